This is an optimization exercise on Yosys and OpenROAD, whose aim is small area, a short achievable clock period and few clock cycles, not a production implementation. Where RTL was checked, it was by simulation tests only, not by an equivalence proof against the original. Order is by start time. A run may have started before the one above it ended, and the first run may already hold edits. Some runs may be left out. An edit can pass the tests and still lose a function that they never use. Only the layout flow was run in runs 2 to 10; the RTL was not checked for function there.

**flow/design.v**
```verilog
`timescale 1 ps / 1 ps
module day2pt2(
  input  logic clk,
  input  logic rst,
  input logic tvalid_rx,
  output logic tready_rx,
  input logic [7:0] tdata_rx,
  input logic tlast_rx,
  output logic tvalid_tx,
  input logic tready_tx,
  output logic [31:0] tdata_tx,
  output logic tlast_tx
);
logic [31:0] acc;
logic [31:0] pow;
logic [7:0] read_val;
logic [3:0] num_shift;
logic [7:0] red_max;
logic [7:0] blue_max;
logic [7:0] green_max;
logic is_number, is_space;
assign is_number = (tdata_rx <= 8'h39 && tdata_rx >= 8'h30);
assign is_space = (tdata_rx == 8'h20);
assign num_shift = (tdata_rx - 8'h30);
logic take;
assign take = tvalid_rx & tready_rx;
typedef enum {PARSE_FRONT, READ_NUMBER_1, READ_NUMBER_2, READ_COLOUR, OUTPUT_RESULT} state_t;
state_t state;
always @(posedge clk) begin
  if(rst) begin
    state <= PARSE_FRONT;
    acc <= '0;
    pow <= '0;
    red_max <= '0;
    blue_max <= '0;
    green_max <= '0;
    read_val <= '0;
    tready_rx <= 1'b0;
    tlast_tx <= 1'b0;
    tdata_tx <= '0;
    tvalid_tx <= 1'b0;
  end else begin
    case (state)
      PARSE_FRONT: begin
        tready_rx <= 1'b1;
        red_max <= '0;
        blue_max <= '0;
        green_max <= '0;
        if(take && tdata_rx == 8'h3A) begin
          acc <= acc + pow;
          state <= READ_NUMBER_1;
        end
        if(tready_tx) begin
          acc <= acc + pow;
          state <= OUTPUT_RESULT;
        end
      end
      READ_NUMBER_1: begin
        tready_rx <= 1'b1;
        if(take && is_number) begin
          read_val <= num_shift;
          state <= READ_NUMBER_2;
        end
        if(take && tlast_rx) begin
          state <= PARSE_FRONT;
          pow <= red_max * blue_max * green_max;
        end
      end
      READ_NUMBER_2: begin
        tready_rx <= 1'b1;
        if(take) begin
          if(is_number) begin
            read_val <= (read_val * 10) + num_shift;
          end
          state <= READ_COLOUR;
        end
      end
      READ_COLOUR: begin
        tready_rx <= 1'b1;
        if(take && ~is_space) begin
          if(8'h72 == tdata_rx && read_val > red_max) begin
            red_max <= read_val;
          end
          if(8'h62 == tdata_rx && read_val > blue_max) begin
            blue_max <= read_val;
          end
          if(8'h67 == tdata_rx && read_val > green_max) begin
            green_max <= read_val;
          end
          state <= READ_NUMBER_1;
        end
      end
      OUTPUT_RESULT: begin
        tready_rx <= 1'b0;
        tvalid_tx <= 1'b1;
        tdata_tx <= acc;
        tlast_tx <= 1'b1;
      end
      default: state <= PARSE_FRONT;
    endcase
  end
end
endmodule
```
**flow/run.sh**
```bash
#!/bin/bash
# synth_recipe.tcl (not shown) runs the flow's synth.tcl, then flattens the netlist and writes it again
# the make line also repeats each setting of config.mk as NAME=value (left out here)
make -C /OpenROAD-flow-scripts/flow DESIGN_CONFIG=/design/flow/config.mk WORK_HOME=/design/flow/orfs CLKGATE_MAP_FILE= SYNTH_SCRIPT=/design/flow/synth_recipe.tcl finish
```
**flow/config.mk**
```make
export PLATFORM = sky130hd
export DESIGN_NAME = day2pt2
export DESIGN_NICKNAME = day2pt2
export VERILOG_FILES = /design/flow/design.v
export SDC_FILE = /design/flow/constraint.sdc
export NUM_CORES = 4
export LEC_CHECK = 0
export CAP_MARGIN = 20
export CORE_MARGIN = 2
export CORE_UTILIZATION = 40
export SLEW_MARGIN = 20
```
**flow/constraint.sdc**
```tcl
create_clock -name core_clock -period 10.0 [get_ports {clk}]
set_input_delay 2.0000 -clock core_clock [delete_from_list [all_inputs] [get_ports {clk}]]
set_output_delay 2.0000 -clock core_clock [all_outputs]
set_load 0.01 [all_outputs]
```
==> results of run 1 <==
## flip-flops by register name, summed over array words and instances (netlist names)
signal     flops
blue_max       8
green_max      8
state          3
tlast_tx       1
acc           32
tready_rx      1
read_val       8
tdata_tx      32
pow           24
red_max        8
## path summary, 6_finish.rpt
check | from | endpoint | slack (ns)
max | red_max[0] | pow[23] | 1.26
max reg2reg | red_max[0] | pow[23] | 1.26
min | tdata_tx[2] | tdata_tx[2] | 0.45
min reg2reg | tdata_tx[2] | tdata_tx[2] | 0.45
## layer usage
layer	part of all wire [%]	up-vias
li1	-	5339
met1	47	5173
met2	47	191
met3	3.0	51
met4	2.2	0
met5	0	-
## logic make-up after synthesis
family | count (synthesis)
adders and majority gates | 261
and+or+nand+nor | 581
buffers and inverters | 246
xor gates and xnor gates | 46
muxes | 30
DFF | 125
AOI/OAI and AO/OA | 296
## cell type report
cell class,instances,area [µm²]
repair buffers,53,513
well taps,442,553
multi-input cells,1214,9610
clock buffers,22,464
clock inverters,10,90.1
flip-flops and latches,125,2500
inverters,187,702
fillers,3288,17900
## stage by stage
stage	util, %	setup WS (ns)	instances	hold WS [ns]
3_3_place_gp	42.9	1.43	2021	0.443
4_1_cts	44.6	1.25	2053	0.454
3_5_place_dp	42.9	1.26	2021	0.446
5_1_grt	44.6	0.633	2053	0.466
2_1_floorplan	-	1.98	1585	0.436
6_report	44.6	1.26	2053	0.450
## worst max-delay path: cells and delay by family (launching register included)
| family | cells | cell delay [ns] |
|---|---|---|
| AOI/OAI and AO/OA | 6 | 1.31 |
| xor gates and xnor gates | 1 | 0.53 |
| adders and majority gates | 10 | 4.90 |
| buffers and inverters | 7 | 0.35 |
| DFF | 1 | 0.71 |
| and+or+nand+nor | 5 | 0.83 |
## cell usage in the layout (no fill, tap or decap), types with 24 or more instances in the layout
cell type        count
xnor2_1             29
a21o_1              30
fa_1               123
a21oi_1            125
dfxtp_1            125
mux2i_1             26
nand2_1            210
ha_1               138
nand3_1             24
inv_1              186
o21ai_0             32
and2_1              88
clkdlybuf4s50_1     46
nor2_1             132
==> summary.md, run 1 <==
| Metric | Value |
|---|---|
| DRC | 0 |
| GRT Total Usage | 19.7% |
| Area fraction in compound gates after synthesis | 14.6% |
| Final Hold Viols | 0 |
| Via count of the first global-routing pass | 10849 |
| TritonCTS buffer count | 17 |
| Mapped Cells | 1585 |
| Seq/Total Area, Yosys | 19.2% |
| Setup Fix Bufs, Post-CTS | 0 |
| Initial Util | 40.3% |
| Die height | 185 µm |
| Fraction of final layout cells with drive strength greater than 1 | 3.60% |
| Die area | 34100 µm² |
| Clock latency at the later pin of the worst-skew pair | 0.43 ns |
| First-pass GRT wire length | 53.8 mm |
| Fin nets | 1872 |
| Xor/xnor cell area share of the yosys netlist | 3.09% |
| Met3 GRT Util | 2.67% |
| Cell taking the most area after synthesis | dfxtp_1 |
| Min cycle time layout | 8.74 ns |
| Met1 GRT Util | 25.9% |
| Synth area leaders | dfxtp_1 (19%), fa_1 (19%), ha_1 (13%) |
| Largest net degree at the start of global routing | 67 |
| Sum Neg Setup Slack | 0 ns |
| Netlist cell types | 77 |
| Slew Viols, Final | 0 |
| Final setup skew | 0.0136 ns |
| # diodes | 0 |
| Routed WL per cell | 15.4 µm |
| CTS tree | yes |
| RSZ-0062 raised after global routing | false |
| Slew HR | 24.9% |
| Final Cell Area | 14400 µm² |
| GR Overflow Total | 0 |
| Slowest stage cell, crit path | dfxtp_1 |
| CORE AREA | 32400 µm² |
| Port-buffer cells | 47 |
| Synth Register Bits | 125 |
| Most used DFF post-synth | dfxtp_1 |
| Most instantiated cells after synthesis | nand2_1 (211), inv_1 (186), ha_1 (138), nor2_1 (132) |
| EDFF count, synth | 0 |
| CP Data Required Time | 10.33 ns |
| CP Class | reg2reg |
| Initial antenna violation count | 0 |
| Synth Area in Simple Gates | 21.5% |
| Initial DRC count | 496 |
| Post-synthesis mux area share | 2.34% |
| Gr busiest metal | met2 |
| Worst Reg2Reg Path Length in Cells | 29 |
| Cell Area, Synth | 13100 µm² |
| Avg Vias per Cell | 5.24 |
| Final setup violation count | 0 |
| Die width | 185 µm |
| Adder-cell area share of the yosys netlist | 32.1% |
| Post-Syn Nets | 1859 |
| Met2 usage | 33.2% |
| Worst Path Arrival | 9.07 ns |
| CP startpoint kind | flop |
| Max Root-Sink Buffers | 2 |
| Most common cell in the netlist | nand2_1 |
| Worst Tran Pin Value | 1.12 ns |
| Post-cts sizing count | 0 |
| Final HPWL DP | 25.1 mm |
| Routability Congestion | 0.921 |
| Detailed-route via count | 10754 |
| CP max stage delay | 0.71 ns |
| Top-level port count | 48 |
| H-tree depth | 4 |
| Status | complete, no violations |
| ANT nets after route | 0 |
| Clock Root Buffer | clkbuf_16 |
| Async set-reset flop share out of synthesis | 0% |
| CTS clk-pin slew, worst paths | 0.06 ns |
| Top-area cell type share of the netlist area | 19.2% |
| Largest family of logic cells by synthesized area | adder cells |
| Area Growth Syn to Fin | 10.6% |
| Hold Crit Depth | 2 |
| Crit Path Max Fanout | 17 |
| Worst Hold Class | reg2reg |
| First-pass detailed-route iteration total | 5 |
| CTS sink cnt | 125 |
| Final WL | 31.6 mm |
| Synthesized area per cell | 8.24 µm² |
| Worst Setup End Kind | flop |
| FMAX | 0.114 GHz |
| Maxcap violations | 0 |
| Core Rows | 66 |
| Area after DPL | 13900 µm² |
| Synth warnings | 1 |
| Critical Path Most Common Cell | fa_1 |
| Tcrit/Tclk final | 87.4% |
| CTS Hold Buffers Added | 0 |
Testbench counts, summed over its fixed seeds: cycles 53,556.
Power of run 1 is not shown: the default activity estimate is doubtful for this run.
==> run 2, diff against run 1 <==
==> flow/design.v (replaced) <==
`timescale 1 ps / 1 ps
module day2pt2(
  input  logic clk,
  input  logic rst,
  input logic tvalid_rx,
  output logic tready_rx,
  input logic [7:0] tdata_rx,
  input logic tlast_rx,
  output logic tvalid_tx,
  input logic tready_tx,
  output logic [31:0] tdata_tx,
  output logic tlast_tx
);
logic take;
assign take = tvalid_rx & tready_rx;
logic is_digit;
assign is_digit = ~tdata_rx[6] & tdata_rx[4] & ~(tdata_rx[3] & tdata_rx[1]);
logic       prevd;       
logic       sp;          
logic [7:0] v;           
logic       pR, pG, pB;  
logic       urgent;      
logic       end_flag;    
logic [6:0] mR, mG, mB;
logic [6:0] A;
logic [3:0] ph;
logic [31:0] acc;
logic        c1, c2;
logic pending, blocked, go, s1, s2, s1_last, s2_last;
assign pending = pR | pG | pB;
assign blocked = (ph != 4'd0);
assign go      = end_flag & ~blocked & ~pending;
assign s1      = go | (ph != 4'd0 && ph <= 4'd6);
assign s1_last = (ph == 4'd6);
assign s2      = (ph >= 4'd7);
assign s2_last = (ph == 4'd13);
logic commit;
assign commit = pending & ~blocked;
logic [6:0] msel;
assign msel = pR ? mR : (pG ? mG : mB);
logic gt;
assign gt = v[6:0] > msel;
logic [6:0] vbin;
assign vbin = v[7:4] * 4'd10 + v[3:0];
logic [7:0] sum1;
assign sum1 = {1'b0, A} + (mG[0] ? mR : 7'd0);
logic [19:0] T;
assign T = {mR[5:0], A, mG};
logic [19:0] addend;
assign addend = (s2 & mB[0]) ? T : 20'd0;
logic [10:0] a0;
logic [10:0] a1;
logic [11:0] a2;
assign a0 = {1'b0, acc[9:0]} + {1'b0, addend[9:0]};
assign a1 = {1'b0, acc[19:10]} + {1'b0, addend[19:10]} + {10'd0, c1};
assign a2 = acc[31:20] + {11'd0, c2};
logic [3:0] ph_n;
always_comb begin
  if (go) ph_n = 4'd1;
  else if (s2_last) ph_n = 4'd0;
  else if (ph != 4'd0) ph_n = ph + 4'd1;
  else ph_n = 4'd0;
end
logic pR_n, pG_n, pB_n, pend_n, urgent_n, end_n;
logic newc;
assign newc = take & sp;
assign pR_n = newc ? ( tdata_rx[4])                : (pR & ~commit);
assign pG_n = newc ? (~tdata_rx[4] &  tdata_rx[0]) : (pG & ~commit);
assign pB_n = newc ? (~tdata_rx[4] & ~tdata_rx[0]) : (pB & ~commit);
assign pend_n   = pR_n | pG_n | pB_n;
assign urgent_n = pend_n & pending & (urgent | (take & ~tdata_rx[6]));
assign end_n    = (end_flag & ~go) | (take & tlast_rx);
logic stall_n;
assign stall_n = (pend_n & urgent_n & (ph_n != 4'd0)) |
                 (end_n & ((ph_n != 4'd0) | pend_n));
logic done;
assign done = tready_tx & ~end_flag & ~blocked & ~c1 & ~c2;
always @(posedge clk) begin
  if (rst) begin
    prevd <= 1'b0;
    sp <= 1'b0;
    pR <= 1'b0;
    pG <= 1'b0;
    pB <= 1'b0;
    urgent <= 1'b0;
    end_flag <= 1'b0;
    ph <= 4'd0;
    tready_rx <= 1'b0;
    tvalid_tx <= 1'b0;
  end else begin
    if (take) begin
      prevd <= is_digit;
      sp <= prevd & ~tdata_rx[4];
    end
    pR <= pR_n;
    pG <= pG_n;
    pB <= pB_n;
    urgent <= urgent_n;
    end_flag <= end_n;
    ph <= ph_n;
    tready_rx <= ~stall_n;
    tvalid_tx <= tvalid_tx | done;
  end
end
always @(posedge clk) begin
  if (take & is_digit)
    v <= prevd ? {v[3:0], tdata_rx[3:0]} : {4'd0, tdata_rx[3:0]};
  else if (take & prevd & ~tdata_rx[4])
    v <= {1'b0, vbin};
end
always @(posedge clk) begin
  if (rst) begin
    mR <= '0;
    mG <= '0;
    mB <= '0;
    A  <= '0;
  end else begin
    if (s1) begin
      A  <= sum1[7:1];
      mG <= {sum1[0], mG[6:1]};
      if (s1_last) mR <= '0;
    end else if (s2) begin
      mB <= {1'b0, mB[6:1]};
      if (s2_last) begin
        mR <= '0;
        A  <= '0;
        mG <= '0;
      end else begin
        {mR[5:0], A, mG} <= {T[18:0], 1'b0};
      end
    end else if (commit & gt) begin
      if (pR) mR <= v[6:0];
      if (pG) mG <= v[6:0];
      if (pB) mB <= v[6:0];
    end
  end
end
always @(posedge clk) begin
  if (rst) begin
    acc <= '0;
    c1 <= 1'b0;
    c2 <= 1'b0;
  end else begin
    acc <= {a2, a1[9:0], a0[9:0]};
    c1 <= a0[10];
    c2 <= a1[10];
  end
end
assign tdata_tx = acc;
assign tlast_tx = tvalid_tx;
endmodule
==> run 2 against run 1 <==
Sequential share of layout area grew 11 points. First-iteration DRC count shrank 44%. Non-clock buffer count fell by 3. Worst setup slack better by 4.8 ns. Fmax up 120%.
==> summary.md, run 2 <==
| Metric | Value |
|---|---|
| Status | complete, no violations |
| CP Class | in2reg |
| Routed WL per cell | 14.9 µm (-3.3%) |
| CORE AREA | 12700 µm² (-61%) |
| Die width | 119 µm (-36%) |
| Sum Neg Setup Slack | 0 ns (unchanged) |
| Async set-reset flop share out of synthesis | 0% (unchanged) |
| Most frequent cells in the layout | dfxtp_1 (75), nor2_1 (72), a21oi_1 (49) |
| Most common cell in the netlist | dfxtp_1 |
| Min cycle time layout | 3.90 ns (-4.84 ns) |
| Cell taking the most area after synthesis | dfxtp_1 |
| RSZ-0062 raised after global routing | false |
| Clock latency at the later pin of the worst-skew pair | 0.34 ns (-0.09 ns) |
| Post-Syn Nets | 674 (-64%) |
| Maxcap violations | 0 (unchanged) |
| Area Growth Syn to Fin | 16.5% |
| Port-buffer cells | 45 (-4.3%) |
| Final WL | 12.1 mm (-62%) |
| EDFF count, synth | 8 (+8) |
| Synth warnings | 1 (unchanged) |
| Die area | 14100 µm² (-59%) |
| Final HPWL DP | 8.49 mm (-66%) |
| Largest net degree at the start of global routing | 85 (+27%) |
| DRC | 0 (unchanged) |
| Worst Setup SP | tvalid_rx |
| Via count of the first global-routing pass | 4276 (-61%) |
| Most used DFF post-synth | dfxtp_1 |
| First-pass GRT wire length | 20.5 mm (-62%) |
| Detailed-route via count | 4409 (-59%) |
| Fraction of final layout cells with drive strength greater than 1 | 6.51% (+2.9 points) |
| Setup Fix Bufs, Post-CTS | 0 (unchanged) |
| Initial antenna violation count | 0 (unchanged) |
| Crit Path Max Fanout | 13 (-4) |
| First-pass detailed-route iteration total | 5 (unchanged) |
| Worst Path Arrival | 3.91 ns (-5.16 ns) |
| Final setup violation count | 0 (unchanged) |
| ANT nets after route | 0 (unchanged) |
| Avg Vias per Cell | 5.40 (+3.0%) |
| Largest register FFs | 32 |
| GR Overflow Total | 0 (unchanged) |
| Slew Viols, Final | 0 (unchanged) |
| Slew HR | 37.7% (+13 points) |
| Synth Register Bits | 83 (-34%) |
| Core Rows | 41 (-38%) |
| FMAX | 0.257 GHz (+120%) |
| Final Hold Viols | 0 (unchanged) |
| H-tree depth | 3 (-1) |
| GRT Total Usage | 17.9% (-1.8 points) |
| CP Data Required Time | 10.01 ns (-0.32 ns) |
| Mapped Cells | 610 (-62%) |
| Die height | 119 µm (-36%) |
| Worst Setup End Kind | flop |
| Final core occ | 48.2% (+3.6 points) |
| CTS Hold Buffers Added | 0 (unchanged) |
| Post-cts sizing count | 0 (unchanged) |
| CTS tree | yes |
| Synthesized area per cell | 8.62 µm² (+4.6%) |
| Clock Root Buffer | clkbuf_16 |
| CTS clk-pin slew, worst paths | 0.06 ns (about the same) |
| Initial Util | 41.3% (+1.0 points) |
| Synth area leaders | dfxtp_1 (29%), ha_1 (11%), nor2_1 (5.1%) |
| CP startpoint kind | input pin |
| Top reg by flops | acc |
| Fin nets | 704 (-62%) |
| Routability Congestion | 0.841 (-8.7%) |
| Most common cell after layout, fill and taps aside | dfxtp_1 |
| Largest regs | acc: 32 flops, v: 8 flops |
| # diodes | 0 (unchanged) |
| Cell Area, Synth | 5260 µm² (-60%) |
| CTS sink cnt | 83 (-34%) |
| Final setup skew | 0.00467 ns (-0.00894 ns) |
| Seq/Total Area, Yosys | 33.1% (+14 points) |
| Hold_ws | 0.463 ns (+0.0128 ns) |
| Most instantiated cells after synthesis | dfxtp_1 (75), nor2_1 (72), a21oi_1 (50), ha_1 (45), nand2_1 (36) |
| TritonCTS buffer count | 9 (-8) |
| Top-level port count | 48 (unchanged) |
| Top-area cell type share of the netlist area | 28.6% (+9.4 points) |
| Worst Hold Class | reg2reg |
| Worst Tran Pin Value | 0.934 ns (-0.184 ns) |
| Tcrit/Tclk final | 39.0% (-48 points) |
| Max Root-Sink Buffers | 2 (unchanged) |
| FF-to-FF Start | ph[1] |
| Initial DRC count | 280 (-44%) |
| Hold_sp | sp |
| Netlist cell types | 59 (-23%) |
-- run 2: cell count changes after synthesis, moves of 12 or more --
| cell | previous run | this run |
|---|---|---|
| a21o_1 | 30 | 8 |
| a21oi_1 | 125 | 50 |
| a31oi_1 | 17 | 3 |
| and2_1 | 88 | 9 |
| clkbuf_1 | 52 | 17 |
| dfxtp_1 | 125 | 75 |
| fa_1 | 123 | 6 |
| ha_1 | 138 | 45 |
| inv_1 | 186 | 26 |
| mux2i_1 | 26 | 13 |
| nand2_1 | 211 | 36 |
| nand4_1 | 16 | 4 |
| nor2_1 | 132 | 72 |
| xnor2_1 | 29 | 13 |
-- run 2: final cells by class --
type                    instances  area, µm²
flip-flops and latches         83       1740
inverters                      26       97.6
clock buffers                  11        233
clock inverters                 5        101
well taps                     172        215
repair buffers                 50        483
multi-input cells             470       3260
fillers                      1282       6600
-- run 2: kinds of logic (layout without fill, tap and decap cells) --
kind of cell             Yosys count  count (layout)  share of synthesized area (%)
flip-flops                        83              83                           33.1
XOR/XNOR                          27              27                           4.50
AO/OA/AOI/OAI                    147             147                           19.3
AND/OR/NAND/NOR                  230             230                           22.1
buffers and inverters             57              92                           5.04
multiplexers                      15              15                           2.90
adder cells (fa/ha/maj)           51              51                           13.0
-- run 2: worst paths after layout --
check,end,depth (start not counted),slack (ns)
min reg2reg,sp,2,0.46
max,v[1],6,6.10
min,sp,2,0.46
max reg2reg,acc[18],13,6.46
-- run 2: per-layer routing --
| layer | GRT usage [%] | routed length, µm | vias to the layer above |
|---|---|---|---|
| met5 | 0 | 0 | - |
| met4 | 6.18 | 172 | 0 |
| met3 | 3.04 | 389 | 12 |
| met2 | 30.1 | 5750 | 80 |
| met1 | 23.2 | 5830 | 2072 |
| li1 | - | - | 2245 |
-- run 2: metrics by stage --
stage	worst slack (ns)	cells	area, µm²
6_report	6.10	817	6130
2_1_floorplan	6.86	610	5260
3_5_place_dp	5.75	801	5790
3_3_place_gp	5.78	801	5790
5_1_grt	5.91	817	6130
4_1_cts	6.12	817	6130
-- run 2: worst max-delay path, stage by stage --
cell             delay [ns]
clkdlybuf4s50_1        0.53
nand2_1                0.12
nor2_1                 0.15
nand2_1                0.11
a21oi_1                0.59
nand2b_1               0.41
Power of run 2 is not shown: the default activity estimate is doubtful for this run.
==> run 3, diff against run 2 <==
--- a/flow/design.v
+++ b/flow/design.v
@@ -11,6 +11,7 @@
   output logic [31:0] tdata_tx,
   output logic tlast_tx
 );
+localparam logic [31:0] CUT = 32'h0410_8420;  
 logic take;
 assign take = tvalid_rx & tready_rx;
 logic is_digit;
@@ -25,8 +26,8 @@
 logic [6:0] A;
 logic [3:0] ph;
 logic [31:0] acc;
-logic        c1, c2;
-logic pending, blocked, go, s1, s2, s1_last, s2_last;
+logic [31:0] cr;         
+logic pending, blocked, go, s1, s1_last, s2, s2_last;
 assign pending = pR | pG | pB;
 assign blocked = (ph != 4'd0);
 assign go      = end_flag & ~blocked & ~pending;
@@ -37,23 +38,71 @@
 logic commit;
 assign commit = pending & ~blocked;
 logic [6:0] msel;
-assign msel = pR ? mR : (pG ? mG : mB);
+assign msel = ({7{pR}} & mR) | ({7{pG}} & mG) | ({7{pB}} & mB);
 logic gt;
-assign gt = v[6:0] > msel;
+always_comb begin
+  logic g, e;
+  g = 1'b0; e = 1'b1;
+  for (int i = 6; i >= 0; i--) begin
+    g = g | (e & v[i] & ~msel[i]);
+    e = e & ~(v[i] ^ msel[i]);
+  end
+  gt = g;
+end
 logic [6:0] vbin;
-assign vbin = v[7:4] * 4'd10 + v[3:0];
+always_comb begin
+  logic [6:0] x, y, z, s;
+  logic c;
+  x = {v[7:4], 3'b0};
+  y = {2'b0, v[7:4], 1'b0};
+  z = {3'b0, v[3:0]};
+  c = 1'b0;
+  for (int i = 0; i < 7; i++) begin
+    s[i] = x[i] ^ y[i] ^ z[i];
+  end
+  vbin = '0;
+  begin
+    logic [6:0] cs;
+    cs[0] = 1'b0;
+    for (int i = 0; i < 6; i++) cs[i+1] = (x[i] & y[i]) | (x[i] & z[i]) | (y[i] & z[i]);
+    for (int i = 0; i < 7; i++) begin
+      vbin[i] = s[i] ^ cs[i] ^ c;
+      c = (s[i] & cs[i]) | (s[i] & c) | (cs[i] & c);
+    end
+  end
+end
 logic [7:0] sum1;
-assign sum1 = {1'b0, A} + (mG[0] ? mR : 7'd0);
+always_comb begin
+  logic c, b;
+  c = 1'b0;
+  for (int i = 0; i < 7; i++) begin
+    b = mG[0] & mR[i];
+    sum1[i] = A[i] ^ b ^ c;
+    c = (A[i] & b) | (A[i] & c) | (b & c);
+  end
+  sum1[7] = c;
+end
 logic [19:0] T;
 assign T = {mR[5:0], A, mG};
-logic [19:0] addend;
-assign addend = (s2 & mB[0]) ? T : 20'd0;
-logic [10:0] a0;
-logic [10:0] a1;
-logic [11:0] a2;
-assign a0 = {1'b0, acc[9:0]} + {1'b0, addend[9:0]};
-assign a1 = {1'b0, acc[19:10]} + {1'b0, addend[19:10]} + {10'd0, c1};
-assign a2 = acc[31:20] + {11'd0, c2};
+logic [31:0] addend;
+assign addend = {12'd0, T & {20{s2 & mB[0]}}};
+logic [31:0] accn;
+logic [31:0] crn;
+always_comb begin
+  logic c;
+  c = 1'b0;
+  crn = '0;
+  for (int i = 0; i < 32; i++) begin
+    if (CUT[i]) begin
+      crn[i] = c;
+      c = cr[i];
+    end
+    accn[i] = acc[i] ^ addend[i] ^ c;
+    c = (acc[i] & addend[i]) | (acc[i] & c) | (addend[i] & c);
+  end
+end
+logic carries;
+assign carries = |(cr & CUT);
 logic [3:0] ph_n;
 always_comb begin
   if (go) ph_n = 4'd1;
@@ -74,7 +123,7 @@
 assign stall_n = (pend_n & urgent_n & (ph_n != 4'd0)) |
                  (end_n & ((ph_n != 4'd0) | pend_n));
 logic done;
-assign done = tready_tx & ~end_flag & ~blocked & ~c1 & ~c2;
+assign done = tready_tx & ~end_flag & ~blocked & ~carries;
 always @(posedge clk) begin
   if (rst) begin
     prevd <= 1'b0;
@@ -138,12 +187,10 @@
 always @(posedge clk) begin
   if (rst) begin
     acc <= '0;
-    c1 <= 1'b0;
-    c2 <= 1'b0;
+    cr <= '0;
   end else begin
-    acc <= {a2, a1[9:0], a0[9:0]};
-    c1 <= a0[10];
-    c2 <= a1[10];
+    acc <= accn;
+    cr <= crn & CUT;
   end
 end
 assign tdata_tx = acc;
==> run 3 against run 2 <==
Worst setup slack got worse by 0.056 ns. Synthesized area fell by 11%. Critical path depth is the same. Count of clock-buffer cells in the layout unchanged. Clock skew up 0.0021 ns. First-iteration DRC count fell by 8.9%. Die area shrank 11%. Routed wire length down 14%. Critical path type unchanged. Critical endpoint is now v[7]. Highest routed layer unchanged.
==> summary.md, run 3 <==
| Metric | Value |
|---|---|
| Largest register FFs | 32 (unchanged) |
| Area Growth Syn to Fin | 17.8% |
| RSZ-0062 raised after global routing | false |
| Routability Congestion | 0.846 (+0.59%) |
| Final WL | 10.4 mm (-14%) |
| Final setup violation count | 0 (unchanged) |
| CTS tree | yes |
| FF/Latch Area | 1800 µm² (+3.4%) |
| Core Rows | 39 (-4.9%) |
| Setup Fix Bufs, Post-CTS | 0 (unchanged) |
| Synthesized area per cell | 9.61 µm² (+12%) |
| CP Class | in2reg |
| Post-Syn Nets | 549 (-19%) |
| CORE AREA | 11400 µm² (-10%) |
| Worst Tran Pin Value | 1.02 ns (+0.0834 ns) |
| Worst Setup End Kind | flop |
| Initial DRC count | 255 (-8.9%) |
| Crit-path cells | clkdlybuf4s50_1, nand2_1, nor2_1, nand2_1, a21oi_1, nand2b_1 |
| CP Data Required Time | 10.01 ns (about the same) |
| Initial antenna violation count | 0 (unchanged) |
| First-pass GRT wire length | 17.3 mm (-16%) |
| WP buf/inv | 1 (unchanged) |
| DRC | 0 (unchanged) |
| FMAX | 0.253 GHz (-1.4%) |
| Slew Viols, Final | 0 (unchanged) |
| Final non-filler cell total | 664 (-19%) |
| Initial Util | 40.8% (-0.50 points) |
| Placed cell count | 648 (-19%) |
| Avg Vias per Cell | 5.34 (-0.96%) |
| Final HPWL DP | 7.29 mm (-14%) |
| FF-to-FF Start | mG[0] |
| Die width | 112 µm (-5.6%) |
| CP max stage delay | 0.63 ns (+0.04 ns) |
| FILL cells | 1105 (-14%) |
| Most common cell in the netlist | dfxtp_1 |
| Via count of the first global-routing pass | 3431 (-20%) |
| Most instantiated cells after synthesis | dfxtp_1 (78), nand2_1 (59), nor2_1 (41), inv_1 (33), fa_1 (29) |
| Fin nets | 580 (-18%) |
| EDFF count, synth | 8 (unchanged) |
| Synth Register Bits | 86 (+3.6%) |
| Synth warnings | 1 (unchanged) |
| CTS sink cnt | 86 (+3.6%) |
| Footprint of the multi-input gates | 2600 µm² (-20%) |
| Final setup skew | 0.00680 ns (+0.00213 ns) |
| Die area | 12500 µm² (-11%) |
| ANT nets after route | 0 (unchanged) |
| Cell taking the most area after synthesis | dfxtp_1 |
| Max Root-Sink Buffers | 2 (unchanged) |
| Crit Path Max Fanout | 12 (-1) |
| Maxcap violations | 0 (unchanged) |
| Netlist cell types | 57 (-3.4%) |
| Routed WL per cell | 15.7 µm (+5.5%) |
| Detailed-route via count | 3549 (-20%) |
| Synth area leaders | dfxtp_1 (33%), fa_1 (12%), ha_1 (5.9%) |
| Top-area cell type share of the netlist area | 33.5% (+4.9 points) |
| Tcrit/Tclk final | 39.5% (+0.56 points) |
| Fraction of final layout cells with drive strength greater than 1 | 5.95% (-0.56 points) |
| Min cycle time layout | 3.95 ns (+0.0558 ns) |
| Critical Path Most Common Cell | nand2_1 |
| Async set-reset flop share out of synthesis | 0% (unchanged) |
| Cell Area, Synth | 4660 µm² (-11%) |
| Top-level port count | 48 (unchanged) |
| Slew HR | 31.9% (-5.8 points) |
| Top reg by flops | acc |
| Flop2flop setup slack | 6.44 ns (-0.02 ns) |
| Clock Root Buffer | clkbuf_16 |
| Largest net degree at the start of global routing | 77 (-9.4%) |
| Worst Hold Class | reg2reg |
| CP startpoint kind | input pin |
| GRT Total Usage | 17.4% (-0.52 points) |
| Status | complete, no violations |
| Sum Neg Setup Slack | 0 ns (unchanged) |
| Post-cts sizing count | 0 (unchanged) |
| H-tree depth | 3 (unchanged) |
| Seq/Total Area, Yosys | 38.6% (+5.5 points) |
| Most common cell after layout, fill and taps aside | dfxtp_1 |
| TritonCTS buffer count | 9 (unchanged) |
| Die height | 112 µm (-5.6%) |
| Worst Path Arrival | 3.96 ns (+0.05 ns) |
| CTS clk-pin slew, worst paths | 0.06 ns (about the same) |
| Worst Setup SP | tvalid_rx |
| Hold_sp | sp |
| First-pass detailed-route iteration total | 5 (unchanged) |
| Final Hold Viols | 0 (unchanged) |
| # diodes | 0 (unchanged) |
| Largest regs | acc: 32 flops, v: 8 flops |
| Clock latency at the later pin of the worst-skew pair | 0.35 ns (about the same) |
| Largest delay share family, worst path | simple AND/OR/NAND/NOR gates |
| Mapped Cells | 485 (-20%) |
| GR Overflow Total | 0 (unchanged) |
| Most frequent cells in the layout | dfxtp_1 (78), nand2_1 (59), clkdlybuf4s50_1 (44) |
| Port-buffer cells | 45 (unchanged) |
| Slowest stage cell, crit path | a21oi_1 |
| CTS Hold Buffers Added | 0 (unchanged) |
| Most used DFF post-synth | dfxtp_1 |
## run 3: changes by cell type in the layout (fill, tap and decap cells not counted), moves of 10 or more
cell,previous run,this run
a21oi_1,49,11
nor2_1,72,41
fa_1,6,29
ha_1,45,22
nand2_1,36,59
o21ai_0,23,6
or3_1,14,1
nor2b_1,15,27
xor2_1,14,3
xnor2_1,13,3
## run 3: final timing paths
kind | cells past startpoint | endpoint
max | 6 | v[7]
min | 2 | sp
max reg2reg | 12 | A[5]
min reg2reg | 2 | sp
## run 3: cell families (layout without fill, tap and decap cells)
kind of cell / after synthesis / count (layout) / share of synthesized area (%)
AOI/OAI and AO/OA: 82 / 82 / 14.2
xor gates and xnor gates: 6 / 6 / 1.13
adders and majority gates: 51 / 51 / 18.4
buffers and inverters: 63 / 99 / 5.58
DFF: 86 / 86 / 38.6
muxes: 15 / 15 / 3.27
and+or+nand+nor: 182 / 182 / 18.8
## run 3: cell type report
cell class,instances,area share [%]
clock buffers,11,4.62
clock inverters,5,1.00
inverters,34,2.32
multi-input cells,336,47.3
flip-flops and latches,86,32.8
well taps,143,3.26
repair buffers,49,8.65
## run 3: through the flow
| step | util, % | worst slack (ns) | hold WS [ns] | cell area, µm² |
|---|---|---|---|---|
| after global routing | 48.1 | 5.86 | 0.496 | 5490 |
| after global placement | 45.4 | 5.70 | 0.455 | 5180 |
| after detailed placement | 45.4 | 5.66 | 0.467 | 5180 |
| after floorplan | - | 6.60 | 0.445 | 4660 |
| after CTS | 48.1 | 6.02 | 0.475 | 5490 |
| final | 48.1 | 6.05 | 0.471 | 5490 |
## run 3: worst register-to-register path: cells and delay by family, from the launching register on
family,cells,cell delay (ns)
AO/OA/AOI/OAI,1,0.24
adder cells (fa/ha/maj),7,2.39
buffers and inverters,3,0.21
flip-flops,1,0.41
AND/OR/NAND/NOR,1,0.21
## run 3: metal layers
layer	wire [µm]	vias to the layer above	global-route usage (%)
li1	-	1734	-
met3	474	18	4.14
met2	4900	96	28.2
met1	4780	1701	22.6
met5	0	-	0
met4	265	0	6.91
Power of run 3 is not shown: the default activity estimate is doubtful for this run.
==> run 4, diff against run 3 <==
==> flow/design.v (replaced) <==
`timescale 1 ps / 1 ps
module day2pt2(
  input  logic clk,
  input  logic rst,
  input logic tvalid_rx,
  output logic tready_rx,
  input logic [7:0] tdata_rx,
  input logic tlast_rx,
  output logic tvalid_tx,
  input logic tready_tx,
  output logic [31:0] tdata_tx,
  output logic tlast_tx
);
localparam logic [31:0] CUT = 32'h0410_8420;  
logic       rv;          
logic       rl;          
logic [6:0] rd;          
always @(posedge clk) begin
  rv <= ~rst & tvalid_rx & tready_rx;
  rl <= tlast_rx;
  rd <= tdata_rx[6:0];
end
logic is_digit;
assign is_digit = ~rd[6] & rd[4] & ~(rd[3] & rd[1]);
logic       prevd;       
logic       sp;          
logic [7:0] v;           
logic       pR, pG, pB;  
logic       urgent;      
logic       end_flag;    
logic [6:0] mR, mG, mB;
logic [6:0] A;
logic [3:0] ph;
logic       en2;         
logic [31:0] acc;
logic [31:0] cr;         
logic pending, blocked, go, s1, s1_last, s2, s2_last;
assign pending = pR | pG | pB;
assign blocked = (ph != 4'd0);
assign go      = end_flag & ~blocked & ~pending;
assign s1      = go | (ph != 4'd0 && ph <= 4'd6);
assign s1_last = (ph == 4'd6);
assign s2      = (ph >= 4'd7);
assign s2_last = (ph == 4'd13);
logic commit;
assign commit = pending & ~blocked;
logic [6:0] msel;
assign msel = ({7{pR}} & mR) | ({7{pG}} & mG) | ({7{pB}} & mB);
logic gt;
always_comb begin
  logic g, e;
  g = 1'b0; e = 1'b1;
  for (int i = 6; i >= 0; i--) begin
    g = g | (e & v[i] & ~msel[i]);
    e = e & ~(v[i] ^ msel[i]);
  end
  gt = g;
end
logic [6:0] vbin;
always_comb begin
  logic [6:0] x, y, z, s, cs;
  logic c;
  x = {v[7:4], 3'b0};
  y = {2'b0, v[7:4], 1'b0};
  z = {3'b0, v[3:0]};
  cs[0] = 1'b0;
  for (int i = 0; i < 7; i++) s[i] = x[i] ^ y[i] ^ z[i];
  for (int i = 0; i < 6; i++) cs[i+1] = (x[i] & y[i]) | (x[i] & z[i]) | (y[i] & z[i]);
  c = 1'b0;
  for (int i = 0; i < 7; i++) begin
    vbin[i] = s[i] ^ cs[i] ^ c;
    c = (s[i] & cs[i]) | (s[i] & c) | (cs[i] & c);
  end
end
logic [7:0] sum1;
always_comb begin
  logic c, c0, c1, b;
  logic [2:0] h0, h1;
  c = 1'b0;
  for (int i = 0; i < 4; i++) begin
    b = s1 & mG[0] & mR[i];
    sum1[i] = A[i] ^ b ^ c;
    c = (A[i] & b) | (A[i] & c) | (b & c);
  end
  c0 = 1'b0; c1 = 1'b1;
  for (int i = 4; i < 7; i++) begin
    b = s1 & mG[0] & mR[i];
    h0[i-4] = A[i] ^ b ^ c0;
    h1[i-4] = A[i] ^ b ^ c1;
    c0 = (A[i] & b) | (A[i] & c0) | (b & c0);
    c1 = (A[i] & b) | (A[i] & c1) | (b & c1);
  end
  sum1[6:4] = c ? h1 : h0;
  sum1[7]   = c ? c1 : c0;
end
logic [19:0] T;
assign T = {A, mG, mR[5:0]};
logic [31:0] addend;
assign addend = {12'd0, T & {20{en2}}};
logic [31:0] accn;
logic [31:0] crn;
always_comb begin
  logic c;
  c = 1'b0;
  crn = '0;
  for (int i = 0; i < 32; i++) begin
    if (CUT[i]) begin
      crn[i] = c;
      c = cr[i];
    end
    accn[i] = acc[i] ^ addend[i] ^ c;
    c = (acc[i] & addend[i]) | (acc[i] & c) | (addend[i] & c);
  end
end
logic carries;
assign carries = |(cr & CUT);
logic [3:0] ph_n;
always_comb begin
  if (go) ph_n = 4'd1;
  else if (s2_last) ph_n = 4'd0;
  else if (ph != 4'd0) ph_n = ph + 4'd1;
  else ph_n = 4'd0;
end
logic pR_n, pG_n, pB_n, pend_n, urgent_n, end_n;
logic newc;
assign newc = rv & sp;
assign pR_n = newc ? ( rd[4])          : (pR & ~commit);
assign pG_n = newc ? (~rd[4] &  rd[0]) : (pG & ~commit);
assign pB_n = newc ? (~rd[4] & ~rd[0]) : (pB & ~commit);
assign pend_n   = pR_n | pG_n | pB_n;
assign urgent_n = pend_n & pending & (urgent | (rv & ~rd[6]));
assign end_n    = (end_flag & ~go) | (rv & rl);
logic stall_n;
assign stall_n = (pend_n & urgent_n & (ph_n != 4'd0)) |
                 (end_n & ((ph_n != 4'd0) | pend_n));
logic done;
assign done = tready_tx & ~end_flag & ~blocked & ~rv & ~carries;
always @(posedge clk) begin
  if (rst) begin
    prevd <= 1'b0;
    sp <= 1'b0;
    pR <= 1'b0;
    pG <= 1'b0;
    pB <= 1'b0;
    urgent <= 1'b0;
    end_flag <= 1'b0;
    ph <= 4'd0;
    en2 <= 1'b0;
    tready_rx <= 1'b0;
    tvalid_tx <= 1'b0;
  end else begin
    if (rv) begin
      prevd <= is_digit;
      sp <= prevd & ~rd[4];
    end
    pR <= pR_n;
    pG <= pG_n;
    pB <= pB_n;
    urgent <= urgent_n;
    end_flag <= end_n;
    ph <= ph_n;
    en2 <= (ph_n >= 4'd7) & (s2 ? mB[5] : mB[6]);
    tready_rx <= ~stall_n;
    tvalid_tx <= tvalid_tx | done;
  end
end
always @(posedge clk) begin
  if (rv & is_digit)
    v <= prevd ? {v[3:0], rd[3:0]} : {4'd0, rd[3:0]};
  else if (rv & prevd & ~rd[4])
    v <= {1'b0, vbin};
end
always @(posedge clk) begin
  if (rst) A <= '0;
  else A <= sum1[7:1];
end
always @(posedge clk) begin
  if (rst) begin
    mR <= '0;
    mG <= '0;
    mB <= '0;
  end else begin
    if (s1 | s2) begin
      if (s2_last) mG <= '0;
      else mG <= {sum1[0], mG[6:1]};
    end else if (commit & gt & pG) mG <= v[6:0];
    if (s1_last | s2_last) mR <= '0;
    else if (s2) mR <= {1'b0, mG[0], mR[5:1]};
    else if (commit & gt & pR) mR <= v[6:0];
    if (s2) mB <= {mB[5:0], 1'b0};
    else if (commit & gt & pB) mB <= v[6:0];
  end
end
always @(posedge clk) begin
  if (rst) begin
    acc <= '0;
    cr <= '0;
  end else begin
    acc <= accn;
    cr <= crn & CUT;
  end
end
assign tdata_tx = acc;
assign tlast_tx = tvalid_tx;
endmodule
==> run 4 against run 3 <==
Non-clock buffer count did not move. Worst setup slack gained 0.18 ns. Count of clock-buffer cells in the layout fell by 2. Synthesized cell count is 9.1% higher. Flip-flop and latch count rose by 9. Synthesized area is 7.6% higher. First-iteration DRC count fell by 17%. Final cell count increased by 10%. Via count increased by 11%. Register-to-register slack worse by 0.21 ns. Critical endpoint is now A[5].
==> summary.md, run 4 <==
| Metric | Value |
|---|---|
| Worst Hold Class | reg2reg |
| Maxcap violations | 0 (unchanged) |
| Die width | 116 µm (+3.6%) |
| Top-area cell type share of the netlist area | 34.7% (+1.2 points) |
| Final WL | 10.8 mm (+3.3%) |
| Top reg by flops | acc |
| CP startpoint kind | flop |
| CTS Hold Buffers Added | 0 (unchanged) |
| Routed WL per cell | 14.7 µm (-6.1%) |
| EDFF count, synth | 8 (unchanged) |
| Netlist cell types | 59 (+3.5%) |
| Synthesized area per cell | 9.48 µm² (-1.4%) |
| First-pass detailed-route iteration total | 5 (unchanged) |
| Final non-filler cell total | 731 (+10%) |
| Initial antenna violation count | 0 (unchanged) |
| Status | complete, no violations |
| Post-cts sizing count | 0 (unchanged) |
| Initial DRC count | 212 (-17%) |
| Die area | 13500 µm² (+7.3%) |
| Detailed-route via count | 3950 (+11%) |
| CP Class | reg2reg |
| Clock Root Buffer | clkbuf_16 |
| Hold endpoint | rv |
| Port-buffer cells | 45 (unchanged) |
| Placed cell count | 715 (+10%) |
| Synth area leaders | dfxtp_1 (35%), fa_1 (10%), ha_1 (6.5%) |
| Most frequent cells in the layout | dfxtp_1 (87), clkdlybuf4s50_1 (44), inv_1 (35), nand2_1 (35) |
| ANT nets after route | 0 (unchanged) |
| CTS sink cnt | 95 (+10%) |
| Async set-reset flop share out of synthesis | 0% (unchanged) |
| Synth warnings | 1 (unchanged) |
| GR Overflow Total | 0 (unchanged) |
| Largest net degree at the start of global routing | 73 (-5.2%) |
| Setup Fix Bufs, Post-CTS | 0 (unchanged) |
| Worst Setup End Kind | flop |
| Top-level port count | 48 (unchanged) |
| Mapped Cells | 529 (+9.1%) |
| Slew HR | 45.7% (+14 points) |
| Final setup violation count | 0 (unchanged) |
| Hold_sp | tready_rx |
| DRC | 0 (unchanged) |
| Area Growth Syn to Fin | 16.6% |
| FMAX | 0.265 GHz (+4.9%) |
| # diodes | 0 (unchanged) |
| Sum Neg Setup Slack | 0 ns (unchanged) |
| Max Root-Sink Buffers | 2 (unchanged) |
| RSZ-0062 raised after global routing | false |
| Final HPWL DP | 7.88 mm (+8.2%) |
| Via count of the first global-routing pass | 3834 (+12%) |
| CP Data Required Time | 10.26 ns (+0.25 ns) |
| First-pass GRT wire length | 18.1 mm (+4.8%) |
| Avg Vias per Cell | 5.40 (+1.1%) |
| Die height | 116 µm (+3.6%) |
| FF-to-FF Start | ph[0] |
| Fin nets | 623 (+7.4%) |
| Most used DFF post-synth | dfxtp_1 |
| Core Rows | 40 (+2.6%) |
| Most common cell in the netlist | dfxtp_1 |
| Largest regs | acc: 32 flops, v: 8 flops |
| CTS clk-pin slew, worst paths | 0.06 ns (about the same) |
| Routability Congestion | 0.890 (+5.2%) |
| Hold_ws | 0.438 ns (-0.0334 ns) |
| Most instantiated cells after synthesis | dfxtp_1 (87), inv_1 (35), nand2_1 (35), nor2_1 (32), nor2b_1 (32) |
| Final setup skew | 0.00741 ns (+0.000602 ns) |
| Tcrit/Tclk final | 37.7% (-1.8 points) |
| Hold Crit Depth | 2 (unchanged) |
| CORE AREA | 12100 µm² (+6.1%) |
| Flop2flop setup slack | 6.23 ns (-0.21 ns) |
| Post-Syn Nets | 594 (+8.2%) |
| Clock latency at the later pin of the worst-skew pair | 0.34 ns (about the same) |
| Crit Path Max Fanout | 7 (-5) |
| RR Endpoint | A[5] |
| Worst Path Arrival | 4.03 ns (+0.07 ns) |
| H-tree depth | 3 (unchanged) |
| Seq/Total Area, Yosys | 39.5% (+0.87 points) |
| Min cycle time layout | 3.77 ns (-0.183 ns) |
| Cell Area, Synth | 5020 µm² (+7.6%) |
| CTS tree | yes |
| GRT Total Usage | 17.0% (-0.44 points) |
| Most common cell after layout, fill and taps aside | dfxtp_1 |
| Initial Util | 41.4% (+0.58 points) |
| Largest register FFs | 32 (unchanged) |
| Fraction of final layout cells with drive strength greater than 1 | 4.80% (-1.2 points) |
| Final Hold Viols | 0 (unchanged) |
| Worst Reg2Reg Path Length in Cells | 17 (+5) |
| Cell taking the most area after synthesis | dfxtp_1 |
| Slew Viols, Final | 0 (unchanged) |
| Worst Tran Pin Value | 0.814 ns (-0.204 ns) |
| TritonCTS buffer count | 9 (unchanged) |
| Synth Register Bits | 95 (+10%) |
## run 4: cell count changes in the layout (fill, tap and decap cells not counted), sizes merged, moves of 10 or more
cell / previous run / this run
nand4: 0 / 14
and3: 16 / 4
a21oi: 15 / 25
nand2: 59 / 35
and2: 8 / 23
o21ai: 8 / 28
mux2i: 13 / 1
a31oi: 1 / 11
o311ai: 0 / 13
## run 4: per-stage QoR
step	util, %	instance area, µm²	setup slack (ns)
2_1_floorplan	-	5020	6.53
3_3_place_gp	45.9	5560	6.34
3_5_place_dp	45.9	5560	6.26
4_1_cts	48.3	5850	6.23
5_1_grt	48.3	5850	5.87
6_report	48.3	5850	6.23
## run 4: how the worst max path moves through the flow
stage                     start  endpoint  depth (start not counted)
after floorplan           ph[0]      A[5]                         16
after detailed placement  ph[0]      A[5]                         17
after global routing      ph[0]      A[6]                         17
after global placement    ph[0]      A[6]                         17
final                     ph[0]      A[5]                         17
after CTS                 ph[0]      A[5]                         17
## run 4: cell families (layout without fill, tap and decap cells)
family	Yosys count	in the layout	share of synthesized area, %
DFF	95	95	39.5
xor gates and xnor gates	8	8	1.40
AOI/OAI and AO/OA	123	123	16.7
muxes	2	2	0.424
adders and majority gates	52	52	16.9
and+or+nand+nor	183	183	19.7
buffers and inverters	66	100	5.46
## run 4: final cells by class
cell class              instances  area, µm²
clock buffers                   9        225
clock inverters                 7       63.8
fillers                      1201       6260
inverters                      35        131
multi-input cells             368       2760
flip-flops and latches         95       1980
well taps                     168        210
repair buffers                 49        475
## run 4: metal layers
| metal | GRT usage, % | share of wire (%) | routed length (µm) | vias to the layer above |
|---|---|---|---|---|
| li1 | - | - | - | 1943 |
| met1 | 21.8 | 46 | 5000 | 1900 |
| met2 | 28.5 | 48 | 5180 | 95 |
| met3 | 4.13 | 4.1 | 439 | 12 |
| met4 | 4.92 | 1.3 | 142 | 0 |
| met5 | 0 | 0 | 0 | - |
## run 4: worst max-delay path, stage by stage, from the launching register on
cell and delay (ns):
dfxtp_1 0.36, inv_1 0.16, ha_1 0.22, nor3b_1 0.20
buf_4 0.19, nand3_1 0.27, a21oi_1 0.43, and2_1 0.19
ha_1 0.16, fa_1 0.16, inv_1 0.05, fa_1 0.34
inv_1 0.07, fa_1 0.22, mux2i_1 0.29, a21oi_1 0.10
o21a_1 0.18, nor3_1 0.12
Power of run 4 is not shown: the default activity estimate is doubtful for this run.
==> run 5, diff against run 4 <==
==> flow/flow/run.sh (new file) <==
#!/bin/bash
# The standard layout, with plain buffers on the ports instead of the delay
# buffers buffer_ports picks by default.  Everything else is standard.sh.
set -euo pipefail
export BUFFER_PORTS_ARGS="-buffer_cell sky130_fd_sc_hd__buf_1"
bash standard.sh > make_finish.log 2>&1
==> flow/standard.sh (new file) <==
#!/bin/bash
# synth_recipe.tcl (not shown) runs the flow's synth.tcl, then flattens the netlist and writes it again
# the make line also repeats each setting of config.mk as NAME=value (left out here)
make -C /OpenROAD-flow-scripts/flow DESIGN_CONFIG=/design/flow/config.mk WORK_HOME=/design/flow/orfs CLKGATE_MAP_FILE= SYNTH_SCRIPT=/design/flow/synth_recipe.tcl "${@:-finish}"
removed: flow/run.sh
==> run 5 against run 4 <==
Utilization fell by 2.5 points. Worst setup slack improved by 0.019 ns. Final area fell by 5.1%. Clock skew fell by 0.0024 ns. First-iteration DRC count rose by 54%. Synthesized cell count did not move. Worst hold slack improved by 0.0025 ns. Synthesized area did not move. Critical path depth fell by 1. Fmax rose by 0.51%. Routed wire length rose by 2.6%.
==> summary.md, run 5 <==
| Metric | Value |
|---|---|
| CTS clk-pin slew, worst paths | 0.06 ns (about the same) |
| Final HPWL DP | 7.75 mm (-1.7%) |
| Largest net degree at the start of global routing | 73 (unchanged) |
| Initial Util | 41.4% (unchanged) |
| CP Data Required Time | 10.27 ns (about the same) |
| Synth area leaders | dfxtp_1 (35%), fa_1 (10%), ha_1 (6.5%) |
| Worst Path Arrival | 4.02 ns (about the same) |
| Via count of the first global-routing pass | 3865 (+0.81%) |
| Cell taking the most area after synthesis | dfxtp_1 |
| Slew Viols, Final | 0 (unchanged) |
| Core Rows | 40 (unchanged) |
| Final WL | 11.0 mm (+2.6%) |
| Min cycle time layout | 3.75 ns (-0.0191 ns) |
| Status | complete, no violations |
| First-pass GRT wire length | 18.9 mm (+4.4%) |
| Final Hold Viols | 0 (unchanged) |
| Setup Fix Bufs, Post-CTS | 0 (unchanged) |
| Die height | 116 µm (unchanged) |
| Final setup violation count | 0 (unchanged) |
| CP max stage delay | 0.44 ns (about the same) |
| Die area | 13500 µm² (unchanged) |
| Most frequent cells in the layout | dfxtp_1 (87), buf_1 (44), inv_1 (35), nand2_1 (35) |
| CP Class | reg2reg |
| FF/Latch Area | 1980 µm² (unchanged) |
| Port-buffer cells | 45 (unchanged) |
| Seq/Total Area, Yosys | 39.5% (unchanged) |
| Async set-reset flop share out of synthesis | 0% (unchanged) |
| Synthesized area per cell | 9.48 µm² (unchanged) |
| Detailed-route via count | 3968 (+0.46%) |
| Post-cts sizing count | 0 (unchanged) |
| Largest register FFs | 32 (unchanged) |
| Synth Register Bits | 95 (unchanged) |
| CTS tree | yes |
| Maxcap violations | 0 (unchanged) |
| EDFF count, synth | 8 (unchanged) |
| Most instantiated cells after synthesis | dfxtp_1 (87), inv_1 (35), nand2_1 (35), nor2_1 (32), nor2b_1 (32) |
| Die width | 116 µm (unchanged) |
| Initial antenna violation count | 0 (unchanged) |
| Post-Syn Nets | 594 (unchanged) |
| FMAX | 0.267 GHz (+0.51%) |
| Top-level port count | 48 (unchanged) |
| Cell Area, Synth | 5020 µm² (unchanged) |
| Final setup margin | 6.25 ns (+0.0191 ns) |
| Final core occ | 45.8% (-2.5 points) |
| GR Overflow Total | 0 (unchanged) |
| Netlist cell types | 59 (unchanged) |
| Most common cell in the netlist | dfxtp_1 |
| H-tree depth | 3 (unchanged) |
| First-pass detailed-route iteration total | 8 (+3) |
| RSZ-0062 raised after global routing | false |
| Clock latency at the later pin of the worst-skew pair | 0.34 ns (about the same) |
| Top reg by flops | acc |
| Worst Setup End Kind | flop |
| Largest regs | acc: 32 flops, v: 8 flops |
| Slew HR | 42.4% (-3.3 points) |
| Area Growth Syn to Fin | 10.7% |
| Max Root-Sink Buffers | 2 (unchanged) |
| Routability Congestion | 0.866 (-2.7%) |
| Final setup skew | 0.00501 ns (-0.00240 ns) |
| Most common cell after layout, fill and taps aside | dfxtp_1 |
| Most used DFF post-synth | dfxtp_1 |
| Worst Hold Class | reg2reg |
| Initial DRC count | 326 (+54%) |
| Fin nets | 623 (unchanged) |
| Routed WL per cell | 15.1 µm (+2.6%) |
| Worst Tran Pin Value | 0.863 ns (+0.0496 ns) |
| # diodes | 0 (unchanged) |
| ANT nets after route | 0 (unchanged) |
| Crit-path cells | inv_1, ha_1, nor3b_1, nand3_1, a21oi_1, and2_1, ha_1, fa_1, inv_1, fa_1, inv_1, fa_1, mux2i_1, a21oi_1, o21a_1, nor3_1 |
| FILL cells | 1185 (-1.3%) |
| Slowest stage cell, crit path | a21oi_1 |
| CP startpoint kind | flop |
| WP buf/inv | 3 (-1) |
| DP Worst Slack | 6.34 ns (+0.0831 ns) |
| DRC | 0 (unchanged) |
| CORE AREA | 12100 µm² (unchanged) |
| Mapped Cells | 529 (unchanged) |
| Top-area cell type share of the netlist area | 34.7% (unchanged) |
| Avg Vias per Cell | 5.43 (+0.46%) |
| Fraction of final layout cells with drive strength greater than 1 | 4.80% (unchanged) |
| GRT Total Usage | 17.8% (+0.87 points) |
| Tcrit/Tclk final | 37.5% (-0.19 points) |
| Sum Neg Setup Slack | 0 ns (unchanged) |
| CTS sink cnt | 95 (unchanged) |
| Largest delay share family, worst path | adder cells |
| Synth warnings | 1 (unchanged) |
| TritonCTS buffer count | 9 (unchanged) |
| Clock Root Buffer | clkbuf_16 |
| Crit Path Max Fanout | 7 (unchanged) |
| Footprint of the multi-input gates | 2760 µm² (unchanged) |
| CTS Hold Buffers Added | 0 (unchanged) |
-- run 5: cell counts after synthesis --
Identical to the previous run, type by type.
-- run 5: cell families (layout without fill, tap and decap cells) --
kind of cell | Yosys count | count (layout) | synth area share (%)
AO/OA/AOI/OAI | 123 | 123 | 16.7
XOR/XNOR | 8 | 8 | 1.40
adder cells (fa/ha/maj) | 52 | 52 | 16.9
buffers and inverters | 66 | 100 | 5.46
flip-flops | 95 | 95 | 39.5
multiplexers | 2 | 2 | 0.424
AND/OR/NAND/NOR | 183 | 183 | 19.7
-- run 5: cell type report --
cell class	instances	share of cell area (%)
timing repair buffer	49	3.61
tap	168	3.79
clock inverter	6	0.676
multi-input combinational	368	49.7
clock buffer	10	4.13
inverter	35	2.37
sequential	95	35.7
-- run 5: path summary, 6_finish.rpt --
kind | endpoint | start | slack [ns] | depth (start not counted)
hold reg to reg | rv | tready_rx | 0.44 | 2
hold / removal | rv | tready_rx | 0.44 | 2
setup / recovery | A[5] | ph[0] | 6.25 | 16
setup reg to reg | A[5] | ph[0] | 6.25 | 16
-- run 5: layer usage --
metal	track usage [%]	routed length, µm
met5	0	0
met4	7.38	265
met3	3.61	521
met2	27.9	5110
met1	24.2	5150
-- run 5: worst register-to-register path, stage by stage, from the launching register on --
cell	delay, ns
dfxtp_1	0.37
inv_1	0.17
ha_1	0.24
nor3b_1	0.26
nand3_1	0.30
a21oi_1	0.44
and2_1	0.19
ha_1	0.17
fa_1	0.16
inv_1	0.05
fa_1	0.35
inv_1	0.07
fa_1	0.22
mux2i_1	0.28
a21oi_1	0.11
o21a_1	0.18
nor3_1	0.12
-- run 5: through the flow --
step | cells | instance area [µm²] | hold WS [ns]
after floorplan | 529 | 5020 | 0.455
after global routing | 731 | 5550 | 0.480
after detailed placement | 715 | 5280 | 0.430
final | 731 | 5550 | 0.440
after CTS | 731 | 5550 | 0.444
after global placement | 715 | 5280 | 0.422
Power of run 5 is not shown: the default activity estimate is doubtful for this run.
==> run 6, diff against run 5 <==
==> flow/design.v (replaced) <==
`timescale 1 ps / 1 ps
module day2pt2(
  input  logic clk,
  input  logic rst,
  input logic tvalid_rx,
  output logic tready_rx,
  input logic [7:0] tdata_rx,
  input logic tlast_rx,
  output logic tvalid_tx,
  input logic tready_tx,
  output logic [31:0] tdata_tx,
  output logic tlast_tx
);
localparam logic [31:0] CUT = 32'h0410_8420;  
logic       clr;         
logic       rv;          
logic       rl;          
logic [6:0] rd;          
always @(posedge clk) begin
  clr <= rst;
  rv <= ~rst & tvalid_rx & tready_rx;
  rl <= tlast_rx;
  rd <= tdata_rx[6:0];
end
logic is_digit;
assign is_digit = ~rd[6] & rd[4] & ~(rd[3] & rd[1]);
logic       prevd;       
logic       sp;          
logic [6:0] v;           
logic       pR, pG, pB;  
logic       wR, wG, wB;  
logic       urgent;      
logic       end_flag;    
logic [6:0] mR, mG, mB;
logic [6:0] A;
logic       st1, st2;    
logic [2:0] cnt;         
logic       m1;          
logic       en2;         
logic [31:0] acc;
logic [31:0] cr;         
logic busy, last, pend, go;
assign busy = st1 | st2;
assign last = (cnt == 3'd6);
assign pend = pR | pG | pB;
logic [6:0] msel;
assign msel = ({7{pR}} & mR) | ({7{pG}} & mG) | ({7{pB}} & mB);
logic gt;
always_comb begin
  logic g, e;
  g = 1'b0; e = 1'b1;
  for (int i = 6; i >= 0; i--) begin
    g = g | (e & v[i] & ~msel[i]);
    e = e & ~(v[i] ^ msel[i]);
  end
  gt = g;
end
logic [6:0] vn;
always_comb begin
  logic [6:0] x, y, z, s, cs;
  logic c;
  x = prevd ? {v[3:0], 3'b0} : 7'd0;
  y = prevd ? {v[5:0], 1'b0} : 7'd0;
  z = {3'b0, rd[3:0]};
  cs[0] = 1'b0;
  for (int i = 0; i < 7; i++) s[i] = x[i] ^ y[i] ^ z[i];
  for (int i = 0; i < 6; i++) cs[i+1] = (x[i] & y[i]) | (x[i] & z[i]) | (y[i] & z[i]);
  c = 1'b0;
  for (int i = 0; i < 7; i++) begin
    vn[i] = s[i] ^ cs[i] ^ c;
    c = (s[i] & cs[i]) | (s[i] & c) | (cs[i] & c);
  end
end
logic [7:0] sum1;
always_comb begin
  logic c, c0, c1, b;
  logic [2:0] h0, h1;
  c = 1'b0;
  for (int i = 0; i < 4; i++) begin
    b = m1 & mR[i];
    sum1[i] = A[i] ^ b ^ c;
    c = (A[i] & b) | (A[i] & c) | (b & c);
  end
  c0 = 1'b0; c1 = 1'b1;
  for (int i = 4; i < 7; i++) begin
    b = m1 & mR[i];
    h0[i-4] = A[i] ^ b ^ c0;
    h1[i-4] = A[i] ^ b ^ c1;
    c0 = (A[i] & b) | (A[i] & c0) | (b & c0);
    c1 = (A[i] & b) | (A[i] & c1) | (b & c1);
  end
  sum1[6:4] = c ? h1 : h0;
  sum1[7]   = c ? c1 : c0;
end
logic [19:0] T;
assign T = {A, mG, mR[5:0]};
logic [31:0] addend;
assign addend = {12'd0, T & {20{en2}}};
logic [31:0] accn;
logic [31:0] crn;
always_comb begin
  logic c;
  c = 1'b0;
  crn = '0;
  for (int i = 0; i < 32; i++) begin
    if (CUT[i]) begin
      crn[i] = c;
      c = cr[i];
    end
    accn[i] = acc[i] ^ addend[i] ^ c;
    c = (acc[i] & addend[i]) | (acc[i] & c) | (addend[i] & c);
  end
end
logic carries;
assign carries = |(cr & CUT);
logic end_c;             
assign end_c = end_flag | (rv & rl);
assign go = end_c & ~busy & ~pend;
logic cmp;               
assign cmp = pend & ~busy;
logic st1_n, st2_n;
assign st1_n = go | (st1 & ~last);
assign st2_n = (st1 & last) | (st2 & ~last);
logic pR_n, pG_n, pB_n, pend_n, urgent_n, end_n;
logic newc;
assign newc = rv & sp;
assign pR_n = newc ? ( rd[4])          : (pR & ~cmp);
assign pG_n = newc ? (~rd[4] &  rd[0]) : (pG & ~cmp);
assign pB_n = newc ? (~rd[4] & ~rd[0]) : (pB & ~cmp);
assign pend_n   = pR_n | pG_n | pB_n;
assign urgent_n = pend_n & pend & (urgent | (rv & ~rd[6]));
assign end_n    = end_c & ~go;
logic busy_n;
assign busy_n = st1_n | st2_n;
logic stall_n;
assign stall_n = (pend_n & urgent_n & busy_n) |
                 (end_n & (busy_n | pend_n));
logic done;
assign done = tready_tx & ~end_flag & ~busy & ~rv & ~pend & ~carries;
always @(posedge clk) begin
  tready_rx <= ~rst & ~stall_n;
  tvalid_tx <= ~rst & ~clr & (tvalid_tx | done);
end
always @(posedge clk) begin
  if (clr) begin
    prevd <= 1'b0;
    sp <= 1'b0;
    pR <= 1'b0;
    pG <= 1'b0;
    pB <= 1'b0;
    wR <= 1'b0;
    wG <= 1'b0;
    wB <= 1'b0;
    urgent <= 1'b0;
    end_flag <= 1'b0;
    st1 <= 1'b0;
    st2 <= 1'b0;
    cnt <= 3'd0;
    m1 <= 1'b0;
    en2 <= 1'b0;
  end else begin
    if (rv) begin
      prevd <= is_digit;
      sp <= prevd & ~rd[4];
    end
    pR <= pR_n;
    pG <= pG_n;
    pB <= pB_n;
    wR <= cmp & gt & pR;
    wG <= cmp & gt & pG;
    wB <= cmp & gt & pB;
    urgent <= urgent_n;
    end_flag <= end_n;
    st1 <= st1_n;
    st2 <= st2_n;
    cnt <= (busy & ~last) ? cnt + 3'd1 : 3'd0;
    m1 <= st1_n & (st1 ? mG[1] : (wG ? v[0] : mG[0]));
    en2 <= st2_n & (st2 ? mB[5] : mB[6]);
  end
end
always @(posedge clk) begin
  if (rv & is_digit) v <= vn;
end
always @(posedge clk) begin
  if (clr) A <= '0;
  else A <= sum1[7:1];
end
always @(posedge clk) begin
  if (clr) begin
    mR <= '0;
    mG <= '0;
    mB <= '0;
  end else begin
    if (busy) begin
      if (st2 & last) mG <= '0;
      else mG <= {sum1[0], mG[6:1]};
    end else if (wG) mG <= v;
    if (last) mR <= '0;
    else if (st2) mR <= {1'b0, mG[0], mR[5:1]};
    else if (wR & ~busy) mR <= v;
    if (st2) mB <= {mB[5:0], 1'b0};
    else if (wB & ~busy) mB <= v;
  end
end
always @(posedge clk) begin
  if (clr) begin
    acc <= '0;
    cr <= '0;
  end else begin
    acc <= accn;
    cr <= crn & CUT;
  end
end
assign tdata_tx = acc;
assign tlast_tx = tvalid_tx;
endmodule
==> flow/run.sh (new file) <==
#!/bin/bash
# synth_recipe.tcl (not shown) runs the flow's synth.tcl, then flattens the netlist and writes it again
# the make line also repeats each setting of config.mk as NAME=value (left out here)
make -C /OpenROAD-flow-scripts/flow DESIGN_CONFIG=/design/flow/config.mk WORK_HOME=/design/flow/orfs CLKGATE_MAP_FILE= SYNTH_SCRIPT=/design/flow/synth_recipe.tcl finish
removed: flow/flow/run.sh
removed: flow/standard.sh
==> run 6 against run 5 <==
Still clean. Synthesized area fell by 7.9%. Flip-flop and latch count grew 5. Worst hold slack gained 0.0013 ns. Utilization grew 2.2 points. Non-clock buffer count is 3 lower.
==> summary.md, run 6 <==
| Metric | Value |
|---|---|
| Status | complete, no violations |
| Initial antenna violation count | 0 (unchanged) |
| Synth warnings | 1 (unchanged) |
| Mapped Cells | 456 (-14%) |
| Async set-reset flop share out of synthesis | 0% (unchanged) |
| Detailed-route via count | 3247 (-18%) |
| Cell Area, Synth | 4620 µm² (-7.9%) |
| CTS clk-pin slew, worst paths | 0.07 ns (about the same) |
| Slowest stage cell, crit path | clkdlybuf4s50_1 |
| Post-Syn Nets | 520 (-12%) |
| Max Root-Sink Buffers | 2 (unchanged) |
| Final setup violation count | 0 (unchanged) |
| Hold_sp | tready_rx |
| Final setup skew | 0.00356 ns (-0.00144 ns) |
| Crit-path cells | clkdlybuf4s50_1 |
| Initial Util | 40.6% (-0.77 points) |
| GRT Total Usage | 15.6% (-2.2 points) |
| First-pass detailed-route iteration total | 6 (-2) |
| Worst Tran Pin Value | 0.987 ns (+0.124 ns) |
| DP Worst Slack | 6.89 ns (+0.553 ns) |
| First-pass GRT wire length | 15.5 mm (-18%) |
| Final non-filler cell total | 638 (-13%) |
| CP Class | reg2out |
| Met2 usage | 23.8% (-4.1 points) |
| Final setup margin | 6.75 ns (+0.494 ns) |
| Gr busiest metal | met2 |
| Setup Fix Bufs, Post-CTS | 0 (unchanged) |
| GR Overflow Total | 0 (unchanged) |
| CORE AREA | 11400 µm² (-6.1%) |
| Clock Root Buffer | clkbuf_16 |
| Slew Viols, Final | 0 (unchanged) |
| CTS sink cnt | 100 (+5.3%) |
| Cell taking the most area after synthesis | dfxtp_1 |
| Clock latency at the later pin of the worst-skew pair | 0.34 ns (about the same) |
| Tcrit/Tclk final | 32.5% (-4.9 points) |
| Min cycle time layout | 3.25 ns (-0.494 ns) |
| Netlist cell types | 48 (-19%) |
| Worst Hold Class | reg2reg |
| FILL cells | 1074 (-9.4%) |
| Most used DFF post-synth | dfxtp_1 |
| Sum Neg Setup Slack | 0 ns (unchanged) |
| Die width | 111 µm (-3.9%) |
| Placed cell count | 622 (-13%) |
| Top reg by flops | acc |
| Worst Path Arrival | 1.25 ns (-2.77 ns) |
| EDFF count, synth | 7 (-1) |
| Core Rows | 39 (-2.5%) |
| Routed WL per cell | 14.3 µm (-5.1%) |
| Maxcap violations | 0 (unchanged) |
| Area Growth Syn to Fin | 18.2% |
| Most common cell after layout, fill and taps aside | dfxtp_1 |
| Synth area leaders | dfxtp_1 (40%), fa_1 (11%), ha_1 (6.8%) |
| RR Endpoint | acc[9] |
| RSZ-0062 raised after global routing | false |
| Final WL | 9.15 mm (-17%) |
| FF-to-FF Start | en2 |
| CTS tree | yes |
| CP startpoint kind | flop |
| ANT nets after route | 0 (unchanged) |
| Synthesized area per cell | 10.1 µm² (+6.9%) |
| FMAX | 0.307 GHz (+15%) |
| # diodes | 0 (unchanged) |
| Slew HR | 34.1% (-8.4 points) |
| Most instantiated cells after synthesis | dfxtp_1 (93), inv_1 (34), nor2_1 (34), a21oi_1 (32), nand2_1 (31) |
| Largest register FFs | 32 (unchanged) |
| Via count of the first global-routing pass | 3163 (-18%) |
| Initial DRC count | 188 (-42%) |
| Port-buffer cells | 45 (unchanged) |
| Largest delay share family, worst path | buffers and inverters |
| CP Data Required Time | 8.00 ns (-2.27 ns) |
| Worst Reg2Reg Path Length in Cells | 8 (-8) |
| Final Hold Viols | 0 (unchanged) |
| WP buf/inv | 1 (-2) |
| Post-cts sizing count | 0 (unchanged) |
| Largest net degree at the start of global routing | 48 (-34%) |
| Flop2flop setup slack | 7.05 ns (+0.80 ns) |
| Top-area cell type share of the netlist area | 40.3% (+5.6 points) |
| Hold endpoint | rv |
| Synth Register Bits | 100 (+5.3%) |
| Fin nets | 554 (-11%) |
| CP max stage delay | 0.55 ns (+0.11 ns) |
| Routability Congestion | 0.879 (+1.5%) |
| H-tree depth | 3 (unchanged) |
| TritonCTS buffer count | 9 (unchanged) |
| Cell depth of the worst setup path | 1 (-15) |
| Fraction of final layout cells with drive strength greater than 1 | 4.85% (+0.053 points) |
| CTS Hold Buffers Added | 0 (unchanged) |
| Worst Setup End Kind | output port |
| DRC | 0 (unchanged) |
| Die height | 111 µm (-3.9%) |
| Avg Vias per Cell | 5.09 (-6.2%) |
| Most frequent cells in the layout | dfxtp_1 (92), clkdlybuf4s50_1 (45), nor2_1 (34), inv_1 (34), a21oi_1 (32) |
| Hold Crit Depth | 2 (unchanged) |
| Seq/Total Area, Yosys | 44.8% (+5.3 points) |
| Met1 GRT Util | 21.8% (-2.4 points) |
| Top-level port count | 48 (unchanged) |
| Die area | 12400 µm² (-7.6%) |
| Most common cell in the netlist | dfxtp_1 |
| Crit Path Max Fanout | 2 (-5) |
| Final HPWL DP | 6.53 mm (-16%) |
| Final core occ | 48.0% (+2.2 points) |
| Met3 GRT Util | 4.41% (+0.80 points) |
run 6: changes by cell type in the layout (fill, tap and decap cells not counted), moves of 5 or more:
cell / before / now
nand4_1: 14 / 0
dfxtp_1: 87 / 92
o311ai_1: 12 / 0
nand3_1: 14 / 0
nor4_1: 9 / 1
clkdlybuf4s50_1: 0 / 45
a22oi_1: 3 / 13
nor3_1: 5 / 20
buf_1: 44 / 0
a31oi_1: 11 / 1
a211oi_1: 8 / 0
a21oi_1: 25 / 32
o21ai_0: 28 / 2
run 6: area by class of cell:
class	count	area (µm²)	area share [%]
Clock buffer	13	292	5.34
Timing Repair Buffer	46	458	8.38
Tap cell	143	179	3.28
Multi-Input combinational cell	299	2310	42.2
Clock inverter	3	25.0	0.458
Sequential cell	100	2070	38.0
Inverter	34	128	2.34
run 6: logic make-up (layout without fill, tap and decap cells):
| kind of cell | count (synthesis) | after routing | share of synthesized area (%) |
|---|---|---|---|
| buf+inv | 57 | 96 | 5.33 |
| fa+ha+maj | 51 | 51 | 18.0 |
| mux | 6 | 6 | 1.33 |
| flops | 100 | 100 | 44.8 |
| xor+xnor | 9 | 9 | 1.71 |
| compound gates | 77 | 77 | 11.2 |
| simple gates | 156 | 156 | 17.5 |
run 6: how the worst max path moves through the flow:
stage	from	to	slack, ns
2_1_floorplan	en2	acc[9]	7.30
3_3_place_gp	tready_tx	tvalid_tx	6.91
3_5_place_dp	tready_tx	tvalid_tx	6.89
4_1_cts	acc[11]	tdata_tx[11]	6.72
5_1_grt	acc[11]	tdata_tx[11]	6.67
6_report	acc[13]	tdata_tx[13]	6.75
run 6: routing by layer:
| metal | vias up | share of wire, % |
|---|---|---|
| li1 | 1606 | - |
| met1 | 1562 | 49 |
| met4 | 0 | 1.2 |
| met3 | 8 | 4.4 |
| met2 | 71 | 46 |
| met5 | - | 0 |
run 6: through the flow:
step                      cell area, µm²  hold slack, ns
after floorplan                     4620           0.417
after global placement              5140           0.426
after detailed placement            5140           0.431
after CTS                           5460           0.446
after global routing                5460           0.470
final                               5460           0.441
Power of run 6 is not shown: the default activity estimate is doubtful for this run.
==> run 7, diff against run 6 <==
==> flow/flow/run.sh (new file) <==
#!/bin/bash
# The standard layout, with plain buffers on the ports instead of the delay
# buffers buffer_ports picks by default.  Everything else is standard.sh.
set -euo pipefail
export BUFFER_PORTS_ARGS="-buffer_cell sky130_fd_sc_hd__buf_1"
bash standard.sh > make_finish.log 2>&1
==> flow/standard.sh (new file) <==
#!/bin/bash
# synth_recipe.tcl (not shown) runs the flow's synth.tcl, then flattens the netlist and writes it again
# the make line also repeats each setting of config.mk as NAME=value (left out here)
make -C /OpenROAD-flow-scripts/flow DESIGN_CONFIG=/design/flow/config.mk WORK_HOME=/design/flow/orfs CLKGATE_MAP_FILE= SYNTH_SCRIPT=/design/flow/synth_recipe.tcl "${@:-finish}"
removed: flow/run.sh
==> run 7 against run 6 <==
Sequential share of layout area grew 2.2 points. Flip-flop and latch count is the same. Worst setup slack gained 0.34 ns. Non-clock buffer count grew 1. Fmax grew 12%. Highest routed layer unchanged. Critical path depth grew 7. Final area shrank 5.4%. Clock skew grew 0.0055 ns. Routed wire length shrank 0.26%. Critical path type is now reg2reg. Largest cell class unchanged. Worst hold slack lost 0.0029 ns. Still clean. Global-route usage is essentially flat. Die area is the same.
==> summary.md, run 7 <==
| Metric | Value |
|---|---|
| Status | complete, no violations |
| Die area | 12400 µm² (unchanged) |
| Core Rows | 39 (unchanged) |
| Mapped Cells | 456 (unchanged) |
| CORE AREA | 11400 µm² (unchanged) |
| Crit Path Max Fanout | 20 (+18) |
| Worst Tran Pin Value | 0.967 ns (-0.0199 ns) |
| EDFF count, synth | 7 (unchanged) |
| Synth Register Bits | 100 (unchanged) |
| Most common cell after layout, fill and taps aside | dfxtp_1 |
| Top-area cell type share of the netlist area | 40.3% (unchanged) |
| Final HPWL DP | 6.52 mm (-0.19%) |
| Most frequent cells in the layout | dfxtp_1 (92), buf_1 (45), nor2_1 (34), inv_1 (34), a21oi_1 (32) |
| Final Hold Viols | 0 (unchanged) |
| GR Overflow Total | 0 (unchanged) |
| DRC | 0 (unchanged) |
| Avg Vias per Cell | 5.10 (+0.30%) |
| Footprint of the multi-input gates | 2300 µm² (-0.22%) |
| Die width | 111 µm (unchanged) |
| Cell Area, Synth | 4620 µm² (unchanged) |
| FILL cells | 1119 (+4.2%) |
| Final setup violation count | 0 (unchanged) |
| Die height | 111 µm (unchanged) |
| Initial Util | 40.6% (unchanged) |
| Area Growth Syn to Fin | 11.8% |
| CP Class | reg2reg |
| CP Data Required Time | 10.28 ns (+2.28 ns) |
| CP startpoint kind | flop |
| First-pass GRT wire length | 15.5 mm (+0.14%) |
| CTS tree | yes |
| Via count of the first global-routing pass | 3162 (-0.032%) |
| CTS clk-pin slew, worst paths | 0.07 ns (about the same) |
| ANT nets after route | 0 (unchanged) |
| Clock latency at the later pin of the worst-skew pair | 0.35 ns (about the same) |
| Final WL | 9.13 mm (-0.26%) |
| Largest register FFs | 32 (unchanged) |
| Cell taking the most area after synthesis | dfxtp_1 |
| Final setup skew | 0.00905 ns (+0.00549 ns) |
| Crit-path cells | and2_1, fa_1, fa_1, fa_1, fa_1, inv_1, fa_1, nor2_1 |
| Worst Reg2Reg Path Length in Cells | 8 (unchanged) |
| Initial antenna violation count | 0 (unchanged) |
| Routed WL per cell | 14.3 µm (-0.42%) |
| Most used DFF post-synth | dfxtp_1 |
| Largest net degree at the start of global routing | 52 (+8.3%) |
| Most instantiated cells after synthesis | dfxtp_1 (93), inv_1 (34), nor2_1 (34), a21oi_1 (32), nand2_1 (31) |
| Port-buffer cells | 45 (unchanged) |
| Most common cell in the netlist | dfxtp_1 |
| Worst Hold Class | reg2reg |
| Routability Congestion | 0.871 (-0.97%) |
| Clock Root Buffer | clkbuf_16 |
| Synthesized area per cell | 10.1 µm² (unchanged) |
| Hold_sp | tready_rx |
| Hold_ws | 0.439 ns (-0.00290 ns) |
| Detailed-route via count | 3262 (+0.46%) |
| Fin nets | 555 (+0.18%) |
| CTS Hold Buffers Added | 0 (unchanged) |
| Top-level port count | 48 (unchanged) |
| Setup Fix Bufs, Post-CTS | 0 (unchanged) |
| Tcrit/Tclk final | 29.2% (-3.4 points) |
| GRT Total Usage | 15.6% (-0.027 points) |
| First-pass detailed-route iteration total | 5 (-1) |
| Fraction of final layout cells with drive strength greater than 1 | 4.84% (-0.0098 points) |
| Top reg by flops | acc |
| Max Root-Sink Buffers | 2 (unchanged) |
| RSZ-0062 raised after global routing | false |
| Min cycle time layout | 2.92 ns (-0.339 ns) |
| Critical Path Most Common Cell | fa_1 |
| Synth area leaders | dfxtp_1 (40%), fa_1 (11%), ha_1 (6.8%) |
| Final setup margin | 7.08 ns (+0.339 ns) |
| Post-Syn Nets | 520 (unchanged) |
| Maxcap violations | 0 (unchanged) |
| Slowest stage cell, crit path | dfxtp_1 |
| Worst Path Arrival | 3.20 ns (+1.95 ns) |
| FMAX | 0.343 GHz (+12%) |
| CTS sink cnt | 100 (unchanged) |
| Initial DRC count | 160 (-15%) |
| Sum Neg Setup Slack | 0 ns (unchanged) |
| # diodes | 0 (unchanged) |
| Synth warnings | 1 (unchanged) |
| H-tree depth | 3 (unchanged) |
| Netlist cell types | 48 (unchanged) |
| Slew HR | 35.4% (+1.3 points) |
| FF/Latch Area | 2070 µm² (unchanged) |
| Async set-reset flop share out of synthesis | 0% (unchanged) |
| Hold endpoint | rv |
| FF-to-FF Start | en2 |
| Seq/Total Area, Yosys | 44.8% (unchanged) |
| Hold Crit Depth | 2 (unchanged) |
| TritonCTS buffer count | 9 (unchanged) |
| RR Endpoint | acc[9] |
| Flop2flop setup slack | 7.08 ns (+0.03 ns) |
| DP Worst Slack | 7.06 ns (+0.163 ns) |
| Worst Setup End Kind | flop |
| Slew Viols, Final | 0 (unchanged) |
| CP max stage delay | 0.48 ns (-0.07 ns) |
| Post-cts sizing count | 0 (unchanged) |
-- run 7: cell counts after synthesis --
No cell type changed its count.
-- run 7: cell families (layout without fill, tap and decap cells) --
logic type / count (synthesis) / after routing / share of synthesized area [%]
adders and majority gates: 51 / 51 / 18.0
xor gates and xnor gates: 9 / 9 / 1.71
buffers and inverters: 57 / 97 / 5.33
AOI/OAI and AO/OA: 77 / 77 / 11.2
muxes: 6 / 6 / 1.33
and+or+nand+nor: 156 / 156 / 17.5
DFF: 100 / 100 / 44.8
-- run 7: stage by stage --
step | cell area [µm²] | util, % | std cells
3_3_place_gp | 4860 | 42.7 | 622
2_1_floorplan | 4620 | - | 456
4_1_cts | 5160 | 45.4 | 639
6_report | 5160 | 45.4 | 639
3_5_place_dp | 4860 | 42.8 | 623
5_1_grt | 5160 | 45.4 | 639
-- run 7: metal layers --
metal	global-route usage, %	wire, µm	vias to the layer above
met2	23.4	3990	77
met3	3.70	468	16
met5	0	0	-
met4	6.09	192	0
li1	-	-	1612
met1	21.8	4480	1557
-- run 7: layout make-up --
class,instances,share of cell area (%)
inverter,34,2.47
clock buffer,10,4.63
tap,143,3.46
multi-input combinational,299,44.6
timing repair buffer,47,3.51
sequential,100,40.1
clock inverter,6,1.21
-- run 7: worst max-delay path: cells and delay by family, from the launching register on --
kind          cells  cell delay [ns]
fa+ha+maj         5             1.92
simple gates      2             0.36
flops             1             0.48
buf+inv           1             0.08
-- run 7: worst max-delay path by stage --
stage	start	endpoint	slack, ns	cells past startpoint
after floorplan	en2	acc[9]	7.30	9
after global routing	en2	acc[9]	6.87	8
after detailed placement	en2	acc[9]	7.06	8
after CTS	en2	acc[9]	7.04	8
final	en2	acc[9]	7.08	8
after global placement	en2	acc[9]	7.11	8
Power of run 7 is not shown: the default activity estimate is doubtful for this run.
==> run 8, diff against run 7 <==
--- a/flow/config.mk
+++ b/flow/config.mk
@@ -8,4 +8,6 @@
 export CAP_MARGIN = 20
 export CORE_MARGIN = 2
 export CORE_UTILIZATION = 40
+export CTS_BUF_LIST = sky130_fd_sc_hd__clkbuf_8
+export CTS_CLUSTER_SIZE = 40
 export SLEW_MARGIN = 20
==> run 8 against run 7 <==
Critical endpoint is now tdata_tx[31]. Count of clock-buffer cells in the layout is the same. Final cell count is the same. Critical path depth shrank 7. Register-to-register slack is essentially flat. Global-route usage shrank 0.10 points. Final area shrank 2.0%. Worst setup slack lost 0.0097 ns. Sequential share of layout area grew 0.80 points. Die area is the same.
==> summary.md, run 8 <==
| Metric | Value |
|---|---|
| Status | complete, no violations |
| Most used DFF post-synth | dfxtp_1 |
| Placed cell count | 623 (unchanged) |
| CTS Hold Buffers Added | 0 (unchanged) |
| Die area | 12400 µm² (unchanged) |
| Core Rows | 39 (unchanged) |
| TritonCTS buffer count | 9 (unchanged) |
| H-tree depth | 3 (unchanged) |
| Min cycle time layout | 2.92 ns (+0.00973 ns) |
| Most frequent cells in the layout | dfxtp_1 (92), buf_1 (45), nor2_1 (34), inv_1 (34), a21oi_1 (32) |
| Avg Vias per Cell | 5.08 (-0.58%) |
| WP buf/inv | 1 (unchanged) |
| CP Data Required Time | 8.00 ns (-2.28 ns) |
| Die height | 111 µm (unchanged) |
| First-pass GRT wire length | 15.5 mm (-0.40%) |
| Initial antenna violation count | 0 (unchanged) |
| Routability Congestion | 0.871 (unchanged) |
| Top-level port count | 48 (unchanged) |
| Initial DRC count | 179 (+12%) |
| Async set-reset flop share out of synthesis | 0% (unchanged) |
| Crit Path Max Fanout | 2 (-90%) |
| DRC | 0 (unchanged) |
| Synth area leaders | dfxtp_1 (40%), fa_1 (11%), ha_1 (6.8%) |
| GR Overflow Total | 0 (unchanged) |
| Routed WL per cell | 14.3 µm (+0.15%) |
| Cell taking the most area after synthesis | dfxtp_1 |
| CTS clk-pin slew, worst paths | 0.09 ns (+0.02 ns) |
| Fin nets | 555 (unchanged) |
| Final setup skew | 0.0197 ns (+0.0107 ns) |
| Synth Register Bits | 100 (unchanged) |
| Slew HR | 35.0% (-0.45 points) |
| Clock latency at the later pin of the worst-skew pair | 0.39 ns (+0.04 ns) |
| CP startpoint kind | flop |
| Final HPWL DP | 6.52 mm (unchanged) |
| Largest register FFs | 32 (unchanged) |
| Top reg by flops | acc |
| Top-area cell type share of the netlist area | 40.3% (unchanged) |
| Setup Fix Bufs, Post-CTS | 0 (unchanged) |
| Most common cell in the netlist | dfxtp_1 |
| Worst Path Arrival | 0.92 ns (-2.28 ns) |
| # diodes | 0 (unchanged) |
| Synthesized area per cell | 10.1 µm² (unchanged) |
| Fraction of final layout cells with drive strength greater than 1 | 4.84% (unchanged) |
| Clock Root Buffer | clkbuf_8 |
| FMAX | 0.342 GHz (-0.33%) |
| Maxcap violations | 0 (unchanged) |
| Final non-filler cell total | 639 (unchanged) |
| Area Growth Syn to Fin | 9.59% |
| Post-cts sizing count | 0 (unchanged) |
| Netlist cell types | 48 (unchanged) |
| Final setup violation count | 0 (unchanged) |
| Cell depth of the worst setup path | 1 (-7) |
| RSZ-0062 raised after global routing | false |
| Die width | 111 µm (unchanged) |
| Worst Tran Pin Value | 0.974 ns (+0.00672 ns) |
| ANT nets after route | 0 (unchanged) |
| Detailed-route via count | 3243 (-0.58%) |
| Final WL | 9.14 mm (+0.15%) |
| First-pass detailed-route iteration total | 5 (unchanged) |
| Synth warnings | 1 (unchanged) |
| Most common cell after layout, fill and taps aside | dfxtp_1 |
| Most instantiated cells after synthesis | dfxtp_1 (93), inv_1 (34), nor2_1 (34), a21oi_1 (32), nand2_1 (31) |
| Tcrit/Tclk final | 29.2% (+0.097 points) |
| Largest net degree at the start of global routing | 52 (unchanged) |
| CTS sink cnt | 100 (unchanged) |
| Worst Setup End Kind | output port |
| Largest delay share family, worst path | flip-flops |
| Slowest stage cell, crit path | dfxtp_1 |
| Worst Hold Class | reg2reg |
| CORE AREA | 11400 µm² (unchanged) |
| Port-buffer cells | 45 (unchanged) |
| Hold Crit Depth | 2 (unchanged) |
| CTS tree | yes |
| Via count of the first global-routing pass | 3163 (+0.032%) |
| Mapped Cells | 456 (unchanged) |
| Crit-path cells | buf_1 |
| Post-Syn Nets | 520 (unchanged) |
| CP Class | reg2out |
| GRT Total Usage | 15.5% (-0.10 points) |
| CP max stage delay | 0.37 ns (-0.11 ns) |
| Slew Viols, Final | 0 (unchanged) |
| Max Root-Sink Buffers | 2 (unchanged) |
| Cell Area, Synth | 4620 µm² (unchanged) |
| EDFF count, synth | 7 (unchanged) |
| Seq/Total Area, Yosys | 44.8% (unchanged) |
| FILL cells | 1122 (+0.27%) |
| Sum Neg Setup Slack | 0 ns (unchanged) |
| Initial Util | 40.6% (unchanged) |
| Worst Reg2Reg Path Length in Cells | 8 (unchanged) |
| Final Hold Viols | 0 (unchanged) |
-- run 8: cell types whose count changed in the layout (fill, tap and decap cells not counted) --
cell,delta
clkbuf_8,+9
clkbuf_16,-9
-- run 8: layout make-up --
cell class | count | area [µm²] | share of cell area, %
multi-input combinational | 299 | 2300 | 45.5
sequential | 100 | 2070 | 40.9
timing repair buffer | 47 | 181 | 3.58
tap | 143 | 179 | 3.53
clock buffer | 10 | 138 | 2.72
inverter | 34 | 128 | 2.52
clock inverter | 6 | 62.6 | 1.24
-- run 8: path summary, 6_finish.rpt --
path	start	endpoint	slack, ns
worst max-delay path	acc[31]	tdata_tx[31]	7.08
worst min-delay path	tready_rx	rv	0.44
worst max register to register	en2	acc[9]	7.08
worst min register to register	tready_rx	rv	0.44
-- run 8: kinds of logic (layout without fill, tap and decap cells) --
family | Yosys count | count (layout) | share of synthesized area (%)
simple gates | 156 | 156 | 17.5
buf+inv | 57 | 97 | 5.33
compound gates | 77 | 77 | 11.2
fa+ha+maj | 51 | 51 | 18.0
mux | 6 | 6 | 1.33
flops | 100 | 100 | 44.8
xor+xnor | 9 | 9 | 1.71
-- run 8: stage by stage --
stage / util [%] / setup WS (ns) / area, µm² / hold WS (ns)
floorplan: - / 7.30 / 4620 / 0.417
detailed placement: 42.8 / 7.06 / 4860 / 0.441
global placement: 42.7 / 7.11 / 4860 / 0.425
CTS: 44.5 / 7.03 / 5060 / 0.455
finish: 44.5 / 7.08 / 5060 / 0.438
global route: 44.5 / 6.86 / 5060 / 0.478
-- run 8: per-layer routing --
layer / GRT usage, % / wire, µm / part of all wire [%] / vias up
met5: 0 / 0 / 0 / -
met4: 5.84 / 165 / 1.8 / 0
met3: 3.70 / 543 / 5.9 / 15
met2: 23.4 / 4060 / 44 / 90
met1: 21.7 / 4370 / 48 / 1532
li1: - / - / - / 1606
-- run 8: worst reg2reg max path: stages, from the launching register on --
cell	delay (ns)
dfxtp_1	0.49
and2_1	0.27
fa_1	0.39
fa_1	0.39
fa_1	0.38
fa_1	0.36
inv_1	0.08
fa_1	0.40
nor2_1	0.09
Power of run 8 is not shown: the default activity estimate is doubtful for this run.
==> run 9, diff against run 8 <==
--- a/flow/design.v
+++ b/flow/design.v
@@ -11,7 +11,7 @@
   output logic [31:0] tdata_tx,
   output logic tlast_tx
 );
-localparam logic [31:0] CUT = 32'h0410_8420;  
+localparam logic [31:0] CUT = 32'h0411_1110;  
 logic       clr;         
 logic       rv;          
 logic       rl;          
@@ -60,7 +60,7 @@
   logic [6:0] x, y, z, s, cs;
   logic c;
   x = prevd ? {v[3:0], 3'b0} : 7'd0;
-  y = prevd ? {v[5:0], 1'b0} : 7'd0;
+  y = prevd ? {2'b0, v[3:0], 1'b0} : 7'd0;
   z = {3'b0, rd[3:0]};
   cs[0] = 1'b0;
   for (int i = 0; i < 7; i++) s[i] = x[i] ^ y[i] ^ z[i];
==> flow/flow/run.sh (replaced) <==
#!/bin/bash
# The standard layout, with plain buffers on the ports instead of the delay
# buffers buffer_ports picks by default, and a smaller clock tree.
set -euo pipefail
export BUFFER_PORTS_ARGS="-buffer_cell sky130_fd_sc_hd__buf_1"
export CTS_ARGS="-sink_clustering_enable -repair_clock_nets -buf_list sky130_fd_sc_hd__clkbuf_8 -sink_clustering_size 40 -dont_use_dummy_load"
bash standard.sh > make_finish.log 2>&1
--- a/flow/config.mk
+++ b/flow/config.mk
@@ -8,6 +8,4 @@
 export CAP_MARGIN = 20
 export CORE_MARGIN = 2
 export CORE_UTILIZATION = 40
-export CTS_BUF_LIST = sky130_fd_sc_hd__clkbuf_8
-export CTS_CLUSTER_SIZE = 40
 export SLEW_MARGIN = 20
==> run 9 against run 8 <==
Final area is 1.1% lower. Still clean on timing, DRC and antenna. Clock skew is 0.00057 ns lower. Critical path type is now in2reg. Fmax is 1.4% lower. Routed wire length is 1.3% higher. Worst setup slack worse by 0.042 ns.
==> summary.md, run 9 <==
| Metric | Value |
|---|---|
| Status | complete, no violations |
| Most common cell after layout, fill and taps aside | dfxtp_1 |
| CP Class | in2reg |
| Final WL | 9.26 mm (+1.3%) |
| GRT Total Usage | 16.1% (+0.59 points) |
| Top-level port count | 48 (unchanged) |
| Min cycle time layout | 2.97 ns (+0.0423 ns) |
| Avg Vias per Cell | 5.05 (-0.50%) |
| Detailed-route via count | 3237 (-0.19%) |
| CTS clk-pin slew, worst paths | 0.09 ns (about the same) |
| Async set-reset flop share out of synthesis | 0% (unchanged) |
| Cell Area, Synth | 4630 µm² (+0.19%) |
| Initial antenna violation count | 0 (unchanged) |
| Xor/xnor cell area share of the yosys netlist | 1.70% (-0.0032 points) |
| Clock Root Buffer | clkbuf_8 |
| Largest family of logic cells by synthesized area | adder cells |
| Synth warnings | 1 (unchanged) |
| Post-synthesis mux area share | 2.19% (+0.86 points) |
| Met2 usage | 25.5% (+2.1 points) |
| Synth Register Bits | 101 (+1.0%) |
| Final Hold Viols | 0 (unchanged) |
| Most instantiated cells after synthesis | dfxtp_1 (94), nor2_1 (43), inv_1 (41), nand2_1 (41), nor2b_1 (26) |
| Gr busiest metal | met2 |
| Die height | 112 µm (about the same) |
| Worst Path Arrival | 3.26 ns (+2.34 ns) |
| Largest register FFs | 32 (unchanged) |
| Crit Path Max Fanout | 1 (-1) |
| Adder-cell area share of the yosys netlist | 17.3% (-0.74 points) |
| Tcrit/Tclk final | 29.7% (+0.42 points) |
| CORE AREA | 11400 µm² (unchanged) |
| Synth Area in Simple Gates | 16.5% (-0.98 points) |
| Area Growth Syn to Fin | 8.16% |
| Slew HR | 33.8% (-1.2 points) |
| Post-cts sizing count | 0 (unchanged) |
| Final HPWL DP | 6.67 mm (+2.3%) |
| Seq/Total Area, Yosys | 45.2% (+0.35 points) |
| Worst Tran Pin Value | 0.990 ns (+0.0160 ns) |
| TritonCTS buffer count | 9 (unchanged) |
| CTS tree | yes |
| EDFF count, synth | 7 (unchanged) |
| Final setup skew | 0.0192 ns (-0.000571 ns) |
| Final setup violation count | 0 (unchanged) |
| Worst Setup End Kind | flop |
| DRC | 0 (unchanged) |
| ANT nets after route | 0 (unchanged) |
| Core Rows | 39 (unchanged) |
| Top-area cell type share of the netlist area | 40.6% (+0.36 points) |
| Cell taking the most area after synthesis | dfxtp_1 |
| Met3 GRT Util | 3.59% (-0.11 points) |
| Final non-filler cell total | 641 (+0.31%) |
| First-pass GRT wire length | 16.1 mm (+4.0%) |
| Via count of the first global-routing pass | 3291 (+4.0%) |
| Most common cell in the netlist | dfxtp_1 |
| Routability Congestion | 0.873 (+0.22%) |
| H-tree depth | 3 (unchanged) |
| Final core occ | 44.0% (-0.50 points) |
| Initial Util | 40.7% (+0.077 points) |
| Initial DRC count | 222 (+24%) |
| Setup Fix Bufs, Post-CTS | 0 (unchanged) |
| CTS Hold Buffers Added | 0 (unchanged) |
| Met1 GRT Util | 21.7% (about the same) |
| Placed cell count | 632 (+1.4%) |
| Fin nets | 562 (+1.3%) |
| Sum Neg Setup Slack | 0 ns (unchanged) |
| Worst Hold Class | reg2reg |
| Post-Syn Nets | 527 (+1.3%) |
| Clock latency at the later pin of the worst-skew pair | 0.36 ns (-0.03 ns) |
| Area fraction in compound gates after synthesis | 11.4% (+0.14 points) |
| Largest net degree at the start of global routing | 71 (+37%) |
| Routed WL per cell | 14.4 µm (+0.97%) |
| Maxcap violations | 0 (unchanged) |
| Netlist cell types | 49 (+2.1%) |
| CTS sink cnt | 101 (+1.0%) |
| Most used DFF post-synth | dfxtp_1 |
| Most frequent cells in the layout | dfxtp_1 (93), buf_1 (45), nor2_1 (43) |
| First-pass detailed-route iteration total | 7 (+2) |
| Synthesized area per cell | 9.96 µm² (-1.7%) |
| FMAX | 0.337 GHz (-1.4%) |
| # diodes | 0 (unchanged) |
| Top reg by flops | acc |
| Die width | 112 µm (about the same) |
| GR Overflow Total | 0 (unchanged) |
| Port-buffer cells | 45 (unchanged) |
| Synth area leaders | dfxtp_1 (41%), fa_1 (11%), ha_1 (6.5%) |
| Max Root-Sink Buffers | 2 (unchanged) |
| RSZ-0062 raised after global routing | false |
| Final Cell Area | 5010 µm² (-1.1%) |
| CP Data Required Time | 10.29 ns (+2.29 ns) |
| Area after DPL | 4880 µm² (+0.41%) |
| Fraction of final layout cells with drive strength greater than 1 | 3.61% (-1.2 points) |
| Mapped Cells | 465 (+2.0%) |
| Slew Viols, Final | 0 (unchanged) |
| CP startpoint kind | input pin |
| Die area | 12500 µm² (+0.18%) |
## run 9: critical path, cell delays in order
cell	delay (ns)
buf_1	0.07
or4b_2	0.59
nor3_1	0.27
a41oi_1	0.16
nor3_1	0.16
## run 9: metrics by stage
step / setup WS (ns) / hold slack (ns)
3_5_place_dp: 6.64 / 0.432
6_report: 7.03 / 0.425
4_1_cts: 7.02 / 0.434
3_3_place_gp: 6.60 / 0.434
5_1_grt: 6.98 / 0.463
2_1_floorplan: 6.98 / 0.423
## run 9: layout make-up
type                       instances  area (µm²)
clock buffer                       9         124
tap                              143         179
sequential                       101        2090
timing repair buffer              47         184
fill                            1120        6360
inverter                          41         154
multi-input combinational        300        2270
## run 9: kinds of logic after synthesis
logic type	Yosys count
AOI/OAI and AO/OA	76
DFF	101
buffers and inverters	64
muxes	10
adders and majority gates	49
and+or+nand+nor	156
xor gates and xnor gates	9
## run 9: path summary, 6_finish.rpt
check | from | end | slack (ns) | cells after the start
hold / removal | tready_rx | rv | 0.43 | 2
hold reg to reg | tready_rx | rv | 0.43 | 2
setup / recovery | tready_tx | tvalid_tx | 7.03 | 5
setup reg to reg | mR[0] | A[6] | 7.29 | 9
## run 9: layer usage
layer / vias up / share of wire, %
li1: 1613 / -
met1: 1523 / 47
met2: 90 / 46
met3: 11 / 5.2
met4: 0 / 1.5
met5: - / 0
Power of run 9 is not shown: the default activity estimate is doubtful for this run.
==> run 10, diff against run 9 <==
==> flow/flow/run.sh (replaced) <==
#!/bin/bash
# The standard layout, with plain buffers on the ports instead of the delay
# buffers buffer_ports picks by default, and a smaller clock tree.
set -euo pipefail
export BUFFER_PORTS_ARGS="-buffer_cell sky130_fd_sc_hd__buf_1"
export CTS_ARGS="-sink_clustering_enable -repair_clock_nets -buf_list sky130_fd_sc_hd__clkbuf_8 -sink_clustering_size 100 -sink_clustering_max_diameter 300 -dont_use_dummy_load"
bash standard.sh > make_finish.log 2>&1
==> run 10 against run 9 <==
Still clean. Synthesized cell count unchanged. First-iteration DRC count unchanged. Non-clock buffer count unchanged. Final area unchanged. Sequential share of layout area unchanged. Critical endpoint unchanged. Largest cell class unchanged.
==> summary.md, run 10 <==
| Metric | Value |
|---|---|
| Port-buffer cells | 45 (unchanged) |
| Fraction of final layout cells with drive strength greater than 1 | 3.61% (unchanged) |
| Clock Root Buffer | clkbuf_8 |
| Detailed-route via count | 3237 (unchanged) |
| Status | complete, no violations |
| Synth area leaders | dfxtp_1 (41%), fa_1 (11%), ha_1 (6.5%) |
| Initial Util | 40.7% (unchanged) |
| Via count of the first global-routing pass | 3291 (unchanged) |
| DRC | 0 (unchanged) |
| Met1 GRT Util | 21.7% (unchanged) |
| Hold_ws | 0.425 ns (unchanged) |
| Worst Tran Pin Value | 0.990 ns (unchanged) |
| Max Root-Sink Buffers | 2 (unchanged) |
| Most common cell after layout, fill and taps aside | dfxtp_1 |
| Netlist cell types | 49 (unchanged) |
| Min cycle time layout | 2.97 ns (unchanged) |
| Met3 GRT Util | 3.59% (unchanged) |
| Slew HR | 33.8% (unchanged) |
| Die height | 112 µm (unchanged) |
| Initial DRC count | 222 (unchanged) |
| Final Hold Viols | 0 (unchanged) |
| Top-level port count | 48 (unchanged) |
| Initial antenna violation count | 0 (unchanged) |
| Synthesized area per cell | 9.96 µm² (unchanged) |
| Die area | 12500 µm² (unchanged) |
| CTS tree | yes |
| Routability Congestion | 0.873 (unchanged) |
| Synth Register Bits | 101 (unchanged) |
| CP max stage delay | 0.59 ns (about the same) |
| Crit-path cells | buf_1, or4b_2, nor3_1, a41oi_1, nor3_1 |
| Largest delay share family, worst path | simple AND/OR/NAND/NOR gates |
| CTS sink cnt | 101 (unchanged) |
| Post-cts sizing count | 0 (unchanged) |
| # diodes | 0 (unchanged) |
| Cell Area, Synth | 4630 µm² (unchanged) |
| Avg Vias per Cell | 5.05 (unchanged) |
| Post-Syn Nets | 527 (unchanged) |
| First-pass detailed-route iteration total | 7 (unchanged) |
| Final HPWL DP | 6.67 mm (unchanged) |
| Slew Viols, Final | 0 (unchanged) |
| TritonCTS buffer count | 9 (unchanged) |
| Crit Path Max Fanout | 1 (unchanged) |
| ANT nets after route | 0 (unchanged) |
| Top reg by flops | acc |
| H-tree depth | 3 (unchanged) |
| Most used DFF post-synth | dfxtp_1 |
| Most instantiated cells after synthesis | dfxtp_1 (94), nor2_1 (43), inv_1 (41), nand2_1 (41), nor2b_1 (26) |
| Worst Setup End Kind | flop |
| Maxcap violations | 0 (unchanged) |
| Die width | 112 µm (unchanged) |
| Gr busiest metal | met2 |
| FILL cells | 1120 (unchanged) |
| Final setup violation count | 0 (unchanged) |
| CORE AREA | 11400 µm² (unchanged) |
| CP Class | in2reg |
| Mapped Cells | 465 (unchanged) |
| Clock latency at the later pin of the worst-skew pair | 0.36 ns (about the same) |
| Tcrit/Tclk final | 29.7% (unchanged) |
| Largest register FFs | 32 (unchanged) |
| Most common cell in the netlist | dfxtp_1 |
| Area Growth Syn to Fin | 8.16% (unchanged) |
| Setup Fix Bufs, Post-CTS | 0 (unchanged) |
| Worst Hold Class | reg2reg |
| Fin nets | 562 (unchanged) |
| Met2 usage | 25.5% (unchanged) |
| Seq/Total Area, Yosys | 45.2% (unchanged) |
| CTS clk-pin slew, worst paths | 0.09 ns (about the same) |
| Routed WL per cell | 14.4 µm (unchanged) |
| Final setup skew | 0.0192 ns (unchanged) |
| Async set-reset flop share out of synthesis | 0% (unchanged) |
| Worst Path Arrival | 3.26 ns (about the same) |
| Synth warnings | 1 (unchanged) |
| Final core occ | 44.0% (unchanged) |
| Slowest stage cell, crit path | or4b_2 |
| GRT Total Usage | 16.1% (unchanged) |
| Sum Neg Setup Slack | 0 ns (unchanged) |
| Core Rows | 39 (unchanged) |
| WP buf/inv | 1 (unchanged) |
| Largest net degree at the start of global routing | 71 (unchanged) |
| RSZ-0062 raised after global routing | false |
| Top-area cell type share of the netlist area | 40.6% (unchanged) |
| FMAX | 0.337 GHz (unchanged) |
| CP Data Required Time | 10.29 ns (about the same) |
| Critical Path Most Common Cell | nor3_1 |
| First-pass GRT wire length | 16.1 mm (unchanged) |
| CP startpoint kind | input pin |
| Cell taking the most area after synthesis | dfxtp_1 |
| CTS Hold Buffers Added | 0 (unchanged) |
| GR Overflow Total | 0 (unchanged) |
| Most frequent cells in the layout | dfxtp_1 (93), buf_1 (45), nor2_1 (43) |
| EDFF count, synth | 7 (unchanged) |
| Final WL | 9.26 mm (unchanged) |
run 10: worst paths after layout:
path                     to  slack [ns]  cells after the start       from
setup / recovery  tvalid_tx        7.03                      5  tready_tx
hold / removal           rv        0.43                      2  tready_rx
setup reg to reg       A[6]        7.29                      9      mR[0]
hold reg to reg          rv        0.43                      2  tready_rx
run 10: final cells by class:
cell class	instances	area [µm²]	share of cell area (%)
clock buffers	9	124	2.47
inverters	41	154	3.07
multi-input cells	300	2270	45.4
flip-flops and latches	101	2090	41.8
well taps	143	179	3.57
repair buffers	47	184	3.67
run 10: worst register-to-register path, delay by kind of cell, from the launching register on:
family                     cells  cell delay, ns
AOI/OAI and AO/OA              3            0.55
adders and majority gates      4            1.38
DFF                            1            0.37
and+or+nand+nor                2            0.35
run 10: kinds of logic (layout without fill, tap and decap cells):
family / Yosys count / after routing / share of synthesized area [%]
simple gates: 156 / 156 / 16.5
mux: 10 / 10 / 2.19
fa+ha+maj: 49 / 49 / 17.3
xor+xnor: 9 / 9 / 1.70
compound gates: 76 / 76 / 11.4
flops: 101 / 101 / 45.2
buf+inv: 64 / 97 / 5.70
run 10: per-layer routing:
metal / share of wire, % / vias to the layer above
met1: 47 / 1523
li1: - / 1613
met3: 5.2 / 11
met2: 46 / 90
met4: 1.5 / 0
met5: 0 / -
run 10: through the flow:
step | setup slack (ns) | std cells | cell area [µm²]
6_report | 7.03 | 641 | 5010
5_1_grt | 6.98 | 641 | 5010
4_1_cts | 7.02 | 641 | 5010
3_5_place_dp | 6.64 | 632 | 4880
3_3_place_gp | 6.60 | 632 | 4880
2_1_floorplan | 6.98 | 465 | 4630
Power of run 10 is not shown: the default activity estimate is doubtful for this run.
==> run 11, diff against run 10 <==
--- a/flow/design.v
+++ b/flow/design.v
@@ -135,11 +135,11 @@
 logic stall_n;
 assign stall_n = (pend_n & urgent_n & busy_n) |
                  (end_n & (busy_n | pend_n));
-logic done;
-assign done = tready_tx & ~end_flag & ~busy & ~rv & ~pend & ~carries;
-always @(posedge clk) begin
+logic idle_r;
+always @(posedge clk) begin
+  idle_r <= ~end_flag & ~busy & ~rv & ~pend & ~carries & ~(tvalid_rx & tready_rx);
   tready_rx <= ~rst & ~stall_n;
-  tvalid_tx <= ~rst & ~clr & (tvalid_tx | done);
+  tvalid_tx <= ~rst & ~clr & (tvalid_tx | (tready_tx & idle_r));
 end
 always @(posedge clk) begin
   if (clr) begin
==> flow/flow/run.sh (replaced) <==
#!/bin/bash
# The standard layout, with plain buffers on the ports instead of the delay
# buffers buffer_ports picks by default, and a smaller clock tree.
set -euo pipefail
export BUFFER_PORTS_ARGS="-buffer_cell sky130_fd_sc_hd__buf_1"
export CTS_ARGS="-sink_clustering_enable -repair_clock_nets -root_buf sky130_fd_sc_hd__clkbuf_16 -buf_list sky130_fd_sc_hd__clkbuf_16 -sink_clustering_size 100 -sink_clustering_max_diameter 500 -dont_use_dummy_load"
bash standard.sh > make_finish.log 2>&1
==> run 11 against run 10 <==
Routed wire length fell by 2.1%. Global-route usage is 0.46 points lower. Register-to-register slack improved by 0.05 ns. Final cell count grew 0.31%. Sequential share of layout area decreased by 0.68 points. Die area increased by 0.42%. Clock skew rose by 0.0092 ns. Worst setup slack improved by 0.062 ns. Count of clock-buffer cells in the layout unchanged. Critical path depth shrank 4. Critical endpoint is now tdata_tx[10].
==> summary.md, run 11 <==
| Metric | Value |
|---|---|
| Top-level port count | 48 (unchanged) |
| Final Hold Viols | 0 (unchanged) |
| Avg Vias per Cell | 4.99 (-1.1%) |
| WP buf/inv | 1 (unchanged) |
| Slew Viols, Final | 0 (unchanged) |
| CORE AREA | 11400 µm² (unchanged) |
| Max Root-Sink Buffers | 2 (unchanged) |
| Final HPWL DP | 6.76 mm (+1.4%) |
| Routability Congestion | 0.906 (+3.8%) |
| Top-area cell type share of the netlist area | 40.9% (+0.26 points) |
| Tcrit/Tclk final | 29.0% (-0.62 points) |
| Synth Area in Simple Gates | 16.8% (+0.25 points) |
| Mapped Cells | 467 (+0.43%) |
| Routed WL per cell | 14.1 µm (-2.4%) |
| Synthesized area per cell | 9.96 µm² (about the same) |
| Seq/Total Area, Yosys | 45.4% (+0.24 points) |
| Slew HR | 35.0% (+1.2 points) |
| Die height | 112 µm (+0.21%) |
| Port-buffer cells | 45 (unchanged) |
| Worst Path Arrival | 0.90 ns (-2.36 ns) |
| Sum Neg Setup Slack | 0 ns (unchanged) |
| Top reg by flops | acc |
| CP startpoint kind | flop |
| Largest family of logic cells by synthesized area | adder cells |
| Netlist cell types | 46 (-6.1%) |
| Maxcap violations | 0 (unchanged) |
| Synth Register Bits | 102 (+0.99%) |
| RSZ-0062 raised after global routing | false |
| Synth warnings | 1 (unchanged) |
| Cell taking the most area after synthesis | dfxtp_1 |
| Adder-cell area share of the yosys netlist | 17.2% (-0.074 points) |
| CTS Hold Buffers Added | 0 (unchanged) |
| Most used DFF post-synth | dfxtp_1 |
| Setup Fix Bufs, Post-CTS | 0 (unchanged) |
| Via count of the first global-routing pass | 3197 (-2.9%) |
| DRC | 0 (unchanged) |
| GRT Total Usage | 15.6% (-0.46 points) |
| Status | complete, no violations |
| Worst Tran Pin Value | 0.972 ns (-0.0180 ns) |
| # diodes | 0 (unchanged) |
| Final setup violation count | 0 (unchanged) |
| First-pass GRT wire length | 15.4 mm (-4.0%) |
| Final setup skew | 0.0283 ns (+0.00917 ns) |
| First-pass detailed-route iteration total | 5 (-2) |
| Most common cell after layout, fill and taps aside | dfxtp_1 |
| Post-Syn Nets | 529 (+0.38%) |
| Final WL | 9.06 mm (-2.1%) |
| Largest register FFs | 32 (unchanged) |
| Most common cell in the netlist | dfxtp_1 |
| Worst Hold Class | reg2reg |
| Die area | 12500 µm² (+0.42%) |
| Largest delay share family, worst path | flip-flops |
| EDFF count, synth | 7 (unchanged) |
| ANT nets after route | 0 (unchanged) |
| Min cycle time layout | 2.90 ns (-0.0622 ns) |
| Slowest stage cell, crit path | dfxtp_1 |
| Detailed-route via count | 3211 (-0.80%) |
| CTS clk-pin slew, worst paths | 0.07 ns (-0.02 ns) |
| Crit-path cells | buf_1 |
| H-tree depth | 3 (unchanged) |
| CP Data Required Time | 8.00 ns (-2.29 ns) |
| CP Class | reg2out |
| Area fraction in compound gates after synthesis | 11.0% (-0.40 points) |
| TritonCTS buffer count | 9 (unchanged) |
| Post-synthesis mux area share | 2.40% (+0.21 points) |
| CTS sink cnt | 102 (+0.99%) |
| Cell Area, Synth | 4650 µm² (+0.43%) |
| Initial Util | 40.9% (+0.18 points) |
| Largest net degree at the start of global routing | 40 (-44%) |
| Async set-reset flop share out of synthesis | 0% (unchanged) |
| Synth area leaders | dfxtp_1 (41%), fa_1 (11%), ha_1 (6.5%) |
| Clock Root Buffer | clkbuf_16 |
| Xor/xnor cell area share of the yosys netlist | 1.70% (-0.0073 points) |
| Area Growth Syn to Fin | 10.5% |
| Post-cts sizing count | 0 (unchanged) |
| Initial antenna violation count | 0 (unchanged) |
| FMAX | 0.344 GHz (+2.1%) |
| Fin nets | 564 (+0.36%) |
| Crit Path Max Fanout | 2 (+1) |
| CP max stage delay | 0.37 ns (-0.22 ns) |
| Final core occ | 45.2% (+1.2 points) |
| GR Overflow Total | 0 (unchanged) |
| Die width | 112 µm (+0.21%) |
| CTS tree | yes |
| Most instantiated cells after synthesis | dfxtp_1 (95), nor2_1 (42), inv_1 (40), nand2_1 (40), nor2b_1 (27) |
| Clock latency at the later pin of the worst-skew pair | 0.35 ns (about the same) |
| Fraction of final layout cells with drive strength greater than 1 | 3.40% (-0.21 points) |
| Initial DRC count | 321 (+45%) |
| Core Rows | 39 (unchanged) |
| Most frequent cells in the layout | dfxtp_1 (94), buf_1 (45), nor2_1 (42) |
| Worst Setup End Kind | output port |
-- run 11: worst paths after layout --
path / depth (start not counted) / slack [ns] / to / startpoint
worst min register to register: 1 / 0.46 / cnt[0] / cnt[0]
worst max register to register: 10 / 7.34 / v[6] / v[1]
worst min-delay path: 1 / 0.46 / cnt[0] / cnt[0]
worst max-delay path: 1 / 7.10 / tdata_tx[10] / acc[10]
-- run 11: cell families after synthesis --
logic type               Yosys count
AO/OA/AOI/OAI                     74
XOR/XNOR                           9
adder cells (fa/ha/maj)           49
buffers and inverters             63
flip-flops                       102
multiplexers                      11
AND/OR/NAND/NOR                  159
-- run 11: per-layer routing --
layer  GRT usage, %  share of wire (%)  vias up
met1           19.3                 45     1476
li1               -                  -     1623
met4           6.75                2.3        0
met5              0                  0        -
met2           25.3                 47       96
met3           4.74                5.3       16
-- run 11: stage by stage --
stage          hold slack, ns  cells  area, µm²  setup WS, ns
6_report                0.459    643       5140          7.10
3_3_place_gp            0.442    634       4910          7.39
4_1_cts                 0.455    643       5140          7.07
3_5_place_dp            0.449    634       4910          7.34
5_1_grt                 0.464    643       5140          7.03
2_1_floorplan           0.423    467       4650          7.49
-- run 11: area by class of cell --
class	count	area, µm²
Multi-Input combinational cell	302	2290
Inverter	40	150
Sequential cell	102	2110
Clock buffer	9	225
Fill cell	1111	6230
Timing Repair Buffer	47	184
Tap cell	143	179
Testbench counts for the RTL of run 11, summed over its fixed seeds: cycles 53,690.
Power of run 11 is not shown: the default activity estimate is doubtful for this run.
==> run 12, diff against run 11 <==
==> flow/flow/run.sh (replaced) <==
#!/bin/bash
# The standard layout, with plain buffers on the ports instead of the delay
# buffers buffer_ports picks by default, a smaller clock tree, and timing
# repair aimed at a shorter period than the clock's.
set -euo pipefail
export BUFFER_PORTS_ARGS="-buffer_cell sky130_fd_sc_hd__buf_1"
export CTS_ARGS="-sink_clustering_enable -repair_clock_nets -buf_list sky130_fd_sc_hd__clkbuf_8 -sink_clustering_size 40 -dont_use_dummy_load"
export SETUP_SLACK_MARGIN=7.25
bash standard.sh > make_finish.log 2>&1
==> run 12 against run 11 <==
Critical path depth stayed put. Utilization is 3.0 points higher. Die area stayed put. Sequential share of layout area is 1.8 points lower. Fmax is 2.1% higher. First-iteration DRC count is 16% lower.
==> summary.md, run 12 <==
| Metric | Value |
|---|---|
| Final Cell Area | 5480 µm² (+6.6%) |
| H-tree depth | 3 (unchanged) |
| Fin nets | 583 (+3.4%) |
| Top-area cell type share of the netlist area | 40.9% (unchanged) |
| Final core occ | 48.2% (+3.0 points) |
| Slew Viols, Final | 0 (unchanged) |
| GRT Total Usage | 16.2% (+0.57 points) |
| Slew HR | 34.9% (-0.10 points) |
| Area Growth Syn to Fin | 17.8% |
| DRC | 0 (unchanged) |
| Sum Neg Setup Slack | 0 ns (unchanged) |
| EDFF count, synth | 7 (unchanged) |
| Met3 GRT Util | 5.66% (+0.93 points) |
| Status | complete, no violations |
| Area after DPL | 4910 µm² (unchanged) |
| Largest register FFs | 32 (unchanged) |
| Most frequent cells in the layout | dfxtp_1 (60), nor2_1 (42), nand2_1 (40), inv_1 (40), dfxtp_2 (35) |
| Worst Hold Class | reg2reg |
| Min cycle time layout | 2.84 ns (-0.0599 ns) |
| Clock latency at the later pin of the worst-skew pair | 0.39 ns (+0.04 ns) |
| Initial antenna violation count | 0 (unchanged) |
| Cell Area, Synth | 4650 µm² (unchanged) |
| CP max stage delay | 0.34 ns (-0.03 ns) |
| Met2 usage | 26.5% (+1.2 points) |
| Port-buffer cells | 45 (unchanged) |
| Met1 GRT Util | 19.6% (+0.30 points) |
| Fraction of final layout cells with drive strength greater than 1 | 20.4% (+17 points) |
| Crit Path Max Fanout | 2 (unchanged) |
| Synthesized area per cell | 9.96 µm² (unchanged) |
| Largest net degree at the start of global routing | 40 (unchanged) |
| Maxcap violations | 0 (unchanged) |
| Synth Register Bits | 102 (unchanged) |
| Crit-path cells | buf_6 |
| Synth area leaders | dfxtp_1 (41%), fa_1 (11%), ha_1 (6.5%) |
| Gr busiest metal | met2 |
| First-pass GRT wire length | 15.9 mm (+3.2%) |
| Die width | 112 µm (unchanged) |
| Max Root-Sink Buffers | 2 (unchanged) |
| WP buf/inv | 1 (unchanged) |
| Initial DRC count | 269 (-16%) |
| Clock Root Buffer | clkbuf_8 |
| Worst Tran Pin Value | 0.974 ns (+0.00150 ns) |
| Top reg by flops | acc |
| ANT nets after route | 0 (unchanged) |
| # diodes | 0 (unchanged) |
| RSZ-0062 raised after global routing | true |
| Detailed-route via count | 3313 (+3.2%) |
| Worst Path Arrival | 0.84 ns (-0.06 ns) |
| Cell taking the most area after synthesis | dfxtp_1 |
| Largest delay share family, worst path | flip-flops |
| Die height | 112 µm (unchanged) |
| CP Data Required Time | 8.00 ns (about the same) |
| Seq/Total Area, Yosys | 45.4% (unchanged) |
| Synth warnings | 1 (unchanged) |
| Core Rows | 39 (unchanged) |
| CP Class | reg2out |
| Worst Setup End Kind | output port |
| Final WL | 9.33 mm (+2.9%) |
| Final setup violation count | 0 (unchanged) |
| CTS sink cnt | 102 (unchanged) |
| Avg Vias per Cell | 5.00 (+0.22%) |
| Routed WL per cell | 14.1 µm (about the same) |
| Final Hold Viols | 0 (unchanged) |
| Via count of the first global-routing pass | 3321 (+3.9%) |
| GR Overflow Total | 0 (unchanged) |
| CORE AREA | 11400 µm² (unchanged) |
| Top-level port count | 48 (unchanged) |
| FMAX | 0.352 GHz (+2.1%) |
| Initial Util | 40.9% (unchanged) |
| Die area | 12500 µm² (unchanged) |
| Most instantiated cells after synthesis | dfxtp_1 (95), nor2_1 (42), inv_1 (40), nand2_1 (40), nor2b_1 (27) |
| CTS clk-pin slew, worst paths | 0.10 ns (+0.03 ns) |
| Mapped Cells | 467 (unchanged) |
| Most common cell in the netlist | dfxtp_1 |
| Most used DFF post-synth | dfxtp_1 |
| Slowest stage cell, crit path | dfxtp_2 |
| CP startpoint kind | flop |
| Netlist cell types | 46 (unchanged) |
| Most common cell after layout, fill and taps aside | dfxtp_1 |
| Tcrit/Tclk final | 28.4% (-0.60 points) |
| CTS tree | yes |
| TritonCTS buffer count | 9 (unchanged) |
| Async set-reset flop share out of synthesis | 0% (unchanged) |
| First-pass detailed-route iteration total | 6 (+1) |
| Post-Syn Nets | 529 (unchanged) |
| Routability Congestion | 0.906 (unchanged) |
| Final setup skew | 0.0438 ns (+0.0155 ns) |
| Final HPWL DP | 6.76 mm (unchanged) |
## run 12: metrics by stage
step / hold slack (ns) / setup slack (ns) / std cells
final: 0.460 / 7.16 / 662
after global routing: 0.466 / 7.10 / 662
after CTS: 0.456 / 7.12 / 659
after detailed placement: 0.449 / 7.34 / 634
after global placement: 0.442 / 7.39 / 634
after floorplan: 0.423 / 7.49 / 467
## run 12: what timing repair did
item | in CTS | in global routing
hold buffers | 0 | 0
buffers inserted | 16 | 3
hold endpoints to repair | 0 | 0
gates resized for setup | 102 | 1
endpoints found under the setup margin | 35 | 38
## run 12: kinds of logic (layout without fill, tap and decap cells)
family	after synthesis	count (layout)	share of synthesized area [%]
simple gates	159	159	16.8
flops	102	102	45.4
compound gates	74	74	11.0
buf+inv	63	115	5.49
fa+ha+maj	49	49	17.2
mux	11	11	2.40
xor+xnor	9	9	1.70
## run 12: area by class of cell
cell class	count	area [µm²]
sequential	102	2160
inverter	40	150
clock buffer	9	124
tap	143	179
timing repair buffer	66	577
fill	1062	5890
multi-input combinational	302	2290
## run 12: layer usage
metal | share of wire (%) | up-vias
met2 | 47 | 89
met5 | 0 | -
met4 | 3.0 | 0
li1 | - | 1657
met3 | 5.0 | 26
met1 | 45 | 1541
## run 12: final timing paths
kind | depth (start not counted) | slack [ns] | end | startpoint
worst max-delay path | 1 | 7.16 | tdata_tx[6] | acc[6]
worst min-delay path | 1 | 0.46 | cnt[0] | cnt[0]
worst max register to register | 9 | 7.43 | A[6] | m1
worst min register to register | 1 | 0.46 | cnt[0] | cnt[0]
Power of run 12 is not shown: the default activity estimate is doubtful for this run.
==> run 13, diff against run 12 <==
==> flow/flow/run.sh (replaced) <==
#!/bin/bash
# The standard layout, with plain buffers on the ports instead of the delay
# buffers buffer_ports picks by default, and a smaller clock tree.
set -euo pipefail
export BUFFER_PORTS_ARGS="-buffer_cell sky130_fd_sc_hd__buf_1"
export CTS_ARGS="-sink_clustering_enable -repair_clock_nets -buf_list sky130_fd_sc_hd__clkbuf_8 -sink_clustering_size 40 -dont_use_dummy_load"
bash standard.sh > make_finish.log 2>&1
==> run 13 against run 12 <==
Synthesized area did not move. Worst setup slack got worse by 0.11 ns. Fmax fell by 3.6%. Synthesized cell count did not move. Sequential share of layout area rose by 2.6 points. Routed wire length fell by 3.5%. Final area fell by 8.1%. Critical endpoint is now tdata_tx[10]. Largest cell class unchanged.
==> summary.md, run 13 <==
| Metric | Value |
|---|---|
| Status | complete, no violations |
| Clock Root Buffer | clkbuf_8 |
| Top-level port count | 48 (unchanged) |
| Largest net degree at the start of global routing | 40 (unchanged) |
| Final setup violation count | 0 (unchanged) |
| Most common cell in the netlist | dfxtp_1 |
| Routability Congestion | 0.906 (unchanged) |
| GR Overflow Total | 0 (unchanged) |
| Seq/Total Area, Yosys | 45.4% (unchanged) |
| Core Rows | 39 (unchanged) |
| CP startpoint kind | flop |
| Setup Fix Bufs, Post-CTS | 0 (-16) |
| CTS clk-pin slew, worst paths | 0.10 ns (about the same) |
| Sum Neg Setup Slack | 0 ns (unchanged) |
| Largest register FFs | 32 (unchanged) |
| Most used DFF post-synth | dfxtp_1 |
| Final WL | 9.00 mm (-3.5%) |
| Worst Setup End Kind | output port |
| First-pass detailed-route iteration total | 6 (unchanged) |
| Avg Vias per Cell | 5.00 (-0.12%) |
| Initial antenna violation count | 0 (unchanged) |
| # diodes | 0 (unchanged) |
| Initial DRC count | 359 (+33%) |
| Most instantiated cells after synthesis | dfxtp_1 (95), nor2_1 (42), inv_1 (40), nand2_1 (40), nor2b_1 (27) |
| Top reg by flops | acc |
| First-pass GRT wire length | 15.5 mm (-2.8%) |
| Synthesized area per cell | 9.96 µm² (unchanged) |
| Synth Register Bits | 102 (unchanged) |
| Fraction of final layout cells with drive strength greater than 1 | 3.40% (-17 points) |
| TritonCTS buffer count | 9 (unchanged) |
| FILL cells | 1121 (+5.6%) |
| Final Cell Area | 5040 µm² (-8.1%) |
| Mapped Cells | 467 (unchanged) |
| Final setup skew | 0.0412 ns (-0.00259 ns) |
| DRC | 0 (unchanged) |
| CP Class | reg2out |
| Worst Hold Class | reg2reg |
| Final Hold Viols | 0 (unchanged) |
| CP Data Required Time | 8.00 ns (about the same) |
| Slew Viols, Final | 0 (unchanged) |
| ANT nets after route | 0 (unchanged) |
| Footprint of the multi-input gates | 2290 µm² (-0.27%) |
| CTS sink cnt | 102 (unchanged) |
| Cell Area, Synth | 4650 µm² (unchanged) |
| Final HPWL DP | 6.76 mm (unchanged) |
| Maxcap violations | 0 (unchanged) |
| Synth warnings | 1 (unchanged) |
| CORE AREA | 11400 µm² (unchanged) |
| Async set-reset flop share out of synthesis | 0% (unchanged) |
| Min cycle time layout | 2.95 ns (+0.106 ns) |
| Area Growth Syn to Fin | 8.34% |
| Via count of the first global-routing pass | 3192 (-3.9%) |
| Die height | 112 µm (unchanged) |
| Post-Syn Nets | 529 (unchanged) |
| Detailed-route via count | 3214 (-3.0%) |
| H-tree depth | 3 (unchanged) |
| Slowest stage cell, crit path | dfxtp_1 |
| Fin nets | 564 (-3.3%) |
| Synth area leaders | dfxtp_1 (41%), fa_1 (11%), ha_1 (6.5%) |
| Slew HR | 35.4% (+0.54 points) |
| RSZ-0062 raised after global routing | false |
| CTS tree | yes |
| Clock latency at the later pin of the worst-skew pair | 0.39 ns (about the same) |
| Post-cts sizing count | 0 (-100%) |
| CTS Hold Buffers Added | 0 (unchanged) |
| Largest delay share family, worst path | flip-flops |
| FF/Latch Area | 2110 µm² (-2.0%) |
| Most common cell after layout, fill and taps aside | dfxtp_1 |
| Most frequent cells in the layout | dfxtp_1 (94), buf_1 (45), nor2_1 (42) |
| Worst Path Arrival | 0.95 ns (+0.11 ns) |
| Top-area cell type share of the netlist area | 40.9% (unchanged) |
| FMAX | 0.339 GHz (-3.6%) |
| Initial Util | 40.9% (unchanged) |
| WP buf/inv | 1 (unchanged) |
| Cell taking the most area after synthesis | dfxtp_1 |
| Crit Path Max Fanout | 2 (unchanged) |
| GRT Total Usage | 15.8% (-0.39 points) |
| Crit-path cells | buf_1 |
| Max Root-Sink Buffers | 2 (unchanged) |
| CP max stage delay | 0.38 ns (+0.04 ns) |
| Tcrit/Tclk final | 29.5% (+1.1 points) |
| Die width | 112 µm (unchanged) |
| Netlist cell types | 46 (unchanged) |
| Die area | 12500 µm² (unchanged) |
| Port-buffer cells | 45 (unchanged) |
| EDFF count, synth | 7 (unchanged) |
| Area after DPL | 4910 µm² (unchanged) |
| Routed WL per cell | 14.0 µm (-0.62%) |
| Worst Tran Pin Value | 0.965 ns (-0.00814 ns) |
run 13: cell counts after synthesis:
Identical to the previous run, type by type.
run 13: logic make-up (layout without fill, tap and decap cells):
family / Yosys count / count (layout) / share of synthesized area [%]
DFF: 102 / 102 / 45.4
muxes: 11 / 11 / 2.40
AOI/OAI and AO/OA: 74 / 74 / 11.0
adders and majority gates: 49 / 49 / 17.2
and+or+nand+nor: 159 / 159 / 16.8
xor gates and xnor gates: 9 / 9 / 1.70
buffers and inverters: 63 / 96 / 5.49
run 13: metrics by stage:
stage / hold slack [ns] / instances / util [%] / setup slack, ns
detailed placement: 0.449 / 634 / 43.2 / 7.34
CTS: 0.456 / 643 / 44.3 / 7.01
global route: 0.466 / 643 / 44.3 / 6.96
floorplan: 0.423 / 467 / - / 7.49
global placement: 0.442 / 634 / 43.2 / 7.39
finish: 0.460 / 643 / 44.3 / 7.05
run 13: worst paths after layout:
kind,startpoint,depth (start not counted),slack [ns],endpoint
worst min-delay path,cnt[0],1,0.46,cnt[0]
worst max-delay path,acc[10],1,7.05,tdata_tx[10]
worst max register to register,v[1],10,7.34,v[6]
worst min register to register,cnt[0],1,0.46,cnt[0]
run 13: per-layer routing:
metal	vias up	share of wire, %	GRT usage (%)	wire [µm]
met4	0	2.7	6.26	242
met2	82	46	25.4	4170
met3	18	5.5	5.61	493
li1	1618	-	-	-
met5	-	0	0	0
met1	1496	46	19.5	4100
run 13: final cells by class:
cell class / instances / share of cell area [%]
multi-input cells: 302 / 45.4
flip-flops and latches: 102 / 42.0
repair buffers: 47 / 3.65
well taps: 143 / 3.55
inverters: 40 / 2.98
clock buffers: 9 / 2.46
Power of run 13 is not shown: the default activity estimate is doubtful for this run.

## what the ideal ports hide
In the flow no input, the clock included, has a driving cell. The finished layouts below were timed again as built, in two steps. Step 1 (the two cells are an assumption about what drives the block):
set clk [get_ports {clk}]
set_driving_cell -lib_cell sky130_fd_sc_hd__clkbuf_16 $clk
set_driving_cell -lib_cell sky130_fd_sc_hd__buf_2 [delete_from_list [all_inputs] $clk]
Step 2, shift: input delay + t, output delay - t, t = (earliest + latest rising clock arrival at the registers) / 2. This alone moves slack from input paths to output paths. Slacks: ideal / step 1 / step 2; pairs: ideal / step 1.
run	shift t [ns]	setup slack, ns	clock arrival spread, ns	worst slew at a driven data input, ns
run 1	0.479	1.264 / 1.264 / 1.264	0.013 / 0.014	0.03
run 2	0.378	6.105 / 6.117 / 5.739	0.005 / 0.005	0.03
run 3	0.383	6.049 / 6.060 / 5.678	0.007 / 0.007	0.04
run 4	0.372	6.232 / 6.232 / 6.232	0.008 / 0.007	0.03
run 5	0.382	6.251 / 6.251 / 6.251	0.005 / 0.005	0.03
run 6	0.380	6.746 / 6.708 / 6.870	0.004 / 0.004	0.05
run 7	0.383	7.085 / 7.073 / 7.085	0.009 / 0.009	0.05
run 8	0.410	7.075 / 7.040 / 7.082	0.020 / 0.020	0.05
run 9	0.389	7.033 / 7.041 / 6.652	0.020 / 0.020	0.04
run 10	0.389	7.033 / 7.041 / 6.652	0.020 / 0.020	0.04
run 11	0.377	7.095 / 7.054 / 7.337	0.028 / 0.028	0.03
run 12	0.398	7.155 / 7.123 / 7.431	0.044 / 0.044	0.03
run 13	0.397	7.049 / 7.017 / 7.343	0.042 / 0.042	0.03
After both steps setup and hold are still met in every run listed.
